From an optimization exercise on the open Yosys and OpenROAD flow, aimed at small area; shortcuts taken in it are not production practice.
Where RTL was checked, it was by simulation tests only, not by an equivalence proof against the original.
The runs stand in the order in which they began. Some may have run side by side, so a run need not build on the results above it, and the first need not be the original design.
Some runs may be left out. An edit can pass the tests and still lose a function that they never use.
For runs 2 and 5 to 7, only the layout was checked, not whether the RTL still works.

### config.mk
export PLATFORM = sky130hd
export DESIGN_NAME = rdcost_unit
export DESIGN_NICKNAME = rdcost_unit
export VERILOG_FILES = /design/flow/design.v
export SDC_FILE = /design/flow/constraint.sdc
export NUM_CORES = 4
export LEC_CHECK = 0
export CAP_MARGIN = 20
export CORE_MARGIN = 2
export CORE_UTILIZATION = 40
export SLEW_MARGIN = 20
### constraint.sdc
create_clock -name core_clock -period 12.0 [get_ports {clk}]
set_input_delay 2.4000 -clock core_clock [delete_from_list [all_inputs] [get_ports {clk}]]
set_output_delay 2.4000 -clock core_clock [all_outputs]
set_load 0.01 [all_outputs]
### design.v
`timescale 1ns / 1ps
module had4x4(
    input clk,
    input [31:0] cur_data0,
    input [31:0] cur_data1,
    input [31:0] cur_data2,
    input [31:0] cur_data3,
    input [31:0] ref_data0,
    input [31:0] ref_data1,
    input [31:0] ref_data2,
    input [31:0] ref_data3,
    output logic [15:0] had_4x4
    );
logic signed [8:0] diff [0:15];
logic signed [15:0] m1 [0:15];
logic signed [15:0] d1 [0:15];
logic signed [15:0] m2 [0:15];
logic signed [15:0] d2 [0:15];
logic [15:0] abs_d2 [0:15];
logic [15:0] tmp_had_4x4;
integer i;
logic [14:0] abs0;
logic [14:0] abs1;
logic [14:0] abs2;
logic [14:0] abs3;
logic [14:0] abs4;
always_comb
begin
    diff[0] = ref_data0[31:24] - cur_data0[31:24];
    diff[1] = ref_data0[23:16] - cur_data0[23:16];
    diff[2] = ref_data0[15:8] - cur_data0[15:8];
    diff[3] = ref_data0[7:0] - cur_data0[7:0];
    diff[4] = ref_data1[31:24] - cur_data1[31:24];
    diff[5] = ref_data1[23:16] - cur_data1[23:16];
    diff[6] = ref_data1[15:8] - cur_data1[15:8];
    diff[7] = ref_data1[7:0] - cur_data1[7:0];
    diff[8] = ref_data2[31:24] - cur_data2[31:24];
    diff[9] = ref_data2[23:16] - cur_data2[23:16];
    diff[10] = ref_data2[15:8] - cur_data2[15:8];
    diff[11] = ref_data2[7:0] - cur_data2[7:0];
    diff[12] = ref_data3[31:24] - cur_data3[31:24];
    diff[13] = ref_data3[23:16] - cur_data3[23:16];
    diff[14] = ref_data3[15:8] - cur_data3[15:8];
    diff[15] = ref_data3[7:0] - cur_data3[7:0];
end
always_comb
begin
  m1[ 0]= diff[ 0] + diff[12];
  m1[ 1]= diff[ 1] + diff[13];
  m1[ 2]= diff[ 2] + diff[14];
  m1[ 3]= diff[ 3] + diff[15];
  m1[ 4]= diff[ 4] + diff[ 8];
  m1[ 5]= diff[ 5] + diff[ 9];
  m1[ 6]= diff[ 6] + diff[10];
  m1[ 7]= diff[ 7] + diff[11];
  m1[ 8]= diff[ 4] - diff[ 8];
  m1[ 9]= diff[ 5] - diff[ 9];
  m1[10]= diff[ 6] - diff[10];
  m1[11]= diff[ 7] - diff[11];
  m1[12]= diff[ 0] - diff[12];
  m1[13]= diff[ 1] - diff[13];
  m1[14]= diff[ 2] - diff[14];
  m1[15]= diff[ 3] - diff[15];
end
always_comb
begin
  d1[ 0] = m1[ 0] + m1[ 4];
  d1[ 1] = m1[ 1] + m1[ 5];
  d1[ 2] = m1[ 2] + m1[ 6];
  d1[ 3] = m1[ 3] + m1[ 7];
  d1[ 4] = m1[ 8] + m1[12];
  d1[ 5] = m1[ 9] + m1[13];
  d1[ 6] = m1[10] + m1[14];
  d1[ 7] = m1[11] + m1[15];
  d1[ 8] = m1[ 0] - m1[ 4];
  d1[ 9] = m1[ 1] - m1[ 5];
  d1[10] = m1[ 2] - m1[ 6];
  d1[11] = m1[ 3] - m1[ 7];
  d1[12] = m1[12] - m1[ 8];
  d1[13] = m1[13] - m1[ 9];
  d1[14] = m1[14] - m1[10];
  d1[15] = m1[15] - m1[11];
end
always_ff @(posedge clk)
begin
  m2[ 0] <= d1[ 0] + d1[ 3];
  m2[ 1] <= d1[ 1] + d1[ 2];
  m2[ 2] <= d1[ 1] - d1[ 2];
  m2[ 3] <= d1[ 0] - d1[ 3];
  m2[ 4] <= d1[ 4] + d1[ 7];
  m2[ 5] <= d1[ 5] + d1[ 6];
  m2[ 6] <= d1[ 5] - d1[ 6];
  m2[ 7] <= d1[ 4] - d1[ 7];
  m2[ 8] <= d1[ 8] + d1[11];
  m2[ 9] <= d1[ 9] + d1[10];
  m2[10] <= d1[ 9] - d1[10];
  m2[11] <= d1[ 8] - d1[11];
  m2[12] <= d1[12] + d1[15];
  m2[13] <= d1[13] + d1[14];
  m2[14] <= d1[13] - d1[14];
  m2[15] <= d1[12] - d1[15];
end
always_comb
begin
  d2[ 0] = m2[ 0] + m2[ 1];
  d2[ 1] = m2[ 0] - m2[ 1];
  d2[ 2] = m2[ 2] + m2[ 3];
  d2[ 3] = m2[ 3] - m2[ 2];
  d2[ 4] = m2[ 4] + m2[ 5];
  d2[ 5] = m2[ 4] - m2[ 5];
  d2[ 6] = m2[ 6] + m2[ 7];
  d2[ 7] = m2[ 7] - m2[ 6];
  d2[ 8] = m2[ 8] + m2[ 9];
  d2[ 9] = m2[ 8] - m2[ 9];
  d2[10] = m2[10] + m2[11];
  d2[11] = m2[11] - m2[10];
  d2[12] = m2[12] + m2[13];
  d2[13] = m2[12] - m2[13];
  d2[14] = m2[14] + m2[15];
  d2[15] = m2[15] - m2[14];
end
always_ff @(posedge clk)
begin
  for(i = 0; i < 16; i++)
  begin
    if(d2[i] < 0)
    begin
        abs_d2[i] <= 0 - d2[i];
    end
    else
        abs_d2[i] <= d2[i];
  end
end
always_comb 
begin
    abs0 = abs_d2[1] + abs_d2[2] + abs_d2[3];
    abs1 = abs_d2[4] + abs_d2[5] + abs_d2[6];
    abs2 = abs_d2[7] + abs_d2[8] + abs_d2[9];
    abs3 = abs_d2[10]+ abs_d2[11] + abs_d2[12];
    abs4 = abs_d2[13] + abs_d2[14] + abs_d2[15];
    tmp_had_4x4 = (abs_d2[0] >> 2) + abs0 + abs1 + abs2 + abs3 + abs4;
end
always_ff @(posedge clk)
begin
    had_4x4 <= tmp_had_4x4 + 1 >> 1;
end    
endmodule
`timescale 1ns / 1ps
module rdcost_unit(
    input clk,
    input first,
    input start_cost,
    input last,
    input [20:0] bits,
    input [31:0] cur_data0,
    input [31:0] cur_data1,
    input [31:0] cur_data2,
    input [31:0] cur_data3,
    input [31:0] ref_data0,
    input [31:0] ref_data1,
    input [31:0] ref_data2,
    input [31:0] ref_data3,
    input [8:0] lamb,
    output logic [20:0] rdcost,
    output logic rdcost_done
    );
logic [21:0] ahad;
logic [15:0] ahad_4x4;
always_ff @(posedge clk)
begin
        rdcost_done <= 0;
        if(start_cost)
        begin
            if(last)
            begin
                rdcost_done <= 1;
                ahad <= ahad + ahad_4x4;
            end
            else if(first)
            begin
                ahad <= {6'd0, ahad_4x4};
            end
            else
                ahad <= ahad + ahad_4x4;
        end
        else
        begin
            ahad <= ahad;
        end
end
had4x4 had(
.clk(clk), .cur_data0(cur_data0), .cur_data1(cur_data1), .cur_data2(cur_data2), .cur_data3(cur_data3),
.ref_data0(ref_data0), .ref_data1(ref_data1), .ref_data2(ref_data2),.ref_data3(ref_data3),.had_4x4(ahad_4x4)
    );
always_comb
begin
    if(rdcost_done)
        rdcost = ahad + lamb * bits;
    else
        rdcost = 0;
end
endmodule
### run.sh
#!/bin/bash
# synth_recipe.tcl (not shown) runs the flow's synth.tcl, then flattens the netlist and writes it again
# the make line also repeats each setting of config.mk as NAME=value (left out here)
make -C /OpenROAD-flow-scripts/flow DESIGN_CONFIG=/design/flow/config.mk WORK_HOME=/design/flow/orfs CLKGATE_MAP_FILE= SYNTH_SCRIPT=/design/flow/synth_recipe.tcl finish
==> reports/results.txt, run 1 <==
The library cell used as clock root buffer was sky130_fd_sc_hd__clkbuf_16. After the last flow step, the layout net total stands at 9,886. For the normalized max-slew margin, the log shows 19.7%.

In the routed design, unresolved DRC markers number 0. In the global route stage, overall resource usage came out at 22.5%. Measured along the y axis, the die boundary spans 411 µm. Row generation in the floorplan step produced 149 rows. STA classifies the critical path startpoint as an input port. In this run the cell area of the synthesized design comes to 66,300 µm². The max-slew violation count is 0. After routing, the total negative slack on setup checks comes to 0 ps.

The run gives 52,526 as the via count of the first global-routing pass. The die covers 169,000 µm². For the share of the yosys chip area belonging to registers, the log shows 15.8%. Across all setup checks in the final design, the least slack found is 447 ps. Counting flops with an async set or reset pin after synthesis yields a share of 0%. The run finished with no timing, DRC or antenna violations.

Timing would allow up to 86.6 MHz. The type of the worst setup path is in -> out. The final worst-path cycle share was 96.3%; the number of synthesized flops with an enable pin was 21.

In the final layout, the share of cells above drive strength 1 is 2.34%. After clock tree synthesis, the setup repair step added 0 buffers. The library cell used most frequently in the layout, excluding fill and tap cells, is sky130_fd_sc_hd__inv_1. Count of endpoints failing hold in the final timing report: 0. The number of nets in the synthesized netlist is 9,710. The tightest min-delay check is of the reg -> reg type. The tools report the kind of end point of the critical path as a primary output.

For the pin with the worst max-slew slack, the measured transition is 1190 ps. STA puts the critical path data arrival time at 9150 ps. Distinct cell type count after synthesis: 97. The core region is 165,000 µm². Count of cells resized by post-cts repair: 0. The count of buffers inserted at the top-level ports was 311. TritonCTS built the clock tree. Hold repair after CTS inserted 0 buffers. CTS saw 514 sinks. Mean routed wirelength per cell: 18.7 µm. At the end of the flow the core is filled with cells to 44.5%. In the layout the commonest cells are sky130_fd_sc_hd__inv_1 (1,147), sky130_fd_sc_hd__ha_1 (1,058), sky130_fd_sc_hd__xnor2_1 (747). Before antenna repair, the detailed router went through 6 iterations.

Dividing the detail-routed via count by the number of cells gives 5.17. Setup repair after global routing left no endpoint under its margin. The mean instance size in the synthesized netlist is 8.26 µm². The tool flagged a number of max-cap violations equal to 0. The number of cells produced by synthesis is 8,032, and the worst clock skew is 26.9 ps. The area growth from synthesis to final layout was 10.5%; the worst-case clock buffer depth was 3. The number of top-level pins was 312; the HPWL after detailed placement was 173,000 µm. Entering global routing, the biggest net connects 23 pins. The number of antenna violations at the first check in global routing is 4, and the highest fanout seen on the critical path is 13. From left edge to right edge, the die measures 411 µm. For the count of warnings emitted by yosys, the log shows 8. In this run, the number of DRC markers left after iteration 0 of detailed routing was 3,364. The tools report the source-to-sink clock delay at the later pin of the worst-skew pair as 660 ps.

Setup violations remaining at the end of the flow were counted as 0. The wire length after detailed routing was 196,000 µm. The time the final worst path needs with I/O delays and setup works out to 11,550 ps. The initial utilization of the core area, before any placement, comes to 40.2%. Timing analysis after detailed placement gives a worst setup slack of 474 ps. The most used flip-flop cell after synthesis is sky130_fd_sc_hd__dfxtp_1.

The number of flip-flops and latches in the synthesized netlist was 514; the required arrival time at the worst endpoint was 9600 ps. The routability congestion estimate is 0.964, and the H-tree depth is 2. Summing all placed instances gives a cell area of 71,400 µm². The logs give 56 for the clock buffer count from CTS and 73,300 µm² for the cell area after layout. After clock tree synthesis, the clock-pin slew on the worst setup and hold paths is 60 ps. For the vias after detailed routing, the log shows 53,965.

The tools report the remaining antenna violation count as 0. The residual overflow from global routing was 0. For the first-pass GRT wire length, the log shows 299,000 µm.
-- sequential cells by signal, indices dropped and copies added (netlist names) --
register and cells:
had.m2 248, ahad 21, had.had_4x4 16, had.abs_d2 228, rdcost_done 1
-- cell usage after synthesis (72+ instances only) --
| cell | number | share of area, % |
|---|---|---|
| sky130_fd_sc_hd__a211oi_1 | 72 | 0.82 |
| sky130_fd_sc_hd__a21o_1 | 177 | 2.0 |
| sky130_fd_sc_hd__a21oi_1 | 582 | 4.4 |
| sky130_fd_sc_hd__and2_1 | 86 | 0.81 |
| sky130_fd_sc_hd__clkbuf_1 | 134 | 0.76 |
| sky130_fd_sc_hd__dfxtp_1 | 493 | 15 |
| sky130_fd_sc_hd__fa_1 | 330 | 10 |
| sky130_fd_sc_hd__ha_1 | 1058 | 20 |
| sky130_fd_sc_hd__inv_1 | 1147 | 6.5 |
| sky130_fd_sc_hd__nand2_1 | 361 | 2.0 |
| sky130_fd_sc_hd__nand2b_1 | 91 | 0.86 |
| sky130_fd_sc_hd__nand3_1 | 95 | 0.72 |
| sky130_fd_sc_hd__nor2_1 | 604 | 3.4 |
| sky130_fd_sc_hd__nor2b_1 | 92 | 0.87 |
| sky130_fd_sc_hd__nor3_1 | 193 | 1.5 |
| sky130_fd_sc_hd__o21ai_0 | 262 | 2.0 |
| sky130_fd_sc_hd__o21bai_1 | 252 | 2.9 |
| sky130_fd_sc_hd__o31ai_1 | 78 | 0.88 |
| sky130_fd_sc_hd__xnor2_1 | 748 | 9.9 |
| sky130_fd_sc_hd__xor2_1 | 350 | 4.6 |
-- final cells by class --
cell class / count / area [µm²]
Multi-Input combinational cell: 6165 / 50600
Sequential cell: 514 / 10500
Inverter: 1148 / 4310
Clock inverter: 29 / 373
Clock buffer: 71 / 1520
Timing Repair Buffer: 323 / 3200
Tap cell: 2189 / 2740
Antenna cell: 2 / 5.00
Fill cell: 16423 / 91500
-- per-stage QoR --
step           hold WS [ps]  std cells
6_report                536      10441
3_3_place_gp            507      10339
5_1_grt                 556      10439
4_1_cts                 538      10439
3_5_place_dp            521      10339
2_1_floorplan           495       8032
-- critical path, stage by stage --
cell,delay (ps)
sky130_fd_sc_hd__clkdlybuf4s50_1,910
sky130_fd_sc_hd__buf_4,280
sky130_fd_sc_hd__nand2_1,90
sky130_fd_sc_hd__fa_1,530
sky130_fd_sc_hd__fa_1,540
sky130_fd_sc_hd__fa_1,450
sky130_fd_sc_hd__fa_1,550
sky130_fd_sc_hd__inv_1,60
sky130_fd_sc_hd__fa_1,450
sky130_fd_sc_hd__ha_1,240
sky130_fd_sc_hd__nor3_1,380
sky130_fd_sc_hd__nor2b_1,90
sky130_fd_sc_hd__a22oi_1,150
sky130_fd_sc_hd__o21ai_0,200
sky130_fd_sc_hd__o211a_1,280
sky130_fd_sc_hd__a41o_1,260
sky130_fd_sc_hd__o41ai_1,400
sky130_fd_sc_hd__xnor2_1,180
sky130_fd_sc_hd__nor2_1,140
sky130_fd_sc_hd__clkdlybuf4s50_1,560
-- layer usage --
layer	GRT usage (%)	vias to the layer above	part of all wire, %
met4	6.37	0	3.1
met2	39.6	1191	48
met3	1.88	210	3.7
met5	0	-	0
li1	-	27230	-
met1	29.3	25334	45
-- kinds of logic after synthesis --
group / Yosys count / share of synthesized area (%)
AND/OR/NAND/NOR: 1777 / 12.8
multiplexers: 20 / 0.321
AO/OA/AOI/OAI: 1878 / 18.6
XOR/XNOR: 1102 / 14.6
adder cells (fa/ha/maj): 1388 / 29.9
flip-flops: 514 / 15.8
buffers and inverters: 1353 / 7.86
-- final timing paths --
check | start | end | slack (ps) | depth (start not counted)
setup / recovery | lamb[2] | rdcost[20] | 450 | 20
hold / removal | had.had_4x4[11] | ahad[11] | 540 | 2
setup reg to reg | had.abs_d2[12][0] | had.had_4x4[14] | 4760 | 28
hold reg to reg | had.had_4x4[11] | ahad[11] | 540 | 2
Power of run 1 is left out: the tool's default activity adds up to more than one toggle a clock period on the data nets, which glitch-free logic cannot reach.
==> run 2: too many edits to list; what changed since run 1 <==
design.v: 202 -> 3230 lines; modules unchanged: 0
  had4x4: edited, 146 -> 2429 lines, shown in part
  rdcost_unit: edited, 54 -> 801 lines, not shown
  code outside the modules changed too, not shown
==> module had4x4 as of run 2, first 11 of 2429 lines <==
module had4x4(
    input [31:0] cur_data0,
    input [31:0] cur_data1,
    input [31:0] cur_data2,
    input [31:0] cur_data3,
    input [31:0] ref_data0,
    input [31:0] ref_data1,
    input [31:0] ref_data2,
    input [31:0] ref_data3,
    output [52:0] cs
    );
removed: run.sh
==> flow/run.sh (new file) <==
#!/bin/bash
set -o pipefail
cp standard.sh standard_sh_copy.txt
export SYNTH_ARGS="-noabc"
bash standard.sh > standard.log 2>&1
==> standard.sh (new file) <==
#!/bin/bash
# synth_recipe.tcl (not shown) runs the flow's synth.tcl, then flattens the netlist and writes it again
# the make line also repeats each setting of config.mk as NAME=value (left out here)
make -C /OpenROAD-flow-scripts/flow DESIGN_CONFIG=/design/flow/config.mk WORK_HOME=/design/flow/orfs CLKGATE_MAP_FILE= SYNTH_SCRIPT=/design/flow/synth_recipe.tcl "${@:-finish}"
==> reports/results.txt, run 2 <==
TritonCTS built the clock tree. The worst-path cell with the longest stage delay was sky130_fd_sc_hd__fa_2 (was sky130_fd_sc_hd__clkdlybuf4s50_1). The register ranked first by flip-flop count is cs_q (was had.m2).

The clock-pin slew on the worst setup and hold paths was 80 ps (was 60 ps). The adder and majority cell fraction of the synthesized area came out at 59.3% (was 29.9%). The most frequent standard cell in the layout excluding fill and tap cells was sky130_fd_sc_hd__inv_1 (unchanged). The run finished with no timing, DRC or antenna violations.

The chip width was 278 µm (was 411 µm); the routability congestion estimate was 0.992 (was 0.964). The max-slew violation count is 0 (unchanged), and the fraction of the mapped netlist area in simple logic gates is 9.65% (was 12.8%). The count of endpoints failing hold in the final timing report is 0 (unchanged), and the xor/xnor cell area share of the yosys netlist is 3.84% (was 14.6%).

The highest clock rate was 84.2 MHz (was 86.6 MHz). Type of the worst setup path: in -> reg (was in -> out). The library cell appearing most often on the critical path was sky130_fd_sc_hd__fa_2 (was sky130_fd_sc_hd__fa_1).

Number of flip-flops under the largest register name: 53 (was 248). The count of final setup violators was 0 (unchanged); the async set-reset flop share out of synthesis was 0% (unchanged). Largest registers: cs_q: 53 flops, ahad: 21 flops (was had.m2: 248 flops, had.abs_d2: 228 flops, ahad: 21 flops).

The detailed route wirelength on metal3 is 4300 µm (was 7300 µm), and the time the final worst path needs with I/O delays and setup is 11,870 ps (was 11,550 ps). Kind of start point of the critical path: an input port (unchanged). Library cell used as clock root buffer: sky130_fd_sc_hd__clkbuf_16 (unchanged). The pin count of the biggest net entering global routing was 26 (was 23). The post-cts hold buffer count is 0 (unchanged), and the number of iterations in the first detailed-routing pass is 5 (was 6). The die area was 77,400 µm² (was 169,000 µm²); the count of inserted antenna diode cells was 0 (was 2).

Most used flip-flop cell after synthesis: sky130_fd_sc_hd__dfxtp_1 (unchanged). The layout net count was 4,799 (was 9,886). The mean routed wirelength per cell came out at 20.1 µm (was 18.7 µm). The cell with the most instances after synthesis was sky130_fd_sc_hd__fa_1 (was sky130_fd_sc_hd__inv_1).

The minimum hold slack is 324 ps (was 536 ps). The kind of end point of the critical path is a flop (was a primary output). The maximum single-stage delay on the critical path works out to 660 ps (was 910 ps). For the wire length after detailed routing, the log shows 91,600 µm (was 196,000 µm). The share of layout cells above drive strength 1 is 25.9% (was 2.34%).

The net count after synthesis is 4,119 (was 9,710). The tools report the distinct cell type count after synthesis as 86 (was 97). For the remaining antenna violation count, the log shows 0 (unchanged). The logs give 0 (unchanged) for the count of maximum capacitance violations and 4,508 (was 10,339) for the cell count after placement. The post-detailed-route DRC marker count is 0 (unchanged). Highest metal layer used by the detailed router: met4 (unchanged). The area growth from synthesis to final layout works out to 29.6% (was 10.5%). The average vias per placed instance works out to 5.02 (was 5.17). The logs give 6.72% (was 15.8%) for the share of the yosys chip area belonging to registers and 61.9% (was 19.7%) for the normalized max-slew margin.

The run gives 30,100 µm² (was 66,300 µm²) as the area of the mapped netlist. Number of synthesized flops with an enable pin: 0 (was 21). Setup repair after global routing could not meet its margin everywhere.

The core footprint was 74,400 µm² (was 165,000 µm²). For the final cell count without fillers, the log shows 4,557 (was 10,441). The first-iteration detailed-routing DRC count was 1,295 (was 3,364). The highest fanout seen on the critical path was 4 (was 13). The endpoint arrival time on the critical path was 12,110 ps (was 9150 ps); the HPWL after detailed placement was 82,800 µm (was 173,000 µm). The count of warnings emitted by yosys is 1 (was 8).

The combinational family with the most area after synthesis was adder cells (unchanged). Source-to-sink clock delay at the later pin of the worst-skew pair: 350 ps (was 660 ps). The run gives 0 (unchanged) as the residual overflow from global routing.

Commonest cells in the netlist: sky130_fd_sc_hd__fa_1 (799), sky130_fd_sc_hd__inv_1 (611), sky130_fd_sc_hd__and2_1 (205) (was sky130_fd_sc_hd__inv_1 (1,147), sky130_fd_sc_hd__ha_1 (1,058), sky130_fd_sc_hd__xnor2_1 (748)). Most used cells in the layout excluding fill and tap cells: sky130_fd_sc_hd__inv_1 (601), sky130_fd_sc_hd__buf_4 (453), sky130_fd_sc_hd__fa_1 (441) (was sky130_fd_sc_hd__inv_1 (1,147), sky130_fd_sc_hd__ha_1 (1,058), sky130_fd_sc_hd__xnor2_1 (747)). The tools report the worst clock skew as 17.2 ps (was 26.9 ps).

Multiplexer area fraction after synthesis: 1.68% (was 0.321%). Die boundary height: 278 µm (was 411 µm). The effective utilization at floorplan is 40.4% (was 40.2%), and the number of flip-flops and latches in the synthesized netlist is 101 (was 514). The required arrival time at the worst endpoint is 12,230 ps (was 9600 ps), and the mean instance size in the synthesized netlist is 10.4 µm² (was 8.26 µm²). The run gives 47,000 µm (was 93,500 µm) as the met2 wirelength from detailed routing. Largest cells by area after synthesis: sky130_fd_sc_hd__fa_1 (53%), sky130_fd_sc_hd__inv_1 (7.6%), sky130_fd_sc_hd__dfxtp_1 (6.7%) (was sky130_fd_sc_hd__ha_1 (20%), sky130_fd_sc_hd__dfxtp_1 (15%), sky130_fd_sc_hd__fa_1 (10%)). The routed metal-1 wirelength came out at 37,400 µm (was 88,600 µm). The logs give 0 (was 4) for the number of antenna violations at the first check in global routing and 22,877 (was 53,965) for the vias after detailed routing.

The first-pass GRT wire length is 141,000 µm (was 299,000 µm). The cell taking the most area after synthesis was sky130_fd_sc_hd__fa_1 (was sky130_fd_sc_hd__ha_1). The via count of the first global-routing pass was 24,662 (was 52,526); the number of rows created at floorplan was 100 (was 149).

The final worst-path cycle share works out to 99.0% (was 96.3%). The worst min-delay path class is reg -> reg (unchanged). The worst-case clock buffer depth was 2 (was 3); the H-tree depth was 3 (was 2).

The number of top-level pins came out at 312 (unchanged). The global-route usage over all layers is 23.9% (was 22.5%). The count of buffers inserted at the top-level ports was 311 (unchanged); the clock buffer count from CTS was 9 (was 56). The number of cells produced by synthesis was 2,904 (was 8,032). The transition time at the pin with the least slew margin is 571 ps (was 1190 ps). The fraction of post-synthesis cell area in the top cell type by area is 53.2% (was 20.0%). For the TritonCTS sink count, the log shows 101 (was 514).

The compound-cell area share of the yosys netlist is 9.68% (was 18.6%), and the utilization after layout is 52.4% (was 44.5%).
run 2: cell count changes after synthesis, moves of 186 or more:
cell / previous run / this run
sky130_fd_sc_hd__xor2_1: 350 / 73
sky130_fd_sc_hd__inv_1: 1147 / 611
sky130_fd_sc_hd__xnor2_1: 748 / 59
sky130_fd_sc_hd__o21bai_1: 252 / 0
sky130_fd_sc_hd__dfxtp_1: 493 / 101
sky130_fd_sc_hd__ha_1: 1058 / 126
sky130_fd_sc_hd__fa_1: 330 / 799
sky130_fd_sc_hd__a21oi_1: 582 / 59
sky130_fd_sc_hd__o21ai_0: 262 / 76
sky130_fd_sc_hd__nand2_1: 361 / 110
sky130_fd_sc_hd__nor2_1: 604 / 78
run 2: per-layer routing:
layer / global-route usage, % / vias up
met4: 6.10 / 0
met5: 0 / -
met3: 2.66 / 99
li1: - / 10415
met2: 42.6 / 616
met1: 30.9 / 11747
run 2: cell families (layout without fill, tap and decap cells):
logic type / after synthesis / after routing
AND/OR/NAND/NOR: 540 / 540
multiplexers: 50 / 50
adder cells (fa/ha/maj): 950 / 952
buffers and inverters: 722 / 1404
XOR/XNOR: 132 / 132
flip-flops: 101 / 101
AO/OA/AOI/OAI: 409 / 409
run 2: final timing paths:
| kind | start | to | slack, ps | cells after the start |
|---|---|---|---|---|
| worst max register to register | ahad[0] | ahad[20] | 5120 | 22 |
| worst min-delay path | hq1[5] | hq2[5] | 320 | 0 |
| worst max-delay path | ref_data0[8] | cs_q[15] | 130 | 30 |
| worst min register to register | hq1[5] | hq2[5] | 320 | 0 |
run 2: repair_timing:
action	in CTS	in global routing
endpoints found under the setup margin	44	45
gates cloned	0	3
resized for setup	182	248
buffers inserted	8	23
pin swaps	71	124
run 2: cell type report:
cell class / count / area [µm²]
flip-flops and latches: 101 / 2020
clock inverters: 6 / 81.3
multi-input cells: 2083 / 26500
repair buffers: 774 / 6660
well taps: 969 / 1210
clock buffers: 9 / 225
inverters: 615 / 2310
fillers: 6715 / 35500
run 2: critical path, delay by kind of cell:
| kind | cells | cell delay (ps) |
|---|---|---|
| AO/OA/AOI/OAI | 4 | 640 |
| adder cells (fa/ha/maj) | 18 | 8030 |
| buffers and inverters | 5 | 730 |
| AND/OR/NAND/NOR | 3 | 310 |
run 2: per-stage QoR:
stage	setup TNS (ps)	setup WS, ps	cell area, µm²
after floorplan	0	37.4	30100
after global placement	-29120	-857	37200
after detailed placement	-32830	-935	37200
after CTS	-1.67	-1.67	38100
after global routing	-439	-92.2	39000
final	0	125	39000
Power of run 2 is left out for the same reason.
==> run 3: too many edits to list; what changed since run 2 <==
design.v: 3230 -> 3302 lines; modules unchanged: 1
  had4x4: edited, 2429 -> 2501 lines, shown in part
==> module had4x4 as of run 3, first 11 of 2501 lines <==
module had4x4(
    input [31:0] cur_data0,
    input [31:0] cur_data1,
    input [31:0] cur_data2,
    input [31:0] cur_data3,
    input [31:0] ref_data0,
    input [31:0] ref_data1,
    input [31:0] ref_data2,
    input [31:0] ref_data3,
    output [52:0] cs
    );
==> flow/run.sh (replaced) <==
#!/bin/bash
# The standard layout (standard.sh) with two changes:
#  - Yosys's generic "abc -fast" pass in the coarse synthesis is skipped
#    (SYNTH_ARGS=-noabc), so the full adders written out in the RTL reach
#    extract_fa intact; the rest of synthesis is the standard script.
#  - the port buffers are the smallest buffer, sky130_fd_sc_hd__buf_1.
set -o pipefail
export SYNTH_ARGS="-noabc"
export BUFFER_PORTS_ARGS="-buffer_cell sky130_fd_sc_hd__buf_1"
bash standard.sh > standard.log 2>&1
==> reports/results.txt, run 3 <==
The tools report the beginning of the worst hold path as hq1[0] (was hq1[5]). The cell with the most instances after synthesis was sky130_fd_sc_hd__fa_1 (unchanged). TritonCTS built the clock tree.

The mean routed wirelength per cell is 20.0 µm (was 20.1 µm). The highest clock rate was 85.0 MHz (was 84.2 MHz); the final worst-path cycle share was 98.1% (was 99.0%). Combinational family with the most area after synthesis: adder cells (unchanged).

The number of flip-flops under the largest register name was 53 (unchanged); the post-detailed-route DRC marker count was 0 (unchanged). The H-tree depth was 3 (unchanged); the routability congestion estimate was 0.999 (was 0.992). The slack of the worst reg-to-reg path came out at 5020 ps (was 5120 ps). The worst-path cell with the longest stage delay was sky130_fd_sc_hd__fa_2 (unchanged). The worst reg2reg path depth came out at 22 (unchanged). The number of flip-flops and latches in the synthesized netlist is 101 (unchanged), and the via count of the first global-routing pass is 22,297 (was 24,662). The xor/xnor cell area share of the yosys netlist was 6.52% (was 3.84%); the number of synthesized flops with an enable pin was 0 (unchanged). The library cell appearing most often on the critical path was sky130_fd_sc_hd__fa_2 (unchanged). For the count of endpoints failing hold in the final timing report, the log shows 0 (unchanged). The fraction of the mapped netlist area in simple logic gates works out to 6.89% (was 9.65%). The tools report the capturing point of the worst reg2reg path as ahad[20] (unchanged). The count of maximum capacitance violations was 0 (unchanged); the multiplexer area fraction after synthesis was 2.77% (was 1.68%). For the wire length after detailed routing, the log shows 80,700 µm (was 91,600 µm).

The worst min-delay path class is reg -> reg (unchanged). The vias after detailed routing came out at 19,340 (was 22,877). Most used cells in the layout excluding fill and tap cells: sky130_fd_sc_hd__inv_1 (592), sky130_fd_sc_hd__fa_1 (584), sky130_fd_sc_hd__buf_4 (343) (was sky130_fd_sc_hd__inv_1 (601), sky130_fd_sc_hd__buf_4 (453), sky130_fd_sc_hd__fa_1 (441)). Total buffers and inverters traversed by the critical path: 5 (unchanged). The number of rows created at floorplan is 96 (was 100), and the first-pass GRT wire length is 126,000 µm (was 141,000 µm). The post-cts hold buffer count was 0 (unchanged); the net count after synthesis was 3,649 (was 4,119). Reg-to-reg critical path startpoint: hq2[0] (was ahad[0]).

Largest cells by area after synthesis: sky130_fd_sc_hd__fa_1 (58%), sky130_fd_sc_hd__inv_1 (8.0%), sky130_fd_sc_hd__dfxtp_1 (7.3%) (was sky130_fd_sc_hd__fa_1 (53%), sky130_fd_sc_hd__inv_1 (7.6%), sky130_fd_sc_hd__dfxtp_1 (6.7%)). The tools report the minimum hold slack as 327 ps (was 324 ps). The core footprint was 68,700 µm² (was 74,400 µm²). Average vias per placed instance: 4.81 (was 5.02). The logs give 14.8 ps (was 17.2 ps) for the worst clock skew and 71,600 µm² (was 77,400 µm²) for the die area. The area growth from synthesis to final layout was 20.6% (was 29.6%).

The most used flip-flop cell after synthesis is sky130_fd_sc_hd__dfxtp_1 (unchanged). For the worst-case clock buffer depth, the log shows 2 (unchanged). The cell taking the most area after synthesis was sky130_fd_sc_hd__fa_1 (unchanged).

The clock buffer count from CTS was 9 (unchanged); the time the final worst path needs with I/O delays and setup was 11,770 ps (was 11,870 ps). The fraction of post-synthesis cell area in the top cell type by area came out at 57.5% (was 53.2%). The distinct cell type count after synthesis is 63 (was 86). The first-iteration detailed-routing DRC count was 1,055 (was 1,295); the residual overflow from global routing was 0 (unchanged). TritonCTS sink count: 101 (unchanged). The normalized max-slew margin was 38.7% (was 61.9%).

For the required arrival time at the worst endpoint, the log shows 12,220 ps (was 12,230 ps). The kind of start point of the critical path was an input port (unchanged). The async set-reset flop share out of synthesis was 0% (unchanged); the die boundary height was 268 µm (was 278 µm).

The number of cells produced by synthesis is 2,470 (was 2,904). The chip width is 268 µm (was 278 µm). The highest fanout seen on the critical path works out to 7 (was 4). The count of cells along the worst hold path is 0 (unchanged), and the maximum single-stage delay on the critical path is 640 ps (was 660 ps).

The remaining antenna violation count was 0 (unchanged); the clock-pin slew on the worst setup and hold paths was 70 ps (was 80 ps). Largest registers: cs_q: 53 flops, ahad: 21 flops (unchanged). The transition time at the pin with the least slew margin is 920 ps (was 571 ps), and the count of buffers inserted at the top-level ports is 311 (unchanged).

The logs give 11,990 ps (was 12,110 ps) for the endpoint arrival time on the critical path and 0 (unchanged) for the number of antenna violations at the first check in global routing. The area of the mapped netlist was 27,800 µm² (was 30,100 µm²). For the global-route usage over all layers, the log shows 23.5% (was 23.9%). Number of top-level pins: 312 (unchanged). For the HPWL after detailed placement, the log shows 74,700 µm (was 82,800 µm). The run finished with no timing, DRC or antenna violations. The share of layout cells above drive strength 1 works out to 20.6% (was 25.9%).

The type of the worst setup path was in -> reg (unchanged). The compound-cell area share of the yosys netlist was 5.40% (was 9.68%); the max-slew violation count was 0 (unchanged). The layout net count came out at 4,268 (was 4,799).

Commonest cells in the netlist: sky130_fd_sc_hd__fa_1 (799), sky130_fd_sc_hd__inv_1 (596), sky130_fd_sc_hd__and2_1 (204) (was sky130_fd_sc_hd__fa_1 (799), sky130_fd_sc_hd__inv_1 (611), sky130_fd_sc_hd__and2_1 (205)). The end point of the most critical hold path is hq2[0] (was hq2[5]). The adder and majority cell fraction of the synthesized area works out to 62.1% (was 59.3%). The register ranked first by flip-flop count was cs_q (unchanged).

Most frequent standard cell in the layout excluding fill and tap cells: sky130_fd_sc_hd__inv_1 (unchanged). For the effective utilization at floorplan, the log shows 40.5% (was 40.4%). The count of warnings emitted by yosys is 1 (unchanged). The beginning of the critical path is cur_data0[24] (was ref_data0[8]).

The run gives 6 (was 5) as the number of iterations in the first detailed-routing pass. The pin count of the biggest net entering global routing is 23 (was 26), and the count of inserted antenna diode cells is 0 (unchanged). Kind of end point of the critical path: a flop (unchanged). Category of cells accounting for the largest share of critical-path delay: adder cells (unchanged). The run gives 0 (unchanged) as the count of final setup violators.

For the share of the yosys chip area belonging to registers, the log shows 7.27% (was 6.72%). The mean instance size in the synthesized netlist is 11.3 µm² (was 10.4 µm²). The library cell used as clock root buffer is sky130_fd_sc_hd__clkbuf_16 (unchanged).

For the source-to-sink clock delay at the later pin of the worst-skew pair, the log shows 350 ps (about the same).
[run 3: cell count changes after synthesis, sizes merged, moves of 36 or more]
cell	delta
a21oi	-49
xor2	+82
nand2	-63
nor2	-63
ha	-36
o21ai	-58
clkbuf	-44
[run 3: repair_timing]
item | CTS | global route
gates cloned | 0 | 2
setup buffers | 2 | 14
hold endpoints to repair | 0 | 0
setup endpoints to repair | 37 | 46
pin swaps | 12 | 73
gates resized for setup | 35 | 231
[run 3: routing by layer]
layer	wire (µm)	vias to the layer above	GRT usage [%]	share of wire, %
met2	42600	433	42.8	53
met4	3330	0	7.55	4.1
met1	31300	10154	29.0	39
met3	3440	130	2.70	4.3
li1	-	8623	-	-
met5	0	-	0	0
[run 3: area by class of cell]
type	instances	area (µm²)
Fill cell	6472	35200
Multi-Input combinational cell	1714	24000
Timing Repair Buffer	662	3830
Inverter	601	2260
Sequential cell	101	2020
Tap cell	931	1160
Clock buffer	10	229
Clock inverter	5	57.6
[run 3: worst max-delay path by stage]
stage                     cells past startpoint  endpoint  slack (ps)
after floorplan                              28  cs_q[15]         0.5
after global routing                         30  cs_q[15]         -50
after detailed placement                     31  cs_q[47]        -650
after global placement                       31  cs_q[47]        -530
after CTS                                    31  cs_q[15]         0.2
final                                        28  cs_q[11]         230
[run 3: cell families (layout without fill, tap and decap cells)]
logic type	Yosys count	in the layout
flip-flops	101	101
AND/OR/NAND/NOR	328	328
XOR/XNOR	207	207
multiplexers	77	77
AO/OA/AOI/OAI	200	200
adder cells (fa/ha/maj)	902	902
buffers and inverters	655	1278
[run 3: stage by stage]
step,TNS (ps),setup WS (ps),instance area [µm²],instances,utilization [%]
after floorplan,0,0.476,27800,2470,-
after global placement,-15410,-527,32400,3991,47.1
after detailed placement,-20100,-648,32400,3991,47.1
after CTS,0,0.165,32800,4008,47.7
after global routing,-113,-47.5,33500,4024,48.8
final,0,229,33500,4024,48.8
Power of run 3 is left out for the same reason.
==> run 4, diff against run 3 <==
--- a/config.mk
+++ b/config.mk
@@ -9,3 +9,4 @@
 export CORE_MARGIN = 2
 export CORE_UTILIZATION = 40
+export GPL_TIMING_DRIVEN = 0
 export SLEW_MARGIN = 20
==> reports/results.txt, run 4 <==
The flow ran to the end and the layout has no timing, DRC or antenna violations. The number of synthesized flops with an enable pin is 0 (unchanged), and the register area is 2020 µm² (unchanged). The total buffers and inverters traversed by the critical path is 9 (was 5), and the area of the mapped netlist is 27,800 µm² (unchanged). The area growth from synthesis to final layout came out at 15.1% (was 20.6%). Worst reg2reg path depth: 22 (unchanged).

Number of cells produced by synthesis: 2,470 (unchanged). The worst min-delay path class was reg -> reg (unchanged). The multiplexer area fraction after synthesis was 2.77% (unchanged); the H-tree depth was 3 (unchanged). The via count of the first global-routing pass is 21,028 (was 22,297).

The register ranked first by flip-flop count was cs_q (unchanged). The count of buffers inserted at the top-level ports works out to 311 (unchanged). The clock-pin slew on the worst setup and hold paths came out at 70 ps (about the same). Wire length after detailed routing: 77,600 µm (was 80,700 µm).

Post-detailed-route DRC marker count: 0 (unchanged). For the vias after detailed routing, the log shows 18,361 (was 19,340). The effective utilization at floorplan was 40.5% (unchanged).

The distinct cell type count after synthesis was 63 (unchanged). The logs give 68,700 µm² (unchanged) for the core footprint and 0 (unchanged) for the count of maximum capacitance violations. The remaining antenna violation count was 0 (unchanged); the clock buffer count from CTS was 9 (unchanged). The run gives 3.33% (was 2.70%) as the met3 layer usage reported by global route. The library cell used as clock root buffer is sky130_fd_sc_hd__clkbuf_16 (unchanged). For the slack of the worst reg-to-reg path, the log shows 5050 ps (was 5020 ps).

Capturing point of the worst reg2reg path: ahad[20] (unchanged). The max-slew violation count was 0 (unchanged); the residual overflow from global routing was 0 (unchanged). The chip width is 268 µm (unchanged), and the worst clock skew is 12.1 ps (was 14.8 ps). The tools report the share of the yosys chip area belonging to registers as 7.27% (unchanged). The tools report the total negative slack for setup checks as 0 ps (unchanged).

The routability congestion estimate came out at 0.946 (was 0.999). The category of cells accounting for the largest share of critical-path delay is adder cells (unchanged). Largest registers: cs_q: 53 flops, ahad: 21 flops (unchanged).

The cell taking the most area after synthesis was sky130_fd_sc_hd__fa_1 (unchanged). The die area was 71,600 µm² (unchanged). The normalized max-slew margin was 48.9% (was 38.7%); the HPWL after detailed placement was 71,600 µm (was 74,700 µm).

The logs give 24,300 µm² (was 24,000 µm²) for the area of the multi-input gates and 96 (unchanged) for the number of rows created at floorplan. The number of flip-flops and latches in the synthesized netlist is 101 (unchanged), and the count of warnings emitted by yosys is 1 (unchanged). The layout net count was 4,035 (was 4,268).

The number of fill cells was 6,537 (was 6,472). The most frequent standard cell in the layout excluding fill and tap cells was sky130_fd_sc_hd__inv_1 (unchanged). For the required arrival time at the worst endpoint, the log shows 12,210 ps (was 12,220 ps). The tools report the number of top-level pins as 312 (unchanged).

Reg-to-reg critical path startpoint: ahad[0] (was hq2[0]). The cell area after layout is 32,000 µm² (was 33,500 µm²). TritonCTS built the clock tree. The first-pass GRT wire length is 119,000 µm (was 126,000 µm), and the global-route usage over all layers is 22.4% (was 23.5%).

The beginning of the worst hold path was hq1[10] (was hq1[0]). The worst-path cell with the longest stage delay was sky130_fd_sc_hd__fa_2 (unchanged). Transition time at the pin with the least slew margin: 767 ps (was 920 ps). Commonest cells in the netlist: sky130_fd_sc_hd__fa_1 (799), sky130_fd_sc_hd__inv_1 (596), sky130_fd_sc_hd__and2_1 (204) (unchanged). The end point of the most critical hold path was hq2[10] (was hq2[0]). The number of antenna violations at the first check in global routing is 0 (unchanged). The most used flip-flop cell after synthesis is sky130_fd_sc_hd__dfxtp_1 (unchanged). For the count of final setup violators, the log shows 0 (unchanged). The logs give 0 (unchanged) for the count of inserted antenna diode cells and 19 (was 23) for the pin count of the biggest net entering global routing. The compound-cell area share of the yosys netlist was 5.40% (unchanged). Net count after synthesis: 3,649 (unchanged). Worst-case clock buffer depth: 2 (unchanged). The minimum hold slack is 317 ps (was 327 ps). The xor/xnor cell area share of the yosys netlist is 6.52% (unchanged), and the async set-reset flop share out of synthesis is 0% (unchanged).

Most used cells in the layout excluding fill and tap cells: sky130_fd_sc_hd__inv_1 (590), sky130_fd_sc_hd__fa_1 (538), sky130_fd_sc_hd__buf_1 (311) (was sky130_fd_sc_hd__inv_1 (592), sky130_fd_sc_hd__fa_1 (584), sky130_fd_sc_hd__buf_4 (343)). The kind of end point of the critical path was a flop (unchanged). The busiest layer in global routing is met2 (unchanged). The met2 track demand over resource was 42.0% (was 42.8%). The source-to-sink clock delay at the later pin of the worst-skew pair is 350 ps (about the same). The TritonCTS sink count was 101 (unchanged). The library cell appearing most often on the critical path is sky130_fd_sc_hd__fa_2 (unchanged). The highest clock rate is 84.5 MHz (was 85.0 MHz). The combinational family with the most area after synthesis was adder cells (unchanged). The fraction of the mapped netlist area in simple logic gates came out at 6.89% (unchanged). The mean routed wirelength per cell is 20.5 µm (was 20.0 µm), and the time the final worst path needs with I/O delays and setup is 11,830 ps (was 11,770 ps).

The instance area after placement is 30,100 µm² (was 32,400 µm²), and the fraction of post-synthesis cell area in the top cell type by area is 57.5% (unchanged). Number of flip-flops under the largest register name: 53 (unchanged). The maximum single-stage delay on the critical path is 640 ps (about the same). The share of layout cells above drive strength 1 is 15.3% (was 20.6%). Largest cells by area after synthesis: sky130_fd_sc_hd__fa_1 (58%), sky130_fd_sc_hd__inv_1 (8.0%), sky130_fd_sc_hd__dfxtp_1 (7.3%) (unchanged). The count of endpoints failing hold in the final timing report is 0 (unchanged), and the adder and majority cell fraction of the synthesized area is 62.1% (unchanged).

The tools report the number of iterations in the first detailed-routing pass as 8 (was 6). The cell with the most instances after synthesis is sky130_fd_sc_hd__fa_1 (unchanged). The run gives 12,030 ps (was 11,990 ps) as the endpoint arrival time on the critical path.

The first-iteration detailed-routing DRC count is 814 (was 1,055). The count of cells along the worst hold path was 0 (unchanged). Die boundary height: 268 µm (unchanged). The mean instance size in the synthesized netlist works out to 11.3 µm² (unchanged).

The highest fanout seen on the critical path is 4 (was 7), and the met1 track demand over resource is 26.8% (was 29.0%). The final worst-path cycle share came out at 98.6% (was 98.1%). The kind of start point of the critical path was an input port (unchanged). Average vias per placed instance: 4.84 (was 4.81). The type of the worst setup path was in -> reg (unchanged).
-- run 4: changes by cell type in the layout (fill, tap and decap cells not counted), moves of 11 or more --
cell	previous run	this run
sky130_fd_sc_hd__mux2i_1	60	38
sky130_fd_sc_hd__fa_1	584	538
sky130_fd_sc_hd__clkbuf_1	1	35
sky130_fd_sc_hd__mux2i_4	3	14
sky130_fd_sc_hd__fa_2	215	261
sky130_fd_sc_hd__mux2i_2	14	25
sky130_fd_sc_hd__buf_4	343	66
-- run 4: final cells by class --
class                   instances  area share, %
repair buffers                378           5.33
well taps                     931           3.64
plain buffers                  51          0.915
flip-flops and latches        101           6.32
multi-input cells            1714           75.9
inverters                     601           7.05
clock inverters                 7          0.188
clock buffers                   9          0.704
-- run 4: cells by family after synthesis --
family | count (synthesis)
flops | 101
xor+xnor | 207
mux | 77
buf+inv | 655
compound gates | 200
fa+ha+maj | 902
simple gates | 328
-- run 4: repair_timing --
action                     CTS  global route
hold buffers                 0             0
setup endpoints to repair   43            44
gates cloned                 1             0
resized for setup          137           218
setup buffers               25            41
pin swaps                   42           122
-- run 4: routing by layer --
layer  up-vias  share of wire [%]
met4         0                2.6
met2       412                 55
met5         -                  0
met1      9707                 38
met3        90                5.1
li1       8152                  -
-- run 4: per-stage QoR --
step / setup slack [ps] / utilization [%] / instances
after floorplan: 0.476 / - / 2470
after global placement: -893 / 43.9 / 3712
after detailed placement: -1060 / 43.9 / 3712
after CTS: -24.2 / 45.2 / 3753
after global routing: -48.6 / 46.6 / 3792
final: 172 / 46.6 / 3792
-- run 4: worst max-delay path by stage --
stage / start / end / slack, ps / cells after the start
final: ref_data2[24] / cs_q[15] / 170 / 31
after global routing: ref_data0[16] / cs_q[11] / -50 / 32
after CTS: cur_data0[24] / cs_q[15] / -20 / 28
after detailed placement: ref_data2[24] / cs_q[15] / -1060 / 29
after global placement: ref_data2[24] / cs_q[15] / -890 / 29
after floorplan: ref_data2[24] / cs_q[15] / 0.5 / 28
Power of run 4 is left out for the same reason.
==> run 5: too many edits to list; what changed since run 4 <==
design.v: 3302 -> 3379 lines; modules unchanged: 1
  had4x4: edited, 2501 -> 2578 lines, shown in part
==> module had4x4 as of run 5, first 11 of 2578 lines <==
module had4x4(
    input [31:0] cur_data0,
    input [31:0] cur_data1,
    input [31:0] cur_data2,
    input [31:0] cur_data3,
    input [31:0] ref_data0,
    input [31:0] ref_data1,
    input [31:0] ref_data2,
    input [31:0] ref_data3,
    output [52:0] cs
    );
==> reports/results.txt, run 5 <==
The run finished with no timing, DRC or antenna violations. The number of synthesized flops with an enable pin is 0 (unchanged). Commonest cells in the netlist: sky130_fd_sc_hd__fa_1 (799), sky130_fd_sc_hd__inv_1 (606), sky130_fd_sc_hd__and2_1 (216) (was sky130_fd_sc_hd__fa_1 (799), sky130_fd_sc_hd__inv_1 (596), sky130_fd_sc_hd__and2_1 (204)). The worst clock skew is 5.98 ps (was 12.1 ps). Largest cells by area after synthesis: sky130_fd_sc_hd__fa_1 (54%), sky130_fd_sc_hd__inv_1 (7.7%), sky130_fd_sc_hd__dfxtp_1 (6.8%) (was sky130_fd_sc_hd__fa_1 (58%), sky130_fd_sc_hd__inv_1 (8.0%), sky130_fd_sc_hd__dfxtp_1 (7.3%)).

The net count after synthesis came out at 4,094 (was 3,649). The kind of end point of the critical path is a flop (unchanged). The tools report the count of warnings emitted by yosys as 1 (unchanged). The library cell appearing most often on the critical path is sky130_fd_sc_hd__fa_1 (was sky130_fd_sc_hd__fa_2). The async set-reset flop share out of synthesis was 0% (unchanged). The number of flip-flops and latches in the synthesized netlist works out to 101 (unchanged). The end point of the most critical hold path is hq2[7] (was hq2[10]). The number of cells produced by synthesis was 2,915 (was 2,470); the layout net count was 4,453 (was 4,035). The busiest layer in global routing was met2 (unchanged). The vias after detailed routing is 22,017 (was 18,361), and the xor/xnor cell area share of the yosys netlist is 2.27% (was 6.52%).

H-tree depth: 3 (unchanged). The type of the worst setup path was in -> reg (unchanged). TritonCTS built the clock tree. The count of cells along the worst hold path came out at 0 (unchanged). Highest fanout seen on the critical path: 5 (was 4). The clock-pin slew on the worst setup and hold paths is 70 ps (about the same). The transition time at the pin with the least slew margin works out to 1140 ps (was 767 ps). The number of flip-flops under the largest register name came out at 53 (unchanged).

For the cell count after placement, the log shows 4,185 (was 3,712). Number of iterations in the first detailed-routing pass: 6 (was 8). The HPWL after detailed placement was 77,600 µm (was 71,600 µm); the mean instance size in the synthesized netlist was 10.2 µm² (was 11.3 µm²).

The area of the mapped netlist was 29,700 µm² (was 27,800 µm²); the distinct cell type count after synthesis was 84 (was 63). Most used cells in the layout excluding fill and tap cells: sky130_fd_sc_hd__inv_1 (601), sky130_fd_sc_hd__fa_1 (548), sky130_fd_sc_hd__buf_1 (317) (was sky130_fd_sc_hd__inv_1 (590), sky130_fd_sc_hd__fa_1 (538), sky130_fd_sc_hd__buf_1 (311)). The residual overflow from global routing was 0 (unchanged). The register ranked first by flip-flop count is cs_q (unchanged). The run gives 1.49% (was 3.33%) as the met3 layer usage reported by global route. The beginning of the worst hold path is hq1[7] (was hq1[10]). The library cell used as clock root buffer was sky130_fd_sc_hd__clkbuf_16 (unchanged). The time the final worst path needs with I/O delays and setup came out at 11,760 ps (was 11,830 ps). Cell taking the most area after synthesis: sky130_fd_sc_hd__fa_1 (unchanged). Worst reg2reg path depth: 22 (unchanged). The multiplexer area fraction after synthesis is 1.58% (was 2.77%), and the maximum single-stage delay on the critical path is 660 ps (was 640 ps). For the wire length after detailed routing, the log shows 87,300 µm (was 77,600 µm). The share of layout cells above drive strength 1 was 13.3% (was 15.3%); the pin count of the biggest net entering global routing was 18 (was 19). The logs give 73,200 µm² (was 68,700 µm²) for the core footprint and 0 (unchanged) for the count of endpoints failing hold in the final timing report.

The remaining antenna violation count is 0 (unchanged), and the area growth from synthesis to final layout is 13.6% (was 15.1%). The via count of the first global-routing pass came out at 23,487 (was 21,028). Beginning of the critical path: ref_data0[0] (was ref_data2[24]).

Required arrival time at the worst endpoint: 12,200 ps (was 12,210 ps). For the clock buffer count from CTS, the log shows 9 (unchanged). The chip width works out to 276 µm (was 268 µm). Setup repair after global routing could not meet its margin everywhere. The number of top-level pins was 312 (unchanged); the source-to-sink clock delay at the later pin of the worst-skew pair was 340 ps (was 350 ps).

The most frequent standard cell in the layout excluding fill and tap cells was sky130_fd_sc_hd__inv_1 (unchanged). The met2 track demand over resource was 40.1% (was 42.0%); the routability congestion estimate was 0.965 (was 0.946). The capturing point of the worst reg2reg path is ahad[20] (unchanged). The share of the yosys chip area belonging to registers was 6.81% (was 7.27%). Worst min-delay path class: reg -> reg (unchanged). The tools report the global-route usage over all layers as 23.2% (was 22.4%). Final worst-path cycle share: 98.0% (was 98.6%). The count of maximum capacitance violations was 0 (unchanged); the TritonCTS sink count was 101 (unchanged). The mean routed wirelength per cell works out to 20.6 µm (was 20.5 µm).

The number of antenna violations at the first check in global routing was 1 (was 0). Worst-path cell with the longest stage delay: sky130_fd_sc_hd__fa_2 (unchanged). The adder and majority cell fraction of the synthesized area is 58.5% (was 62.1%), and the first-iteration detailed-routing DRC count is 1,669 (was 814). Post-detailed-route DRC marker count: 0 (unchanged).

The final cell count without fillers came out at 4,239 (was 3,792). Cell with the most instances after synthesis: sky130_fd_sc_hd__fa_1 (unchanged). The first-pass GRT wire length is 136,000 µm (was 119,000 µm), and the compound-cell area share of the yosys netlist is 9.88% (was 5.40%).

The run gives 85.0 MHz (was 84.5 MHz) as the highest clock rate. The slack of the worst reg-to-reg path is 5120 ps (was 5050 ps), and the count of buffers inserted at the top-level ports is 311 (unchanged). The tools report the count of final setup violators as 0 (unchanged). The run gives 0 (unchanged) as the max-slew violation count. The fraction of the mapped netlist area in simple logic gates was 11.8% (was 6.89%). For the endpoint arrival time on the critical path, the log shows 11,960 ps (was 12,030 ps). Largest registers: cs_q: 53 flops, ahad: 21 flops (unchanged). For the normalized max-slew margin, the log shows 23.5% (was 48.9%). Combinational family with the most area after synthesis: adder cells (unchanged). The reg-to-reg critical path startpoint was ahad[0] (unchanged). The logs give 2 (unchanged) for the worst-case clock buffer depth and 76,400 µm² (was 71,600 µm²) for the die area. The fraction of post-synthesis cell area in the top cell type by area came out at 53.9% (was 57.5%). The most used flip-flop cell after synthesis was sky130_fd_sc_hd__dfxtp_1 (unchanged). The number of rows created at floorplan is 99 (was 96), and the met1 track demand over resource is 31.4% (was 26.8%). The die boundary height works out to 276 µm (was 268 µm). For the effective utilization at floorplan, the log shows 40.6% (was 40.5%).

The average vias per placed instance is 5.19 (was 4.84). Kind of start point of the critical path: an input port (unchanged).
run 5: cell count changes after synthesis, moves of 20 or more:
cell                       change
sky130_fd_sc_hd__a21oi_1      +58
sky130_fd_sc_hd__a221o_1      +21
sky130_fd_sc_hd__a22oi_1      -23
sky130_fd_sc_hd__clkbuf_1     +54
sky130_fd_sc_hd__mux2i_1      -37
sky130_fd_sc_hd__nand2_1      +75
sky130_fd_sc_hd__nand2b_1     +20
sky130_fd_sc_hd__nor2_1      +107
sky130_fd_sc_hd__nor3_1       +44
sky130_fd_sc_hd__o21ai_0      +31
sky130_fd_sc_hd__o22ai_1      -26
sky130_fd_sc_hd__xor2_1      -125
run 5: cells by family after synthesis:
logic type                 count (synthesis)
xor gates and xnor gates                  77
DFF                                      101
AOI/OAI and AO/OA                        397
and+or+nand+nor                          663
adders and majority gates                914
muxes                                     45
buffers and inverters                    718
run 5: timing repair:
| action | 4_1_cts | 5_1_grt |
|---|---|---|
| resized for setup | 140 | 219 |
| hold endpoints to repair | 0 | 0 |
| pin swaps | 36 | 90 |
| hold buffers | 0 | 0 |
| gates cloned | 0 | 0 |
| setup endpoints to repair | 44 | 41 |
| buffers inserted | 15 | 34 |
run 5: layout make-up:
| type | instances | area, µm² |
|---|---|---|
| antenna | 1 | 2.50 |
| buffer | 97 | 455 |
| clock buffer | 9 | 225 |
| clock inverter | 7 | 50.0 |
| fill | 7039 | 39500 |
| inverter | 609 | 2290 |
| multi-input combinational | 2096 | 26000 |
| sequential | 101 | 2020 |
| tap | 959 | 1200 |
| timing repair buffer | 360 | 1540 |
run 5: how the worst max path moves through the flow:
stage                to  slack (ps)
2_1_floorplan  cs_q[15]           3
3_3_place_gp   cs_q[11]       -1110
3_5_place_dp   cs_q[11]       -1160
4_1_cts        cs_q[15]           1
5_1_grt        cs_q[27]         -40
6_report       cs_q[27]         240
run 5: critical path, delay by kind of cell:
family	cells	cell delay, ps
adder cells (fa/ha/maj)	16	7380
AND/OR/NAND/NOR	3	910
AO/OA/AOI/OAI	4	710
buffers and inverters	6	530
run 5: metal layers:
layer / routed length (µm) / vias to the layer above
met2: 43500 / 670
met5: 0 / -
met4: 3150 / 0
met3: 4360 / 111
met1: 36300 / 11365
li1: - / 9871
run 5: per-stage QoR:
step | hold WS [ps] | instance area, µm² | worst slack [ps] | utilization [%] | setup TNS (ps)
floorplan | 310 | 29800 | 3.27 | - | 0
global placement | 311 | 32100 | -1110 | 43.9 | -37420
detailed placement | 312 | 32100 | -1160 | 43.9 | -38810
CTS | 328 | 32900 | 1.12 | 44.9 | 0
global route | 332 | 33700 | -44.9 | 46.1 | -116
finish | 324 | 33700 | 240 | 46.1 | 0
Power of run 5 is left out for the same reason.
==> run 6: too many edits to list; what changed since run 5 <==
design.v: 3379 -> 3313 lines; modules unchanged: 0
  had4x4: edited, 2578 -> 2476 lines, shown in part
  rdcost_unit: edited, 801 -> 837 lines, not shown
==> module had4x4 as of run 6, first 11 of 2476 lines <==
module had4x4(
    input [31:0] cur_data0,
    input [31:0] cur_data1,
    input [31:0] cur_data2,
    input [31:0] cur_data3,
    input [31:0] ref_data0,
    input [31:0] ref_data1,
    input [31:0] ref_data2,
    input [31:0] ref_data3,
    output [59:0] cs
    );
==> reports/results.txt, run 6 <==
The number of flip-flops under the largest register name was 60 (was 53); the pin count of the biggest net entering global routing was 20 (was 18). The logs give 1 (unchanged) for the count of warnings emitted by yosys and 0 (unchanged) for the residual overflow from global routing. The number of cells produced by synthesis was 2,776 (was 2,915); the net count after synthesis was 3,960 (was 4,094). The tools report the number of antenna violations at the first check in global routing as 1 (unchanged).

The average vias per placed instance is 5.03 (was 5.19). The logs give 85 (was 84) for the distinct cell type count after synthesis and 4,321 (was 4,453) for the layout net count. Kind of end point of the critical path: a flop (unchanged). The chip width is 275 µm (was 276 µm).

The run gives 11,990 ps (was 11,960 ps) as the endpoint arrival time on the critical path. The type of the worst setup path is in -> reg (unchanged). Most used cells in the layout excluding fill and tap cells: sky130_fd_sc_hd__fa_1 (634), sky130_fd_sc_hd__inv_1 (616), sky130_fd_sc_hd__buf_1 (314) (was sky130_fd_sc_hd__inv_1 (601), sky130_fd_sc_hd__fa_1 (548), sky130_fd_sc_hd__buf_1 (317)). Number of flip-flops and latches in the synthesized netlist: 108 (was 101). The fraction of post-synthesis cell area in the top cell type by area was 54.3% (was 53.9%).

The HPWL after detailed placement was 73,000 µm (was 77,600 µm); the final worst-path cycle share was 98.1% (was 98.0%). For the area of the mapped netlist, the log shows 29,400 µm² (was 29,700 µm²). The number of fill cells was 6,984 (was 7,039).

Required arrival time at the worst endpoint: 12,210 ps (was 12,200 ps). Core footprint: 73,000 µm² (was 73,200 µm²). The flow ran to the end and the layout has no timing, DRC or antenna violations. The mean routed wirelength per cell was 19.7 µm (was 20.6 µm); the count of buffers inserted at the top-level ports was 311 (unchanged). The kind of start point of the critical path is an input port (unchanged). The smallest setup slack after layout is 222 ps (was 240 ps). The async set-reset flop share out of synthesis is 0% (unchanged).

The run gives 7.67 ps (was 5.98 ps) as the worst clock skew. The clock-pin slew on the worst setup and hold paths is 70 ps (about the same), and the die boundary height is 275 µm (was 276 µm). The highest fanout seen on the critical path was 10 (was 5). The TritonCTS sink count came out at 108 (was 101). The cell with the most instances after synthesis was sky130_fd_sc_hd__fa_1 (unchanged).

The cell area after layout came out at 33,400 µm² (was 33,700 µm²). The run gives 31,800 µm² (was 32,100 µm²) as the instance area after placement. The tools report the minimum hold slack as 329 ps (was 324 ps). The die area came out at 75,800 µm² (was 76,400 µm²). The most used flip-flop cell after synthesis was sky130_fd_sc_hd__dfxtp_1 (unchanged).

The vias after detailed routing was 20,634 (was 22,017); the number of top-level pins was 312 (unchanged). The mean instance size in the synthesized netlist is 10.6 µm² (was 10.2 µm²), and the post-detailed-route DRC marker count is 0 (unchanged). The run gives 21.9% (was 23.2%) as the global-route usage over all layers. Commonest cells in the netlist: sky130_fd_sc_hd__fa_1 (798), sky130_fd_sc_hd__inv_1 (622), sky130_fd_sc_hd__and2_1 (207) (was sky130_fd_sc_hd__fa_1 (799), sky130_fd_sc_hd__inv_1 (606), sky130_fd_sc_hd__and2_1 (216)). Register ranked first by flip-flop count: cs_q (unchanged). The run gives 340 ps (about the same) as the source-to-sink clock delay at the later pin of the worst-skew pair. Largest registers: cs_q: 60 flops, ahad: 21 flops (was cs_q: 53 flops, ahad: 21 flops). The clock buffer count from CTS came out at 9 (unchanged).

The worst min-delay path class is reg -> reg (unchanged). The tools report the pre-CTS worst setup slack as -1170 ps (was -1160 ps). The remaining antenna violation count is 0 (unchanged).

The run gives 0 (unchanged) as the count of endpoints failing hold in the final timing report. Cell taking the most area after synthesis: sky130_fd_sc_hd__fa_1 (unchanged). The tools report the library cell used as clock root buffer as sky130_fd_sc_hd__clkbuf_16 (unchanged).

The count of maximum capacitance violations was 0 (unchanged); the post-cts hold buffer count was 0 (unchanged). TritonCTS built the clock tree. Largest cells by area after synthesis: sky130_fd_sc_hd__fa_1 (54%), sky130_fd_sc_hd__inv_1 (7.9%), sky130_fd_sc_hd__dfxtp_1 (7.3%) (was sky130_fd_sc_hd__fa_1 (54%), sky130_fd_sc_hd__inv_1 (7.7%), sky130_fd_sc_hd__dfxtp_1 (6.8%)).

The first-pass GRT wire length was 125,000 µm (was 136,000 µm); the time the final worst path needs with I/O delays and setup was 11,780 ps (was 11,760 ps). For the routability congestion estimate, the log shows 0.979 (was 0.965). The share of layout cells above drive strength 1 is 12.1% (was 13.3%), and the via count of the first global-routing pass is 22,089 (was 23,487). The number of iterations in the first detailed-routing pass was 6 (unchanged). The wire length after detailed routing came out at 80,800 µm (was 87,300 µm).

The logs give 1,299 (was 1,669) for the first-iteration detailed-routing DRC count and 7.34% (was 6.81%) for the share of the yosys chip area belonging to registers. The area growth from synthesis to final layout came out at 13.5% (was 13.6%). The logs give 0 (unchanged) for the max-slew violation count and 2 (unchanged) for the worst-case clock buffer depth. The H-tree depth came out at 3 (unchanged).

The effective utilization at floorplan was 40.4% (was 40.6%). Most frequent standard cell in the layout excluding fill and tap cells: sky130_fd_sc_hd__fa_1 (was sky130_fd_sc_hd__inv_1). The count of final setup violators was 0 (unchanged); the normalized max-slew margin was 48.9% (was 23.5%).

Number of synthesized flops with an enable pin: 0 (unchanged). The run gives 84.9 MHz (was 85.0 MHz) as the highest clock rate. Number of rows created at floorplan: 99 (unchanged).

The transition time at the pin with the least slew margin came out at 763 ps (was 1140 ps).
[run 6: cell types whose count changed after synthesis, sizes merged, moves of 22 or more]
cell	previous run	this run
xor2	30	95
nor2	122	81
nor3	50	11
o21ai	51	77
clkbuf	93	70
nand2b	37	15
xnor2	47	25
[run 6: worst max-delay path, stage by stage]
cell	delay, ps
sky130_fd_sc_hd__buf_1	70
sky130_fd_sc_hd__inv_1	40
sky130_fd_sc_hd__ha_1	180
sky130_fd_sc_hd__fa_1	480
sky130_fd_sc_hd__inv_1	70
sky130_fd_sc_hd__fa_1	420
sky130_fd_sc_hd__fa_1	620
sky130_fd_sc_hd__inv_1	70
sky130_fd_sc_hd__fa_2	520
sky130_fd_sc_hd__inv_1	110
sky130_fd_sc_hd__fa_1	440
sky130_fd_sc_hd__fa_1	470
sky130_fd_sc_hd__fa_1	460
sky130_fd_sc_hd__fa_1	460
sky130_fd_sc_hd__fa_1	460
sky130_fd_sc_hd__fa_1	460
sky130_fd_sc_hd__fa_1	460
sky130_fd_sc_hd__fa_2	690
sky130_fd_sc_hd__inv_1	100
sky130_fd_sc_hd__o221a_2	280
sky130_fd_sc_hd__o21ai_1	140
sky130_fd_sc_hd__o221ai_1	210
sky130_fd_sc_hd__o21ai_2	200
sky130_fd_sc_hd__buf_4	220
sky130_fd_sc_hd__mux2_2	350
sky130_fd_sc_hd__mux4_2	520
sky130_fd_sc_hd__fa_2	630
sky130_fd_sc_hd__fa_1	450
[run 6: cell type report]
| cell class | count | area, µm² | area share (%) |
|---|---|---|---|
| Buffer | 85 | 432 | 1.29 |
| Sequential cell | 108 | 2160 | 6.47 |
| Tap cell | 959 | 1200 | 3.59 |
| Multi-Input combinational cell | 1956 | 25500 | 76.2 |
| Clock buffer | 9 | 225 | 0.674 |
| Inverter | 623 | 2340 | 7.00 |
| Antenna cell | 1 | 2.50 | 0.00749 |
| Clock inverter | 7 | 58.8 | 0.176 |
| Timing Repair Buffer | 354 | 1540 | 4.59 |
[run 6: path summary, 6_finish.rpt]
kind | cells past startpoint | to | slack, ps | startpoint
setup / recovery | 28 | cs_q[30] | 220 | ref_data3[8]
hold / removal | 0 | hq2[12] | 330 | hq1[12]
setup reg to reg | 18 | hq1[12] | 4860 | cs_q[12]
hold reg to reg | 0 | hq2[12] | 330 | hq1[12]
[run 6: kinds of logic after synthesis]
| kind of cell | count (synthesis) | synth area share, % |
|---|---|---|
| buffers and inverters | 713 | 9.31 |
| DFF | 108 | 7.34 |
| and+or+nand+nor | 499 | 9.07 |
| muxes | 77 | 3.34 |
| xor gates and xnor gates | 120 | 3.59 |
| adders and majority gates | 925 | 59.4 |
| AOI/OAI and AO/OA | 334 | 7.95 |
[run 6: through the flow]
stage / instances / util [%] / setup TNS, ps
6_report: 4102 / 45.8 / 0
3_5_place_dp: 4046 / 43.6 / -33240
3_3_place_gp: 4046 / 43.6 / -32660
4_1_cts: 4070 / 44.5 / -13.1
5_1_grt: 4101 / 45.8 / -297
2_1_floorplan: 2776 / - / 0
[run 6: per-layer routing]
metal	GRT usage [%]	wire length, µm	vias to the layer above
met2	37.8	40800	579
met4	7.27	3140	0
li1	-	-	9285
met3	2.04	3650	100
met1	29.0	33200	10670
met5	0	0	-
[run 6: timing repair]
item / 4_1_cts / 5_1_grt
endpoints found under the setup margin: 40 / 42
pin swaps: 21 / 71
resized for setup: 97 / 217
buffers inserted: 12 / 29
gates cloned: 0 / 3
Power of run 6 is left out for the same reason.
==> run 7: too many edits to list; what changed since run 6 <==
design.v: 3313 -> 3303 lines; modules unchanged: 0
  had4x4: edited, 2476 -> 2490 lines, shown in part
  rdcost_unit: edited, 837 -> 813 lines, not shown
==> module had4x4, changes in run 7, first 6 of 147 lines <==
@@ -8,7 +8,7 @@
     input [31:0] ref_data2,
     input [31:0] ref_data3,
-    output [59:0] cs
+    output [47:0] cs
     );
==> reports/results.txt, run 7 <==
The run finished with no timing, DRC or antenna violations. The tools report the required arrival time at the worst endpoint as 12,260 ps (was 12,210 ps). The TritonCTS sink count was 96 (was 108); the transition time at the pin with the least slew margin was 854 ps (was 763 ps).

For the worst-case clock buffer depth, the log shows 2 (unchanged). The share of layout cells above drive strength 1 is 21.6% (was 12.1%), and the number of flip-flops under the largest register name is 48 (was 60). The number of rows created at floorplan was 96 (was 99). The async set-reset flop share out of synthesis was 0% (unchanged).

The most frequent standard cell in the layout excluding fill and tap cells is sky130_fd_sc_hd__inv_1 (was sky130_fd_sc_hd__fa_1). The area growth from synthesis to final layout is 17.7% (was 13.5%), and the utilization after layout is 47.4% (was 45.8%). The post-detailed-route DRC marker count was 0 (unchanged). For the clock buffer count from CTS, the log shows 9 (unchanged). Largest registers: cs_q: 48 flops, ahad: 21 flops (was cs_q: 60 flops, ahad: 21 flops). Kind of start point of the critical path: an input port (unchanged). The most used flip-flop cell after synthesis was sky130_fd_sc_hd__dfxtp_1 (unchanged). Largest cells by area after synthesis: sky130_fd_sc_hd__fa_1 (58%), sky130_fd_sc_hd__inv_1 (8.5%), sky130_fd_sc_hd__dfxtp_1 (7.0%) (was sky130_fd_sc_hd__fa_1 (54%), sky130_fd_sc_hd__inv_1 (7.9%), sky130_fd_sc_hd__dfxtp_1 (7.3%)). The logs give 72,200 µm (was 73,000 µm) for the HPWL after detailed placement and 12,130 ps (was 11,990 ps) for the endpoint arrival time on the critical path. Register ranked first by flip-flop count: cs_q (unchanged). The kind of end point of the critical path is a flop (unchanged). The final worst-path cycle share is 98.8% (was 98.1%), and the time the final worst path needs with I/O delays and setup is 11,860 ps (was 11,780 ps). Via count of the first global-routing pass: 21,270 (was 22,089).

The global-route usage over all layers was 23.0% (was 21.9%). The die boundary height was 267 µm (was 275 µm). The pre-CTS worst setup slack came out at -1460 ps (was -1170 ps).

The mean instance size in the synthesized netlist works out to 11.2 µm² (was 10.6 µm²). Number of synthesized flops with an enable pin: 0 (unchanged). The chip width is 267 µm (was 275 µm). For the number of top-level pins, the log shows 312 (unchanged).

The run gives 79,000 µm (was 80,800 µm) as the wire length after detailed routing. The run gives 10.7 ps (was 7.67 ps) as the worst clock skew. The routability congestion estimate was 0.969 (was 0.979).

The highest fanout seen on the critical path is 5 (was 10), and the number of iterations in the first detailed-routing pass is 6 (unchanged). The net count after synthesis is 3,641 (was 3,960). Library cell used as clock root buffer: sky130_fd_sc_hd__clkbuf_16 (unchanged). The run gives 123,000 µm (was 125,000 µm) as the first-pass GRT wire length. Max-slew violation count: 0 (unchanged).

Library cell appearing most often on the critical path: sky130_fd_sc_hd__fa_2 (was sky130_fd_sc_hd__fa_1). For the count of endpoints failing hold in the final timing report, the log shows 0 (unchanged). Setup repair after global routing could not meet its margin everywhere. The run gives 29,800 µm² (was 31,800 µm²) as the instance area after placement. The normalized max-slew margin was 43.1% (was 48.9%). TritonCTS built the clock tree. The number of cells produced by synthesis came out at 2,456 (was 2,776). The mean routed wirelength per cell was 21.1 µm (was 19.7 µm). The category of cells accounting for the largest share of critical-path delay is adder cells (unchanged). The logs give 4,042 (was 4,321) for the layout net count and 32,400 µm² (was 33,400 µm²) for the cell area after layout. Commonest cells in the netlist: sky130_fd_sc_hd__fa_1 (798), sky130_fd_sc_hd__inv_1 (623), sky130_fd_sc_hd__and2_1 (201) (was sky130_fd_sc_hd__fa_1 (798), sky130_fd_sc_hd__inv_1 (622), sky130_fd_sc_hd__and2_1 (207)).

Reg-to-reg critical path startpoint: ahad[0] (was cs_q[12]). The tools report the first-iteration detailed-routing DRC count as 1,047 (was 1,299). Worst-path cell with the longest stage delay: sky130_fd_sc_hd__fa_2 (unchanged).

The tools report the smallest setup slack after layout as 138 ps (was 222 ps). The logs give 71,000 µm² (was 75,800 µm²) for the die area and 18,515 (was 20,634) for the vias after detailed routing. The tools report the cell count after placement as 3,649 (was 4,046).

The post-cts hold buffer count is 0 (unchanged). The average vias per placed instance is 4.95 (was 5.03), and the maximum single-stage delay on the critical path is 640 ps (was 690 ps). For the final cell count without fillers, the log shows 3,744 (was 4,102).

The number of fill cells is 6,312 (was 6,984), and the count of maximum capacitance violations is 0 (unchanged). The beginning of the critical path is ref_data3[8] (unchanged). The tools report the residual overflow from global routing as 0 (unchanged). The area of the mapped netlist is 27,600 µm² (was 29,400 µm²). The cell with the most instances after synthesis is sky130_fd_sc_hd__fa_1 (unchanged).

Count of final setup violators: 0 (unchanged). Effective utilization at floorplan: 40.3% (was 40.4%). The tools report the source-to-sink clock delay at the later pin of the worst-skew pair as 340 ps (about the same). The fraction of post-synthesis cell area in the top cell type by area works out to 57.9% (was 54.3%). The total buffers and inverters traversed by the critical path was 8 (was 7); the count of warnings emitted by yosys was 1 (unchanged). The cell taking the most area after synthesis was sky130_fd_sc_hd__fa_1 (unchanged). The tools report the number of antenna violations at the first check in global routing as 2 (was 1).

The type of the worst setup path is in -> reg (unchanged). The run gives 68,500 µm² (was 73,000 µm²) as the core footprint. Most used cells in the layout excluding fill and tap cells: sky130_fd_sc_hd__inv_1 (608), sky130_fd_sc_hd__fa_2 (418), sky130_fd_sc_hd__fa_1 (380) (was sky130_fd_sc_hd__fa_1 (634), sky130_fd_sc_hd__inv_1 (616), sky130_fd_sc_hd__buf_1 (314)).

The beginning of the worst hold path was hq1[3] (was hq1[12]). The run gives 24,700 µm² (was 25,500 µm²) as the area of the multi-input gates. The number of flip-flops and latches in the synthesized netlist works out to 96 (was 108).

The worst min-delay path class was reg -> reg (unchanged). The count of buffers inserted at the top-level ports was 311 (unchanged); the clock-pin slew on the worst setup and hold paths was 60 ps (was 70 ps). The register area is 1920 µm² (was 2160 µm²). The H-tree depth is 3 (unchanged).

The remaining antenna violation count was 0 (unchanged); the share of the yosys chip area belonging to registers was 6.97% (was 7.34%). Count of inserted antenna diode cells: 0 (was 1). For the pin count of the biggest net entering global routing, the log shows 19 (was 20). The distinct cell type count after synthesis is 55 (was 85), and the highest clock rate is 84.3 MHz (was 84.9 MHz).
run 7: changes by cell type after synthesis, moves of 16 or more:
cell / previous run / this run
sky130_fd_sc_hd__a21oi_1: 50 / 23
sky130_fd_sc_hd__a22oi_1: 6 / 26
sky130_fd_sc_hd__a31oi_1: 20 / 1
sky130_fd_sc_hd__clkbuf_1: 69 / 42
sky130_fd_sc_hd__mux2i_1: 52 / 77
sky130_fd_sc_hd__mux4_2: 16 / 0
sky130_fd_sc_hd__nand2_1: 109 / 43
sky130_fd_sc_hd__nand3_1: 18 / 1
sky130_fd_sc_hd__nor2_1: 81 / 16
sky130_fd_sc_hd__o21ai_0: 74 / 16
sky130_fd_sc_hd__o22ai_1: 17 / 39
sky130_fd_sc_hd__xnor2_1: 25 / 56
sky130_fd_sc_hd__xor2_1: 94 / 155
run 7: path summary, 6_finish.rpt:
check             endpoint  slack, ps  depth (start not counted)
setup / recovery  cs_q[38]        140                         30
hold / removal      hq2[3]        330                          0
setup reg to reg  ahad[20]       5090                         22
hold reg to reg     hq2[3]        330                          0
run 7: metal layers:
layer	up-vias	share of wire (%)	wire (µm)	GRT usage [%]
met2	525	52	40900	40.6
met3	116	4.2	3300	2.08
met1	9774	40	31700	29.8
met5	-	0	0	0
met4	0	4.0	3150	7.27
li1	8100	-	-	-
run 7: timing repair:
action | 4_1_cts | 5_1_grt
setup endpoints to repair | 36 | 36
gates resized for setup | 315 | 246
gates cloned | 4 | 0
buffers inserted | 39 | 41
pin swaps | 99 | 204
run 7: area by class of cell:
cell class              count  share of cell area (%)
multi-input cells        1686                    76.0
clock buffers               9                   0.694
plain buffers              46                   0.791
clock inverters             7                   0.189
repair buffers            395                    5.76
well taps                 882                    3.40
inverters                 623                    7.21
flip-flops and latches     96                    5.93
run 7: worst reg2reg max path, stage by stage, from the launching register on:
cell                      delay (ps)
sky130_fd_sc_hd__dfxtp_1         330
sky130_fd_sc_hd__and2_1          140
sky130_fd_sc_hd__ha_1            200
sky130_fd_sc_hd__fa_1            380
sky130_fd_sc_hd__fa_1            400
sky130_fd_sc_hd__fa_1            400
sky130_fd_sc_hd__fa_1            390
sky130_fd_sc_hd__fa_1            400
sky130_fd_sc_hd__fa_1            400
sky130_fd_sc_hd__fa_1            400
sky130_fd_sc_hd__fa_1            390
sky130_fd_sc_hd__fa_1            390
sky130_fd_sc_hd__fa_1            390
sky130_fd_sc_hd__fa_1            390
sky130_fd_sc_hd__fa_1            370
sky130_fd_sc_hd__ha_1            200
sky130_fd_sc_hd__ha_1            190
sky130_fd_sc_hd__ha_1            190
sky130_fd_sc_hd__ha_1            180
sky130_fd_sc_hd__ha_1            180
sky130_fd_sc_hd__ha_1            180
sky130_fd_sc_hd__ha_1            190
sky130_fd_sc_hd__xnor2_1         120
run 7: stage by stage:
stage / setup TNS [ps] / hold WS [ps]
2_1_floorplan: -1.46 / 310
3_3_place_gp: -35540 / 310
3_5_place_dp: -38820 / 312
4_1_cts: 0 / 329
5_1_grt: -536 / 331
6_report: 0 / 327
run 7: logic make-up (layout without fill, tap and decap cells):
group,count (synthesis),count (layout),synth area share [%]
xor gates and xnor gates,212,212,6.76
AOI/OAI and AO/OA,194,194,5.05
buffers and inverters,674,1080,9.28
DFF,96,96,6.97
and+or+nand+nor,285,285,5.94
adders and majority gates,918,918,63.2
muxes,77,77,2.80
Power of run 7 is left out for the same reason.

## separate check: timing with driven ports
In the flow no input, the clock included, has a driving cell. The finished layouts below were timed again as built, in two steps.
Step 1 sets driving cells, clkbuf_16 on the clock port and buf_2 on the other inputs (assumed; they add their load-dependent delay and slew).
Step 2 moves the port delays by t, midway between the first and last clock arrival at a register: inputs arrive t later, outputs are due t later. That takes back most of the time a late clock gives input paths.
Three values: no drivers, after step 1, after step 2; two values: the first two.
| run | t, ns | setup WS [ns] | hold WS [ns] | worst setup path at the end | latest minus earliest clock arrival (ns) |
|---|---|---|---|---|---|
| run 1 | 0.713 | 0.447 / 0.418 / 0.418 | 0.536 / 0.536 / 0.536 | input to output | 0.030 / 0.030 |
| run 2 | 0.385 | 0.125 / 0.148 / -0.236 | 0.324 / 0.324 / 0.324 | input to register | 0.017 / 0.017 |
| run 3 | 0.391 | 0.229 / 0.251 / -0.139 | 0.327 / 0.327 / 0.327 | input to register | 0.017 / 0.017 |
| run 4 | 0.384 | 0.172 / 0.190 / -0.194 | 0.317 / 0.317 / 0.317 | input to register | 0.012 / 0.012 |
| run 5 | 0.384 | 0.240 / 0.217 / -0.167 | 0.324 / 0.324 / 0.324 | input to register | 0.006 / 0.007 |
| run 6 | 0.380 | 0.222 / 0.245 / -0.135 | 0.329 / 0.329 / 0.329 | input to register | 0.007 / 0.008 |
| run 7 | 0.382 | 0.138 / 0.142 / -0.240 | 0.327 / 0.327 / 0.327 | input to register | 0.011 / 0.011 |
With both steps, setup timing fails in 6 of these runs, where it was met with ideal ports. The setup slack of run 5, which loses most, moves by -0.023 ns with the drivers and by -0.407 ns with both steps.
